Context: an optimization exercise on an open-source flow, tuned for small area. The choices shown serve that exercise and are no tape-out recipe. Where RTL was checked, it was by simulation tests only, not by an equivalence proof against the original. Order is by start time. A run may have started before the one above it ended, and the first run may already hold edits. Not every run is shown, and edits may drop behaviour that the tests do not exercise. Function not checked in run 1: the RTL went through the layout flow alone. Power is estimated from default activity; no workload was simulated.

## design/flow/run.sh

```bash
#!/bin/bash
# synth_recipe.tcl (not shown) runs the flow's synth.tcl, then flattens the netlist and writes it again
# the make line also repeats each setting of config.mk as NAME=value (left out here)
make -C /OpenROAD-flow-scripts/flow DESIGN_CONFIG=/design/flow/config.mk WORK_HOME=/design/flow/orfs CLKGATE_MAP_FILE= SYNTH_SCRIPT=/design/flow/synth_recipe.tcl finish
```

## design/flow/config.mk

```make
export PLATFORM = sky130hd
export DESIGN_NAME = processor
export DESIGN_NICKNAME = processor
export VERILOG_FILES = /design/flow/design.v
export SDC_FILE = /design/flow/constraint.sdc
export NUM_CORES = 4
export LEC_CHECK = 0
export CAP_MARGIN = 20
export CORE_MARGIN = 2
export CORE_UTILIZATION = 45
export SLEW_MARGIN = 20
```

## design/flow/constraint.sdc

```tcl
create_clock -name core_clock -period 12.5 [get_ports {clk}]
set_input_delay 2.5000 -clock core_clock [delete_from_list [all_inputs] [get_ports {clk}]]
set_output_delay 2.5000 -clock core_clock [all_outputs]
set_load 0.01 [all_outputs]
```

## design/flow/design.v

```verilog
module processor( input         clk, reset,
                  output [31:0] PC,
                  input  [31:0] instruction,
                  output        WE,
                  output [31:0] address_to_mem,
                  output [31:0] data_to_mem,
                  input  [31:0] data_from_mem
                );
	wire [4:0]  Rs;
	wire [4:0]  Rt;
	wire [4:0]  Rd;
	wire [5:0]  Opcode;
	wire [5:0]  Funct;
	wire [4:0]  Shamt;
	wire [15:0] Immediate;
	wire [31:0] SignImm;
	wire [3:0] ALUControl;
	wire RegWrite, RegDst, ALUSrc, Branch, MemWrite, MemToReg, Jal, Jr;
	wire[4:0]  A1Input, A2Input, A3Input;
	wire[31:0] WD3Input;
	wire[31:0] RD1Wire, RD2Wire;
	wire[4:0]  WriteReg;
	wire[31:0] SrcA, SrcB, ALUOut;
	wire Zero;
	wire[31:0] inputPC, outputPC, PCPlus4, PCBranch, PCJal, PCJr;
	wire beqWire;
	wire[31:0] Result;
	assign Opcode =    instruction[31:26];
	assign Rs =        instruction[25:21];
	assign Rt =        instruction[20:16];
	assign Rd =        instruction[15:11];
	assign Shamt =     instruction[10:6];
	assign Funct =     instruction[5:0];
	assign Immediate = instruction[15:0];
	Extend16_32 myExtend(Immediate, SignImm);
	ControlUnit myControlUnit(Opcode, Funct, Shamt,
		                        ALUControl,
		                        RegWrite, RegDst, ALUSrc, Branch, MemWrite, MemToReg, Jal, Jr);
	assign A1Input = Rs;
	assign A2Input = Rt;
	Multx5b_2in MLTXJal_RegisterA3(5'b11111, WriteReg, Jal, A3Input);  
	Multx5b_2in MLTXRegDst_RtOrRd(Rd, Rt, RegDst, WriteReg);     
	Multx32b_2in MLTXJal_RegisterWD3(PCPlus4, Result, Jal, WD3Input);  
	Register32_Array myRegArray (RegWrite, clk, A1Input, A2Input, A3Input,
		                           WD3Input,
		                           RD1Wire, RD2Wire);
	assign SrcA = RD1Wire;
	Multx32b_2in MLTXAluSrc_ALU(SignImm, RD2Wire, ALUSrc, SrcB);
	ALU2 myAlu (SrcA, SrcB, ALUControl,
		          Zero, ALUOut);	
	Multx32b_2in MLTXMemToReg_CPUResult(data_from_mem, ALUOut, MemToReg, Result);
	assign PCPlus4 = outputPC + 4;
	assign PCBranch = (SignImm << 2) + (PCPlus4);
	assign PCJr = RD1Wire;
	assign PCJal = { PCPlus4[31:28], instruction[25:0], 2'b00 };
	assign beqWire = (Branch & Zero);	
	PCMutex myPCMultx(PCJr, PCJal, PCBranch, PCPlus4,
                    Jr, Jal, beqWire,
                    inputPC);
	Register32_reset myPC(inputPC, clk, reset, outputPC);
	assign PC = outputPC;
	assign WE =             MemWrite;
	assign data_to_mem =    RD2Wire;
	assign address_to_mem = ALUOut;
endmodule
module Multx5b_2in(input[4:0] a, b, input s, output[4:0] out);
	assign out = s==1 ? a : b;
endmodule
module Multx32b_2in(input[31:0] a, b, input s, output[31:0] out);
	assign out = s==1 ? a : b;
endmodule
module Comparator(input [31:0] ina, inb, output out);
	assign out = ina==inb;
endmodule
module Extend16_32(input [15:0] in, output [31:0] out);
	assign out = {{16{in[15]}},in[15:0]};
endmodule
module Register32(input[31:0] in,  input clk, output reg [31:0] out);
	always @(posedge clk) begin 
	    out <= in;
	end
endmodule
module Register32_reset( input[31:0] in,
	                     input clk, reset,
	                     output reg [31:0] out);
	always @(posedge clk or posedge reset) begin
		if (reset)	out <= 0;
		else        out <= in;
	end
endmodule
module Register32_Array( input WE3, clk, input[4:0] A1, A2, A3,
                         input[31:0] WD3,
                         output [31:0] RD1, RD2);
	reg [31:0] reg_array [31:0];
	assign RD1 = (A1==0) ? 0 : reg_array[A1[4:0]];
	assign RD2 = (A2==0) ? 0 : reg_array[A2[4:0]];
	always @(posedge clk) begin	
		if (WE3) begin
			reg_array[A3[4:0]] <= WD3[31:0];
		end
	end
endmodule
module PCMutex( input[31:0] jr, jal, beq, plus4,
								input sJr, sJal, sBeq,
								output reg[31:0] pc);
always @ (*) begin
	if      (sJr == 1)	pc = jr;
	else if (sJal ==1)	pc = jal;
	else if (sBeq == 1)	pc = beq;
	else                pc = plus4;
end
endmodule
module ALU2 (
input[31:0] SrcA, SrcB, 
input[3:0]  ALUControl, 
output reg  Zero,
output reg[31:0] ALUResult
);
wire [33:0] w1, w2, w3, w4, w5, w6, w7, w8, w9, w10, w11;
complementAdd32B                myCircuit1(SrcA, SrcB, w1[31:0], w1[32], w1[33]);    
complementSub32B                myCircuit2(SrcA, SrcB, w2[31:0], w2[32], w2[33]);    
logicAND32B                     myCircuit3(SrcA, SrcB, w3[31:0]);                    
logicOR32B                      myCircuit4(SrcA, SrcB, w4[31:0]);                    
logicXOR32B                     myCircuit5(SrcA, SrcB, w5[31:0]);                    
slt32B                          myCircuit6(SrcA, SrcB, w6[31:0]);                    
FourTimesUnsignedAdd8B          myCircuit7(SrcA, SrcB, w7[31:0]);                    
FourTimesSaturatedUnsignedAdd8B myCircuit8(SrcA, SrcB, w8[31:0]);                    
srlv32B                         myCircuit9(SrcA, SrcB, w9[31:0]);                    
sllv32B                        myCircuit10(SrcA, SrcB, w10[31:0]);                   
srav32B                        myCircuit11(SrcA, SrcB, w11[31:0]);                   
always @ (*) begin
	case (ALUControl)
	  4'b0010 : begin ALUResult = w1[31:0]; Zero = (ALUResult == 0) ? 1 : 0; end  
	  4'b0110 : begin ALUResult = w2[31:0]; Zero = (ALUResult == 0) ? 1 : 0; end  
	  4'b0000 : begin ALUResult = w3[31:0]; Zero = (ALUResult == 0) ? 1 : 0; end  
	  4'b0001 : begin ALUResult = w4[31:0]; Zero = (ALUResult == 0) ? 1 : 0; end  
	  4'b0011 : begin ALUResult = w5[31:0]; Zero = (ALUResult == 0) ? 1 : 0; end  
	  4'b0111 : begin ALUResult = w6[31:0]; Zero = (ALUResult == 0) ? 1 : 0; end  
	  4'b1000 : begin ALUResult = w7[31:0]; Zero = (ALUResult == 0) ? 1 : 0; end  
	  4'b1001 : begin ALUResult = w8[31:0]; Zero = (ALUResult == 0) ? 1 : 0; end  
	  4'b0101 : begin ALUResult = w9[31:0]; Zero = (ALUResult == 0) ? 1 : 0; end  
	  4'b1010 : begin ALUResult = w10[31:0]; Zero = (ALUResult == 0) ? 1 : 0; end  
	  4'b1111 : begin ALUResult = w11[31:0]; Zero = (ALUResult == 0) ? 1 : 0; end  
	  default : begin ALUResult = w1[31:0]; Zero = (ALUResult == 0) ? 1 : 0; end
	endcase
end
endmodule
module complementAdd32B(
	input [31:0] a,
	input [31:0] b,
    output [31:0] sum,
	output carry,
	output overflow);
	wire signA;
	wire signB;
	wire signSum;
	wire [32:0] widenSum;
	assign widenSum = a + b;
	assign sum = widenSum[31:0];
	assign signSum = sum[31];
	assign signA = a[31];
	assign signB = b[31];
	assign carry = widenSum[32];
	assign overflow = ((signA == signB) && (signA != signSum )) ? 1'd1 : 1'd0;
endmodule
module FourTimesUnsignedAdd8B(
	input [31:0] a,
	input [31:0] b,
    output [31:0] sum);
	wire [7:0] a1, a2, a3, a4;
	wire [7:0] b1, b2, b3, b4;
	assign a1 = a[7:0]; assign a2 = a[15:8]; assign a3 = a[23:16]; assign a4 = a[31:24];
	assign b1 = b[7:0]; assign b2 = b[15:8]; assign b3 = b[23:16]; assign b4 = b[31:24];
	assign sum = {a4+b4, a3+b3, a2+b2, a1+b1};
endmodule
module SaturatedUnsignedAdd8B(
	input [7:0] a,
	input [7:0] b,
	output [7:0] sum);
	wire [8:0] widenSum;
	wire [8:0] widenA;
	wire [8:0] widenB;
	assign widenA = {1'b0, a[7:0]};
	assign widenB = {1'b0, b[7:0]};
	assign widenSum = widenA + widenB;
	assign sum = (widenSum[8] == 1) ? 8'b11111111 : a + b;
endmodule
module FourTimesSaturatedUnsignedAdd8B(
	input [31:0] a,
	input [31:0] b,
	output [31:0] sum);
	SaturatedUnsignedAdd8B myCircuit1(a[7:0],   b[7:0],   sum[7:0]);
	SaturatedUnsignedAdd8B myCircuit2(a[15:8],  b[15:8],  sum[15:8]);
	SaturatedUnsignedAdd8B myCircuit3(a[23:16], b[23:16], sum[23:16]);
	SaturatedUnsignedAdd8B myCircuit4(a[31:24], b[31:24], sum[31:24]);
endmodule
module complementSub32B(
	input [31:0] a,
	input [31:0] b,
  output [31:0] sum,
	output carry,
	output overflow);
	wire[31:0] complementB;
	assign complementB = (~b) + 1;
	complementAdd32B add(a, complementB, sum, carry, overflow);
endmodule
module srlv32B(
	input [31:0] a,
	input [31:0] b,  
	output [31:0] result);
	assign result = b >> a;
endmodule
module sllv32B(
	input [31:0] a,
	input [31:0] b,
	output [31:0] result);
	assign result = b << a;
endmodule
module srav32B(
	input [31:0] a,
	input signed [31:0] b,  
	output [31:0] result);
	assign result = b >>> a;
endmodule
module logicAND32B(
	input [31:0] a,
	input [31:0] b,
	output [31:0] result);
	assign result = a & b;
endmodule
module logicOR32B(
	input [31:0] a,
	input [31:0] b,
	output [31:0] result);
	assign result = a | b;
endmodule
module logicXOR32B(
	input [31:0] a,
	input [31:0] b,
	output [31:0] result);
	assign result = a ^ b;
endmodule
module slt32B(
	input [31:0] a,
	input [31:0] b,
	output [31:0] result);
	assign result = (a < b) ? 1 : 0;
endmodule
module MainDecoder(
input[5:0] Opcode,
output reg RegWrite, RegDst, ALUSrc,
output reg[1:0] ALUOp,
output reg  Branch, MemWrite, MemToReg, Jal, Jr);
always @ (*) begin
	case (Opcode)
	  6'b000000 : {RegWrite, RegDst, ALUSrc, ALUOp, Branch, MemWrite, MemToReg, Jal, Jr} = {1'b1, 1'b1, 1'b0, 2'b10, 1'b0, 1'b0, 1'b0, 1'b0, 1'b0};
	  6'b100011 : {RegWrite, RegDst, ALUSrc, ALUOp, Branch, MemWrite, MemToReg, Jal, Jr} = {1'b1, 1'b0, 1'b1, 2'b00, 1'b0, 1'b0, 1'b1, 1'b0, 1'b0};
	  6'b101011 : {RegWrite, RegDst, ALUSrc, ALUOp, Branch, MemWrite, MemToReg, Jal, Jr} = {1'b0, 1'b0, 1'b1, 2'b00, 1'b0, 1'b1, 1'b0, 1'b0, 1'b0};
	  6'b000100 : {RegWrite, RegDst, ALUSrc, ALUOp, Branch, MemWrite, MemToReg, Jal, Jr} = {1'b0, 1'b0, 1'b0, 2'b01, 1'b1, 1'b0, 1'b0, 1'b0, 1'b0};
	  6'b001000 : {RegWrite, RegDst, ALUSrc, ALUOp, Branch, MemWrite, MemToReg, Jal, Jr} = {1'b1, 1'b0, 1'b1, 2'b00, 1'b0, 1'b0, 1'b0, 1'b0, 1'b0};
	  6'b000011 : {RegWrite, RegDst, ALUSrc, ALUOp, Branch, MemWrite, MemToReg, Jal, Jr} = {1'b1, 1'b0, 1'b0, 2'b00, 1'b0, 1'b0, 1'b0, 1'b1, 1'b0};
	  6'b000111 : {RegWrite, RegDst, ALUSrc, ALUOp, Branch, MemWrite, MemToReg, Jal, Jr} = {1'b0, 1'b0, 1'b0, 2'b00, 1'b0, 1'b0, 1'b0, 1'b0, 1'b1};
	  6'b011111 : {RegWrite, RegDst, ALUSrc, ALUOp, Branch, MemWrite, MemToReg, Jal, Jr} = {1'b1, 1'b1, 1'b0, 2'b11, 1'b0, 1'b0, 1'b0, 1'b0, 1'b0};
	  default   : {RegWrite, RegDst, ALUSrc, ALUOp, Branch, MemWrite, MemToReg, Jal, Jr} = {1'b0, 1'b0, 1'b0, 2'b00, 1'b0, 1'b0, 1'b0, 1'b0, 1'b0};
	endcase
end
endmodule
module ALUDecoder(
input[1:0] ALUOp,
input [4:0] Shamt,
input [5:0] Funct,
output reg [3:0] ALUControl
);
always @ (*) begin
	case (ALUOp)
	  2'b00 : ALUControl = 4'b0010;
	  2'b01 : ALUControl = 4'b0110;
	  2'b10 : begin
	  	if      ( Funct == 6'b100000 ) ALUControl = 4'b0010;
	  	else if ( Funct == 6'b100010 ) ALUControl = 4'b0110;
	  	else if ( Funct == 6'b100100 ) ALUControl = 4'b0000;
	  	else if ( Funct == 6'b100101 ) ALUControl = 4'b0001;
	  	else if ( Funct == 6'b101010 ) ALUControl = 4'b0111;
	  	else if ( Funct == 6'b000100 ) ALUControl = 4'b1010;   
	  	else if ( Funct == 6'b000110 ) ALUControl = 4'b0101;   
	  	else if ( Funct == 6'b000111 ) ALUControl = 4'b1111;   
	  	else                           ALUControl = 4'b0010;
	  end
	  2'b11 : begin
		if      (( Funct == 6'b010000 ) && ( Shamt == 5'b00000 )) ALUControl = 4'b1000;
	  else if (( Funct == 6'b010000 ) && ( Shamt == 5'b00100 )) ALUControl = 4'b1001;	  	
	  else                                                       ALUControl = 4'b0010;
	  end
	endcase
end
endmodule
module ControlUnit(
input [5:0] Opcode,
input [5:0] Funct,
input [4:0] Shamt,
output[3:0] ALUControl,
output RegWrite, RegDst, ALUSrc, Branch, MemWrite, MemToReg, Jal, Jr
);
wire [1:0] WIREALUOp;
MainDecoder myDecoder1(Opcode, RegWrite, RegDst, ALUSrc, WIREALUOp, Branch, MemWrite, MemToReg, Jal, Jr);
ALUDecoder  myDecoder2(WIREALUOp, Shamt, Funct, ALUControl);
endmodule
```

==> reports/metrics.cfg, run 1 <==
[run_status]
outcome=timing/DRC/antenna clean

[power_and_ir_drop]
power.switching_mw=4.35
internal-power_mw=7.48
leakagePower_nw=24.6
power_mw=11.8
comb_power_share=0.354
pwr-share-clk=0.263
ir_drop_uv=141
pwr_density_cell_mw_per_mm2=163
power_frac_seq=0.383
p_sw_frac=0.368

[timing]
rsz0062_at_grt=no
max_freq_ghz=0.0811
setup_tns_ns=0
finalMaxSlewViolations=0
timing.final.hold_violations=0
worstMarginPinSlew_ns=1.32
maxSlewHeadroom=0.111
period_minus_slack_ns=12.33
finalSetupViolations=0
period_share=0.986
fin_skew_ns=0.0658

[synthesis]
ys_top_cells_by_area=edfxtp_1 48%, mux4_2 16%, mux2i_1 4.5%, ha_1 2.5%, nand2_1 1.9%
synthAdderAreaFrac=0.0267
synth_xor_xnor_area_share=0.0157
yosys.area.top_type=edfxtp_1
ys_seq_area_frac=0.497
synth_async_sr_flop_share=0.0303
yosys.area_share.simple=0.0810
synth-edff-count=1024
synth-compound-area-share=0.124
synth_top_family_by_area=multiplexers
yosysWarnings=6
syn_area_sq_mm=0.0635
synth-seq-cells=1056
synth_mux_area_frac=0.220
synth_top_area_share=0.484
yosysUniqueCellTypes=98
synth_ff_type=edfxtp_1
syn_inst=4819
syn_area_per_cell_sq_um=13.2

[layout]
fillers=11900
fin_cells=7100
areaGrowthSynthToFinish_pct=14.7
final_layout_size_suffix_gt1_frac=0.236
nNetsFinal=5321
final_area_sq_mm=0.0729

[placement]
dp_hpwl_mm=212
gp_congestion=1.15
portBuffers=162
placed_cells=6888
placed_cell_area_sq_mm=0.0694

[clock_tree]
clk_latency_ns=0.76
hold_buffers=0
h-tree-depth=3
cts_inserted_buffers=108
clkSinkCount=1056
clk_pin_slew_worst_paths_ns=0.07
clock-root-buffer=clkbuf_16
cts_tree=done
clock_path_buffers=3

[setup_path]
start_kind=primary input
cp-end-kind=output pin
required_ns=10.00
cp.arrival_ns=9.83
critPathMaxFanout=18
reg2reg_slack_ns=4.49
startpoint=instruction[29]
worstSetupPathType=in2out
reg2reg_from=myRegArray.reg_array[30][20]

[routing]
drtIter0Drc=7782
drt-total-wl_mm=298
viasPerCell=7.13
firstDrtPassIters=7
postRouteAntennaNets=0
vias=50600
wl_per_cell_um=42.0
drcViolationCount=0

[floorplan]
start_util=0.455
core.rowCount=137
num_io_pins=163
dieWidth_um=380
core_sq_mm=0.140
die_area_sq_mm=0.144
die_h_um=380

[grt]
grt_max_degree=70
grt-ovfl-total=0
antenna_found_initial=24
grt_pass1_wl_mm=405
grt_pass1_vias=48500
grt_util_all_layers=0.407

[worst_hold_path]
min_from=myPC.out[1]
hp-class=reg2reg

[job]
maxCapViolCount=0

-- per-layer routing --
metal	wire (um)	up-vias	global-route usage
met2	133000	3664	0.619
met5	64	-	0
li1	-	20100	-
met4	24200	10	0.268
met1	108000	25900	0.527
met3	33700	845	0.0876
-- per-stage QoR --
stage	utilization	hold slack [ns]	worst slack [ns]
6_report	0.522	0.524	0.173
5_1_grt	0.521	0.539	0.0236
4_1_cts	0.521	0.527	0.147
3_5_place_dp	0.497	0.513	0.196
3_3_place_gp	0.496	0.495	0.109
2_1_floorplan	-	0.534	1.17
-- layout make-up --
type	count	area, sq um	area share
multi-input combinational	3282	30300	0.416
clock buffer	135	2800	0.0385
tap	1876	2350	0.0322
antenna	9	22.5	0.000309
timing repair buffer	557	4870	0.0668
sequential	1056	31600	0.433
clock inverter	67	546	0.00749
inverter	118	443	0.00608
-- worst max-delay path, stage by stage --
cell	delay, ns
clkdlybuf4s50_1	0.70
or4b_1	0.55
a211oi_4	0.27
buf_12	0.18
buf_4	0.23
nor2_1	0.09
a32oi_1	0.37
inv_2	0.12
ha_1	0.22
inv_1	0.09
fa_1	0.22
nor2b_1	0.19
o21ai_0	0.17
a2111oi_0	0.61
buf_4	0.22
or3_1	0.18
and3_1	0.44
o32ai_1	0.25
o211a_1	0.28
nor3_1	0.25
nor2_1	0.09
a21oi_1	0.20
a21oi_1	0.21
o21ai_0	0.42
buf_4	0.19
a21oi_1	0.08
clkdlybuf4s50_1	0.49
-- cell usage after synthesis, drive strengths merged (15+ instances only) --
cell and instances:
edfxtp 1024, mux4 451, nand2 318, nor2 311, mux2i 285, a21oi 219
o21ai 198, buf 197, clkbuf 166, ha 126, inv 114, a211oi 107
xnor2 95, nor3 88, mux2 83, a221oi 78, o22ai 72, a22oi 71
nand3 68, o221ai 45, and2 42, nand4 42, nor2b 39, and3 36
nor4 35, a22o 34, a31oi 32, dfrtp 32, o211ai 30, a21o 28
nand2b 22, o21bai 22, xor2 19, a221o 16, a211o 15, o31ai 15
or3 15
-- timing repair --
item | CTS | global route
endpoints found under the setup margin | 0 | 4
buffers inserted | 0 | 1
gates resized for setup | 0 | 5
-- state kept, by name, summed over array words and instances, names as in the netlist --
register / flops
myPC.out: 32
myRegArray.reg_array: 1024
-- power groups by stage --
stage	logic (mW)	registers [mW]	clock network [mW]
after global routing	4.32	4.53	3.27
final	4.19	4.53	3.12
after floorplan	2.03	4.63	0
after CTS	4.03	4.53	3.14
after global placement	4.01	4.60	0
after detailed placement	4.02	4.60	0
-- worst paths after layout --
check / to / depth (start not counted)
worst max-delay path: address_to_mem[0] / 27
min in group asynchronous: myPC.out[22] / 3
worst min register to register: myPC.out[1] / 2
worst min-delay path: myPC.out[1] / 2
max in group asynchronous: myPC.out[2] / 3
worst max register to register: myPC.out[23] / 25
-- layout by cell type, fill, tap and decap left out, types with 32 or more instances in the layout --
cell,Yosys,final
edfxtp_1,1024,1024
mux4_2,451,451
buf_4,38,374
nand2_1,318,318
mux2i_1,285,285
nor2_1,308,270
a21oi_1,218,218
o21ai_0,195,161
clkdlybuf4s50_1,0,153
ha_1,126,126
clkbuf_16,0,108
inv_1,110,107
a211oi_1,107,105
xnor2_1,95,93
nor3_1,87,85
mux2_2,81,81
a221oi_1,75,73
o22ai_1,72,72
a22oi_1,70,68
nand3_1,68,68
o221ai_1,45,45
nand4_1,42,42
and2_1,41,38
nor2_4,1,36
and3_1,36,35
nor2b_1,39,35
a22o_1,34,34
dfrtp_1,32,32
-- cells by family after synthesis --
logic type               after synthesis
multiplexers                         819
adder cells (fa/ha/maj)              132
buffers and inverters                481
AO/OA/AOI/OAI                       1135
flip-flops                          1056
AND/OR/NAND/NOR                     1082
XOR/XNOR                             114
==> run 2, diff against run 1 <==
==> design/flow/design.v (replaced) <==
module processor( input         clk, reset,
                  output [31:0] PC,
                  input  [31:0] instruction,
                  output        WE,
                  output [31:0] address_to_mem,
                  output [31:0] data_to_mem,
                  input  [31:0] data_from_mem
                );
	wire [5:0]  op = instruction[31:26];
	wire [4:0]  rs = instruction[25:21];
	wire [4:0]  rt = instruction[20:16];
	wire [4:0]  rd = instruction[15:11];
	wire [5:0]  fn = instruction[5:0];
	wire grp0    = ~op[5] & ~op[4] & ~op[3];           
	wire is_jump = grp0 & op[0];                       
	wire is_jr   = is_jump & op[2];
	wire is_jal  = is_jump & ~op[2];
	wire is_beq  = grp0 & ~op[0] & op[2];
	wire is_lw   = op[5] & ~op[3];
	wire reg_we  = ~((op[5] & op[3]) | (~op[5] & ~op[4] & op[2]));
	wire wa_31   = ~op[5] & ~op[4] & op[0];
	wire use_rd  = op[4] | (~op[5] & ~op[3]);
	wire alu_imm = op[5] | (op[3] & ~op[4]);
	wire subm    = grp0 & ~op[2] & fn[1];              
	wire bytem   = op[4];
	wire r_alu   = ~op[4] & ~op[3];
	wire sel_sum = ~op[5] & (~r_alu | (fn[5] & ~fn[2] & ~fn[3]));
	wire sel_slt = r_alu & fn[5] & ~fn[2] & fn[3];
	wire sel_g   = r_alu & fn[5] & fn[2];              
	wire sel_p   = r_alu & fn[5] & fn[2] & fn[0];      
	wire sel_sh  = r_alu & ~fn[5];
	wire sel_shr = sel_sh & fn[1];
	wire sel_shl = sel_sh & ~fn[1];
	wire [31:0] rv1, rv2, wd;
	wire [4:0]  wa = wa_31 ? 5'd31 : (use_rd ? rd : rt);
	wire [31:1] wen, wenb, sel1, sel2;
	wire [31:0] rf_q [1:31];
	wdecoder wdec(.a(wa), .en(reg_we), .y(wen), .yb(wenb));
	rdecoder rdec1(.a(rs), .y(sel1));
	rdecoder rdec2(.a(rt), .y(sel2));
	genvar k, b;
	generate
		for (k = 1; k < 32; k = k + 1) begin : regs
			reg  [31:0] q;
			wire [31:0] d;
			for (b = 0; b < 32; b = b + 1) begin : bits
				hold h(.en(wen[k]), .enb(wenb[k]), .d(wd[b]), .q(q[b]), .y(d[b]));
			end
			always @(posedge clk) q <= d;
			assign rf_q[k] = q;
		end
		for (b = 0; b < 32; b = b + 1) begin : rd_bits
			wire [31:1] col;
			for (k = 1; k < 32; k = k + 1) begin : c
				assign col[k] = rf_q[k][b];
			end
			rd_bit p1(.sel(sel1), .q(col), .y(rv1[b]));
			rd_bit p2(.sel(sel2), .q(col), .y(rv2[b]));
		end
	endgenerate
	wire [31:0] simm = {{16{instruction[15]}}, instruction[15:0]};
	wire [31:0] bop  = alu_imm ? simm : (rv2 ^ {32{subm}});
	wire [31:0] sum, p, g;
	wire [3:0]  cby;
	adder u_add(.a(rv1), .b(bop), .cin(subm), .bytem(bytem), .sum(sum), .p(p), .g(g), .cby(cby));
	wire [3:0] sat = cby & {4{bytem & instruction[8]}};
	wire eq = ~|p;                                     
	wire [31:0] shr;
	wire fill = fn[0] & rv2[31];
	wire big  = |rv1[31:5];
	shifter u_sh(.a(rv1[4:0]), .b(rv2), .left(~fn[1]), .fill(fill), .y(shr));
	reg  [31:0] pc;
	wire [31:0] pc4, pc_next;
	pc_logic u_pc(.pc(pc), .instruction(instruction), .rv1(rv1),
	              .is_jr(is_jr), .is_jal(is_jal), .take(is_beq & eq),
	              .pc4(pc4), .pc_next(pc_next));
	always @(posedge clk or posedge reset)
		if (reset) pc <= 32'd0;
		else       pc <= pc_next;
	wire bigfill = alu_on & sel_sh & big & fill;
	wire sw_mem = is_lw;
	wire sw_pc4 = wa_31;
	wire alu_on = ~is_lw & ~wa_31;
	generate
		for (b = 0; b < 32; b = b + 1) begin : wb
			res_bit r(.s_sum(alu_on & sel_sum), .sum(sum[b]),
			          .s_g(alu_on & sel_g), .g(g[b]), .s_p(alu_on & sel_p), .p(p[b]),
			          .s_shr(alu_on & sel_shr & ~big), .shr(shr[b]),
			          .s_shl(alu_on & sel_shl & ~big), .shl(shr[31-b]),
			          .s_mem(sw_mem), .mem(data_from_mem[b]),
			          .s_pc4(sw_pc4), .pc4(pc4[b]),
			          .x(sat[b/8] | bigfill | (b == 0 ? (alu_on & sel_slt & ~cby[3]) : 1'b0)),
			          .y(wd[b]));
		end
	endgenerate
	assign PC             = pc;
	assign WE             = op[5] & op[3];
	assign address_to_mem = sum;
	assign data_to_mem    = rv2;
endmodule
module wdecoder(input [4:0] a, input en, output [31:1] y, output [31:1] yb);
	wire [3:0] lo = {4{en}} & {a[1] & a[0], a[1] & ~a[0], ~a[1] & a[0], ~a[1] & ~a[0]};
	wire [7:0] hi;
	genvar k;
	generate
		for (k = 0; k < 8; k = k + 1) begin : h
			assign hi[k] = (a[4:2] == k);
		end
		for (k = 1; k < 32; k = k + 1) begin : d
			assign y[k]  = hi[k/4] & lo[k%4];
			assign yb[k] = ~(hi[k/4] & lo[k%4]);
		end
	endgenerate
endmodule
module rdecoder(input [4:0] a, output [31:1] y);
	wire [3:0] lo = {a[1] & a[0], a[1] & ~a[0], ~a[1] & a[0], ~a[1] & ~a[0]};
	wire [7:0] hi;
	genvar k;
	generate
		for (k = 0; k < 8; k = k + 1) begin : h
			assign hi[k] = (a[4:2] == k);
		end
		for (k = 1; k < 32; k = k + 1) begin : d
			assign y[k] = hi[k/4] & lo[k%4];
		end
	endgenerate
endmodule
module hold(input en, enb, d, q, output y);
	assign y = (en & d) | (enb & q);
endmodule
module aoi222(input a1, b1, a2, b2, a3, b3, output y);
	assign y = ~((a1 & b1) | (a2 & b2) | (a3 & b3));
endmodule
module rd_bit(input [31:1] sel, input [31:1] q, output y);
	wire [10:0] n;
	genvar k;
	generate
		for (k = 0; k < 10; k = k + 1) begin : g
			aoi222 a(.a1(sel[3*k+1]), .b1(q[3*k+1]), .a2(sel[3*k+2]), .b2(q[3*k+2]),
			         .a3(sel[3*k+3]), .b3(q[3*k+3]), .y(n[k]));
		end
	endgenerate
	assign n[10] = ~(sel[31] & q[31]);
	assign y = ~(&n);
endmodule
module res_bit(input s_sum, sum, s_g, g, s_p, p, s_shr, shr, s_shl, shl,
               s_mem, mem, s_pc4, pc4, x, output y);
	assign y = (s_sum & sum) | (s_g & g) | (s_p & p) | (s_shr & shr) |
	           (s_shl & shl) | (s_mem & mem) | (s_pc4 & pc4) | x;
endmodule
module adder(input [31:0] a, b, input cin, bytem,
             output [31:0] sum, output [31:0] p, output [31:0] g, output [3:0] cby);
	localparam N = 36;
	assign p = a ^ b;
	assign g = a & b;
	wire [N-1:0] g0, p0;
	genvar i, l;
	generate
		for (i = 0; i < N; i = i + 1) begin : pos
			if (i == 0) begin : c0
				assign g0[i] = cin; assign p0[i] = 1'b0;
			end else if (i % 9 == 0) begin : cut
				assign g0[i] = 1'b0; assign p0[i] = ~bytem;
			end else begin : nb
				assign g0[i] = g[i - 1 - (i / 9)]; assign p0[i] = p[i - 1 - (i / 9)];
			end
		end
	endgenerate
	wire [N-1:0] gl [0:11];
	wire [N-1:0] pl [0:11];
	assign gl[0] = g0; assign pl[0] = p0;
	generate
		for (l = 0; l < 6; l = l + 1) begin : up
			for (i = 0; i < N; i = i + 1) begin : n
				if ((i + 1) % (2 << l) == 0) begin : op
					assign gl[l+1][i] = gl[l][i] | (pl[l][i] & gl[l][i - (1 << l)]);
					assign pl[l+1][i] = pl[l][i] & pl[l][i - (1 << l)];
				end else begin : pass
					assign gl[l+1][i] = gl[l][i]; assign pl[l+1][i] = pl[l][i];
				end
			end
		end
		for (l = 4; l >= 0; l = l - 1) begin : dn
			for (i = 0; i < N; i = i + 1) begin : n
				if ((i + 1) % (2 << l) == (1 << l) && i >= (2 << l)) begin : op
					assign gl[11-l][i] = gl[10-l][i] | (pl[10-l][i] & gl[10-l][i - (1 << l)]);
					assign pl[11-l][i] = pl[10-l][i] & pl[10-l][i - (1 << l)];
				end else begin : pass
					assign gl[11-l][i] = gl[10-l][i]; assign pl[11-l][i] = pl[10-l][i];
				end
			end
		end
		for (i = 1; i < N; i = i + 1) begin : s
			if (i % 9 != 0) begin : nb
				assign sum[i - 1 - (i / 9)] = p0[i] ^ gl[11][i - 1];
			end
		end
	endgenerate
	assign cby = {gl[11][35], gl[11][26], gl[11][17], gl[11][8]};
endmodule
module shifter(input [4:0] a, input [31:0] b, input left, fill, output [31:0] y);
	wire [31:0] t0, t1, t2, t3, t4;
	genvar k;
	generate
		for (k = 0; k < 32; k = k + 1) begin : st
			mux2i m0(.a0(b[k]), .a1(b[31-k]), .s(left), .y(t0[k]));                    
			mux2i m1(.a0(t0[k]), .a1(k + 1 < 32 ? t0[k+1] : ~fill), .s(a[0]), .y(t1[k]));
			mux2i m2(.a0(t1[k]), .a1(k + 2 < 32 ? t1[k+2] : fill), .s(a[1]), .y(t2[k]));  
			mux2i m3(.a0(t2[k]), .a1(k + 4 < 32 ? t2[k+4] : ~fill), .s(a[2]), .y(t3[k]));
			mux2i m4(.a0(t3[k]), .a1(k + 8 < 32 ? t3[k+8] : fill), .s(a[3]), .y(t4[k]));  
			mux2i m5(.a0(t4[k]), .a1(k + 16 < 32 ? t4[k+16] : ~fill), .s(a[4]), .y(y[k]));
		end
	endgenerate
endmodule
module mux2i(input a0, a1, s, output y);
	assign y = ~(s ? a1 : a0);
endmodule
module pc_logic(input [31:0] pc, input [31:0] instruction, input [31:0] rv1,
                input is_jr, is_jal, take,
                output [31:0] pc4, output [31:0] pc_next);
	wire [32:2] ci;
	assign ci[2] = 1'b1;
	genvar i;
	generate
		for (i = 2; i < 32; i = i + 1) begin : inc
			assign pc4[i] = pc[i] ^ ci[i];
			assign ci[i+1] = pc[i] & ci[i];
		end
	endgenerate
	assign pc4[1:0] = pc[1:0];
	wire [15:0] imm = instruction[15:0];
	wire s = imm[15];
	wire [18:2] cb;
	wire [31:0] br;
	assign cb[2] = 1'b1;
	generate
		for (i = 2; i < 18; i = i + 1) begin : low
			assign br[i] = pc[i] ^ imm[i-2] ^ cb[i];
			assign cb[i+1] = (pc[i] & imm[i-2]) | (cb[i] & (pc[i] ^ imm[i-2]));
		end
	endgenerate
	wire [32:18] ch;         
	wire mv = cb[18] ^ s;    
	assign ch[18] = 1'b1;
	generate
		for (i = 18; i < 32; i = i + 1) begin : high
			br_high h(.pc(pc[i]), .s(s), .mv(mv), .ch(ch[i]), .br(br[i]), .cho(ch[i+1]));
		end
	endgenerate
	assign br[1:0] = pc[1:0];
	wire s_jr = is_jr;
	wire s_jal = ~is_jr & is_jal;
	wire s_br = ~is_jr & ~is_jal & take;
	wire s_p4 = ~is_jr & ~is_jal & ~take;
	wire [31:0] jt = {pc4[31:28], instruction[25:0], 2'b00};
	generate
		for (i = 0; i < 32; i = i + 1) begin : nx
			pc_bit m(.s_jr(s_jr), .jr(rv1[i]), .s_jal(s_jal), .jal(jt[i]),
			         .s_br(s_br), .br(br[i]), .s_p4(s_p4), .p4(pc4[i]), .y(pc_next[i]));
		end
	endgenerate
endmodule
module br_high(input pc, s, mv, ch, output br, cho);
	assign br = pc ^ (mv & ch);
	assign cho = ch & (pc ^ s);
endmodule
module pc_bit(input s_jr, jr, s_jal, jal, s_br, br, s_p4, p4, output y);
	assign y = (s_jr & jr) | (s_jal & jal) | (s_br & br) | (s_p4 & p4);
endmodule
==> design/flow/flow/run.sh (new file) <==
#!/bin/bash
# Layout flow: the standard ORFS flow (standard.sh), with the port buffers that
# global placement inserts made from the smallest buffer cell instead of the default.
# ORFS keeps each step's full log under orfs/logs/; make's own output goes to make.log.
set -euo pipefail
cd "$(dirname "$0")/.."
export BUFFER_PORTS_ARGS="-buffer_cell sky130_fd_sc_hd__buf_1"
bash standard.sh > make.log 2>&1
==> design/flow/standard.sh (new file) <==
#!/bin/bash
# synth_recipe.tcl (not shown) runs the flow's synth.tcl, then flattens the netlist and writes it again
# the make line also repeats each setting of config.mk as NAME=value (left out here)
make -C /OpenROAD-flow-scripts/flow DESIGN_CONFIG=/design/flow/config.mk WORK_HOME=/design/flow/orfs CLKGATE_MAP_FILE= SYNTH_SCRIPT=/design/flow/synth_recipe.tcl "${@:-finish}"
--- a/design/flow/config.mk
+++ b/design/flow/config.mk
@@ -9,3 +9,8 @@
 export CORE_MARGIN = 2
 export CORE_UTILIZATION = 45
+export CTS_BUF_LIST = sky130_fd_sc_hd__clkbuf_8
+export CTS_CLUSTER_DIAMETER = 50
+export CTS_CLUSTER_SIZE = 16
+export SETUP_SLACK_MARGIN = 0.1
 export SLEW_MARGIN = 20
+export SYNTH_HIERARCHICAL = 1
removed: design/flow/run.sh
==> reports/metrics.cfg, run 2 <==
[floorplan]
die_h_um=323  ; -15%
core.rowCount=117  ; -15%
num_io_pins=163  ; unchanged
core_sq_mm=0.101  ; -27%
die_area_sq_mm=0.105  ; -27%
dieWidth_um=323  ; -15%
start_util=0.452  ; -0.00217

[clock_tree]
clock-root-buffer=clkbuf_8
clkSinkCount=1024  ; -3.0%
cts_tree=done
cts_setup_buffers=0  ; unchanged
cts_resized=0  ; unchanged
clock_path_buffers=3  ; unchanged
clk_pin_slew_worst_paths_ns=0.08  ; about the same
h-tree-depth=3  ; unchanged
hold_buffers=0  ; unchanged
cts_inserted_buffers=112  ; +3.7%
clk_latency_ns=0.86  ; +0.10 ns

[routing]
viasPerCell=7.95  ; +12%
drt-total-wl_mm=229  ; -23%
vias=46800  ; -7.4%
drcViolationCount=0  ; unchanged
drtIter0Drc=11600  ; +49%
firstDrtPassIters=13  ; +6
postRouteAntennaNets=0  ; unchanged
wl_per_cell_um=38.9  ; -7.5%

[setup_path]
cp.depth=20  ; -26%
cp-end-kind=output pin
critPathMaxStageDelay_ns=0.72  ; +0.02 ns
required_ns=10.00  ; about the same
cp_num_buf_inv=3  ; -5
reg2reg_slack_ns=4.74  ; +0.25 ns
critPathMaxFanout=24  ; +6
crit_end=address_to_mem[31]
startpoint=instruction[16]
reg2reg_to=pc[28]
reg2reg_from=pc[2]
reg2reg_depth=24  ; -4.0%
cp.arrival_ns=9.42  ; -0.41 ns
start_kind=primary input
crit_path_cell_trace=buf_1, nand2b_1, nor2_4, buf_4, a222oi_1, nand4_1, a2111o_1, xor2_1, a21oi_1, ha_1, a21o_1, a21o_1, a211o_1, a221o_1, or2_1, a211o_1, a221o_1, fa_1, xor2_1, buf_1
worstSetupPathType=in2out
cp_slowest_cell=nand2b_1
cp_top_family=compound AO/OA/AOI/OAI gates

[power_and_ir_drop]
leakagePower_nw=21.0  ; -15%
ir_drop_uv=172  ; +22%
power_mw=12.2  ; +3.4%
pwr_density_cell_mw_per_mm2=230  ; +42%

[timing]
worstMarginPinSlew_ns=1.21  ; -0.105 ns
maxSlewHeadroom=0.189  ; +0.0772
fin_ws_ns=0.581  ; +0.407 ns
holdWs_ns=0.502  ; -0.0222 ns
finalMaxSlewViolations=0  ; unchanged
fin_skew_ns=0.0557  ; -0.0102 ns
setup_tns_ns=0  ; unchanged
timing.final.hold_violations=0  ; unchanged
period_share=0.954  ; -0.0326
rsz0062_at_grt=no
max_freq_ghz=0.0839  ; +3.4%
finalSetupViolations=0  ; unchanged
period_minus_slack_ns=11.92  ; -0.407 ns

[layout]
nNetsFinal=4582  ; -14%
final_layout_size_suffix_gt1_frac=0.125  ; -0.112
final_area_sq_mm=0.0531  ; -27%
finalCoreUtilization=0.524  ; +0.00220
areaGrowthSynthToFinish_pct=15.8
fin_cells=5892  ; -17%
final_common_cell=a22o_1
layout_common_cells=1024 x a22o_1, 992 x dfxtp_1, 640 x a222oi_1, 192 x mux2i_1, 179 x buf_4
largest_reg_flops=992  ; -3.1%

[grt]
gr-usage-met3=0.167  ; +0.0795
antenna_found_initial=10  ; -58%
top_usage_layer=met2
grt_pass1_wl_mm=319  ; -21%
gr-usage-met1=0.544  ; +0.0163
grt_util_all_layers=0.419  ; +0.0120
grt-ovfl-total=0  ; unchanged
grt_max_degree=37  ; -47%
grt_pass1_vias=43300  ; -11%
grt_use_met2=0.575  ; -0.0438

[placement]
placed_cell_area_sq_mm=0.0502  ; -28%
dp_hpwl_mm=144  ; -32%
dp_slack_ns=0.991  ; +0.795 ns
portBuffers=161  ; -0.62%
gp_congestion=0.995  ; -14%
placed_cells=5672  ; -18%

[job]
maxCapViolCount=0  ; unchanged

[run_status]
outcome=timing/DRC/antenna clean

[worst_hold_path]
hp-class=reg2reg
min_from=regs[8].q[7]

[synthesis]
yosysWarnings=8  ; +2
syn_inst=3987  ; -17%
syn_area_sq_mm=0.0459  ; -28%
syn_area_per_cell_sq_um=11.5  ; -13%

==> run 2: cell types whose count changed in the layout (fill, tap and decap cells not counted), moves of 241 or more <==
cell      previous run  this run
a222oi_1             4       640
a22o_1              34      1024
dfxtp_1              0       992
edfxtp_1          1024         0
mux4_2             451         0
nor2_1             270        29
==> run 2: area by class of cell <==
class / instances / area (sq um)
clock buffers: 121 / 1670
fillers: 9167 / 48300
well taps: 1368 / 1710
multi-input cells: 2903 / 25600
repair buffers: 350 / 2200
flip-flops and latches: 1024 / 20700
diodes: 3 / 7.51
clock inverters: 91 / 1120
inverters: 32 / 120
==> run 2: where the power goes <==
group | internal [mW] | total [mW] | switching (mW)
Combinational | 1.55 | 4.02 | 2.47
Clock | 1.32 | 2.76 | 1.45
Sequential | 4.47 | 5.46 | 0.984
==> run 2: per-layer routing <==
layer / part of all wire / routed length, um
met4: 0.070 / 16100
met3: 0.15 / 35000
met1: 0.38 / 86600
met2: 0.40 / 91100
met5: 0.00095 / 217
==> run 2: how the worst min path moves through the flow <==
stage	endpoint	slack, ns	cells past startpoint
2_1_floorplan	regs[10].q[0]	0.46	1
3_3_place_gp	regs[10].q[5]	0.47	1
3_5_place_dp	regs[2].q[8]	0.48	1
4_1_cts	regs[9].q[1]	0.50	1
5_1_grt	regs[26].q[9]	0.52	1
6_report	regs[8].q[7]	0.50	1
==> run 3, diff against run 2 <==
==> design/flow/run.sh (new file) <==
#!/bin/bash
# synth_recipe.tcl (not shown) runs the flow's synth.tcl, then flattens the netlist and writes it again
# the make line also repeats each setting of config.mk as NAME=value (left out here)
make -C /OpenROAD-flow-scripts/flow DESIGN_CONFIG=/design/flow/config.mk WORK_HOME=/design/flow/orfs CLKGATE_MAP_FILE= SYNTH_SCRIPT=/design/flow/synth_recipe.tcl finish
--- a/design/flow/config.mk
+++ b/design/flow/config.mk
@@ -12,5 +12,5 @@
 export CTS_CLUSTER_DIAMETER = 50
 export CTS_CLUSTER_SIZE = 16
-export SETUP_SLACK_MARGIN = 0.1
+export SETUP_SLACK_MARGIN = 0.3
 export SLEW_MARGIN = 20
 export SYNTH_HIERARCHICAL = 1
removed: design/flow/flow/run.sh
removed: design/flow/standard.sh
==> reports/metrics.cfg, run 3 <==
[run_status]
outcome=timing/DRC/antenna clean

[grt]
grt_pass1_wl_mm=320  ; +0.36%
grt_max_degree=48  ; +30%
grt_pass1_vias=43800  ; +1.1%
antenna_found_initial=11  ; +1
grt-ovfl-total=0  ; unchanged
grt_util_all_layers=0.421  ; +0.00244

[setup_path]
cp_slowest_cell=clkdlybuf4s50_1
crit_path_cell_trace=clkdlybuf4s50_1, or2_2, nor2_4, a222oi_1, nand4_1, a2111o_1, xor2_1, a21oi_1, ha_1, a211oi_1, a211oi_1, a211o_1, a221o_1, or2_1, a211o_1, a221o_1, fa_1, xor2_1, clkdlybuf4s50_1
startpoint=instruction[20]
cp-end-kind=output pin
reg2reg_from=pc[2]
reg2reg_depth=25  ; +4.2%
worstSetupPathType=in2out
reg2reg_to=pc[25]
critPathMaxFanout=19  ; -21%
reg2reg_slack_ns=4.89  ; +0.15 ns
start_kind=primary input
critPathMaxStageDelay_ns=0.84  ; +0.12 ns
crit_end=address_to_mem[31]
cp.arrival_ns=9.72  ; +0.30 ns
required_ns=10.00  ; about the same

[placement]
gp_congestion=1.03  ; +3.9%
portBuffers=161  ; unchanged
dp_hpwl_mm=147  ; +2.1%
placed_cell_area_sq_mm=0.0517  ; +3.0%

[timing]
holdWs_ns=0.504  ; +0.00156 ns
max_freq_ghz=0.0818  ; -2.5%
period_minus_slack_ns=12.22  ; +0.301 ns
maxSlewHeadroom=0.172  ; -0.0166
finalMaxSlewViolations=0  ; unchanged
finalSetupViolations=0  ; unchanged
setup_tns_ns=0  ; unchanged
rsz0062_at_grt=no
period_share=0.978  ; +0.0241
timing.final.hold_violations=0  ; unchanged
worstMarginPinSlew_ns=1.24  ; +0.0263 ns
fin_skew_ns=0.0681  ; +0.0124 ns

[clock_tree]
clk_latency_ns=0.86  ; about the same
clkSinkCount=1024  ; unchanged
cts_inserted_buffers=108  ; -3.6%
clock-root-buffer=clkbuf_8
h-tree-depth=3  ; unchanged
clock_path_buffers=3  ; unchanged
clk_pin_slew_worst_paths_ns=0.08  ; about the same
cts_tree=done

[synthesis]
syn_inst=3987  ; unchanged
syn_area_per_cell_sq_um=11.5  ; unchanged
syn_area_sq_mm=0.0459  ; unchanged
yosysWarnings=8  ; unchanged

[worst_hold_path]
hp-class=reg2reg

[floorplan]
core_sq_mm=0.101  ; unchanged
core.rowCount=117  ; unchanged
start_util=0.452  ; unchanged
die_h_um=323  ; unchanged
die_area_sq_mm=0.105  ; unchanged
dieWidth_um=323  ; unchanged
num_io_pins=163  ; unchanged

[layout]
layout_common_cells=1024 x a22o_1, 992 x dfxtp_1, 640 x a222oi_1, 242 x buf_4, 192 x mux2i_1
final_common_cell=a22o_1
final_area_sq_mm=0.0544  ; +2.4%
largest_reg_flops=992  ; unchanged
final_layout_size_suffix_gt1_frac=0.135  ; +0.0109
areaGrowthSynthToFinish_pct=18.6
nNetsFinal=4644  ; +1.4%

[routing]
firstDrtPassIters=12  ; -1
drcViolationCount=0  ; unchanged
wl_per_cell_um=38.7  ; -0.33%
vias=47000  ; +0.39%
viasPerCell=7.90  ; -0.57%
postRouteAntennaNets=0  ; unchanged
drt-total-wl_mm=230  ; +0.64%
drtIter0Drc=11700  ; +0.49%

[power_and_ir_drop]
p_sw_frac=0.397  ; -0.00320
power.switching_mw=4.89  ; -0.11%
power_frac_seq=0.443  ; -0.003
internal-power_mw=7.43  ; +1.2%
comb_power_share=0.348  ; +0.020
pwr-share-clk=0.209  ; -0.017
pwr_density_cell_mw_per_mm2=227  ; -1.7%
leakagePower_nw=21.6  ; +3.1%
power_mw=12.3  ; +0.69%
ir_drop_uv=118  ; -31%

[job]
maxCapViolCount=0  ; unchanged

## run 3: layer usage
layer | GRT usage | wire length, um
met3 | 0.158 | 34800
met1 | 0.540 | 86100
met5 | 0 | 62
met4 | 0.265 | 16800
met2 | 0.594 | 92800
## run 3: per-stage QoR
stage,worst slack [ns],std cells,util
2_1_floorplan,2.21,3989,-
3_3_place_gp,0.524,5733,0.509
3_5_place_dp,0.512,5736,0.510
4_1_cts,0.500,5939,0.535
5_1_grt,0.335,5948,0.536
6_report,0.280,5949,0.536
## run 3: power groups by stage
stage               Sequential, mW  Clock, mW  Combinational, mW
finish                        5.46       2.57               4.29
global route                  5.57       2.70               4.42
floorplan                     5.22          0               2.45
detailed placement            5.44          0               4.09
global placement              5.43          0               4.03
CTS                           5.40       2.57               4.10
## run 3: worst min path at each step
stage | cells after the start | slack (ns) | end | start
finish | 1 | 0.50 | regs[4].q[28] | regs[4].q[28]
global route | 1 | 0.52 | regs[8].q[20] | regs[8].q[20]
CTS | 1 | 0.50 | regs[22].q[5] | regs[22].q[5]
detailed placement | 1 | 0.48 | regs[26].q[21] | regs[26].q[21]
global placement | 1 | 0.47 | regs[7].q[4] | regs[7].q[4]
floorplan | 1 | 0.46 | regs[10].q[0] | regs[10].q[0]
## run 3: worst max-delay path: cells and delay by family
kind,cells,cell delay (ns)
AOI/OAI and AO/OA,9,2.84
and+or+nand+nor,4,1.60
buffers and inverters,2,1.45
adders and majority gates,2,0.67
xor gates and xnor gates,2,0.64
## run 3: what timing repair did
action,4_1_cts,5_1_grt
setup buffers,0,6
hold buffers,0,0
endpoints found under the setup margin,0,4
gates resized for setup,0,5
## run 3: layout make-up
type	instances	area, sq um
repair buffers	416	3700
clock inverters	83	912
clock buffers	120	1650
flip-flops and latches	1024	20700
inverters	32	120
multi-input cells	2903	25600
well taps	1368	1710
diodes	3	7.51
fillers	8977	47000
==> run 4, diff against run 3 <==
--- a/design/flow/design.v
+++ b/design/flow/design.v
@@ -100,16 +100,27 @@
 endmodule
 module wdecoder(input [4:0] a, input en, output [31:1] y, output [31:1] yb);
-	wire [3:0] lo = {4{en}} & {a[1] & a[0], a[1] & ~a[0], ~a[1] & a[0], ~a[1] & ~a[0]};
-	wire [7:0] hi;
-	genvar k;
-	generate
+	wire [3:0] lo, lon;
+	wire [7:0] hi, hin;
+	genvar k;
+	generate
+		for (k = 0; k < 4; k = k + 1) begin : l
+			assign lo[k]  = en & (a[1:0] == k);
+			assign lon[k] = ~(en & (a[1:0] == k));
+		end
 		for (k = 0; k < 8; k = k + 1) begin : h
-			assign hi[k] = (a[4:2] == k);
+			assign hi[k]  = (a[4:2] == k);
+			assign hin[k] = ~(a[4:2] == k);
 		end
 		for (k = 1; k < 32; k = k + 1) begin : d
-			assign y[k]  = hi[k/4] & lo[k%4];
-			assign yb[k] = ~(hi[k/4] & lo[k%4]);
-		end
-	endgenerate
+			nor2  n(.a(hin[k/4]), .b(lon[k%4]), .y(y[k]));
+			nand2 m(.a(hi[k/4]), .b(lo[k%4]), .y(yb[k]));
+		end
+	endgenerate
+endmodule
+module nor2(input a, b, output y);
+	assign y = ~(a | b);
+endmodule
+module nand2(input a, b, output y);
+	assign y = ~(a & b);
 endmodule
 module rdecoder(input [4:0] a, output [31:1] y);
@@ -146,6 +157,15 @@
 module res_bit(input s_sum, sum, s_g, g, s_p, p, s_shr, shr, s_shl, shl,
                s_mem, mem, s_pc4, pc4, x, output y);
-	assign y = (s_sum & sum) | (s_g & g) | (s_p & p) | (s_shr & shr) |
-	           (s_shl & shl) | (s_mem & mem) | (s_pc4 & pc4) | x;
+	wire n1, n2, n3;
+	aoi222 a1(.a1(s_sum), .b1(sum), .a2(s_g), .b2(g), .a3(s_p), .b3(p), .y(n1));
+	aoi222 a2(.a1(s_shr), .b1(shr), .a2(s_shl), .b2(shl), .a3(s_mem), .b3(mem), .y(n2));
+	aoi21 a3(.a1(s_pc4), .a2(pc4), .b1(x), .y(n3));
+	nand3 o(.a(n1), .b(n2), .c(n3), .y(y));
+endmodule
+module aoi21(input a1, a2, b1, output y);
+	assign y = ~((a1 & a2) | b1);
+endmodule
+module nand3(input a, b, c, output y);
+	assign y = ~(a & b & c);
 endmodule
 module adder(input [31:0] a, b, input cin, bytem,
==> design/flow/flow/run.sh (new file) <==
#!/bin/bash
# Layout flow: the standard ORFS flow (standard.sh), with the port buffers that
# global placement inserts made from the smallest buffer cell instead of the default.
# ORFS keeps each step's full log under orfs/logs/; make's own output goes to make.log.
set -euo pipefail
cd "$(dirname "$0")/.."
export BUFFER_PORTS_ARGS="-buffer_cell sky130_fd_sc_hd__buf_1"
bash standard.sh > make.log 2>&1
==> design/flow/standard.sh (new file) <==
#!/bin/bash
# synth_recipe.tcl (not shown) runs the flow's synth.tcl, then flattens the netlist and writes it again
# the make line also repeats each setting of config.mk as NAME=value (left out here)
make -C /OpenROAD-flow-scripts/flow DESIGN_CONFIG=/design/flow/config.mk WORK_HOME=/design/flow/orfs CLKGATE_MAP_FILE= SYNTH_SCRIPT=/design/flow/synth_recipe.tcl "${@:-finish}"
--- a/design/flow/config.mk
+++ b/design/flow/config.mk
@@ -9,8 +9,8 @@
 export CORE_MARGIN = 2
 export CORE_UTILIZATION = 45
-export CTS_BUF_LIST = sky130_fd_sc_hd__clkbuf_8
-export CTS_CLUSTER_DIAMETER = 50
-export CTS_CLUSTER_SIZE = 16
-export SETUP_SLACK_MARGIN = 0.3
+export CTS_BUF_LIST = sky130_fd_sc_hd__clkbuf_4
+export CTS_CLUSTER_DIAMETER = 35
+export CTS_CLUSTER_SIZE = 8
+export SETUP_SLACK_MARGIN = 0.1
 export SLEW_MARGIN = 20
 export SYNTH_HIERARCHICAL = 1
removed: design/flow/run.sh
==> reports/metrics.cfg, run 4 <==
[setup_path]
cp.arrival_ns=9.45  ; -0.27 ns
reg2reg_depth=25  ; unchanged
reg2reg_to=pc[20]
startpoint=instruction[19]
cp-end-kind=output pin
required_ns=10.00  ; about the same
reg2reg_from=pc[2]
critPathMaxFanout=17  ; -2
worstSetupPathType=in2out
start_kind=primary input
reg2reg_slack_ns=5.10  ; +0.21 ns

[routing]
viasPerCell=7.89  ; -0.16%
postRouteAntennaNets=0  ; unchanged
firstDrtPassIters=11  ; -1
drt-total-wl_mm=226  ; -1.8%
drtIter0Drc=12200  ; +4.3%
wl_per_cell_um=38.0  ; -1.8%
vias=47000  ; -0.16%
drcViolationCount=0  ; unchanged

[timing]
rsz0062_at_grt=no
period_share=0.956  ; -0.0217
fin_ws_ns=0.551  ; +0.272 ns
finalSetupViolations=0  ; unchanged
fin_skew_ns=0.0862  ; +0.0181 ns
period_minus_slack_ns=11.95  ; -0.272 ns
finalMaxSlewViolations=0  ; unchanged
maxSlewHeadroom=0.158  ; -0.0139
worstMarginPinSlew_ns=1.26  ; +0.0193 ns
setup_tns_ns=0  ; unchanged
timing.final.hold_violations=0  ; unchanged
max_freq_ghz=0.0837  ; +2.3%

[layout]
nNetsFinal=4629  ; -0.32%
fin_cells=5949  ; unchanged
areaGrowthSynthToFinish_pct=16.0
largest_reg_flops=992  ; unchanged
multi_input_area_sq_mm=0.0254  ; -1.0%
layout_common_cells=992 x a22o_1, 992 x dfxtp_1, 704 x a222oi_1, 221 x clkbuf_4, 192 x mux2i_1
fillers=8930  ; -0.52%
finalCoreUtilization=0.527  ; -0.00891
final_layout_size_suffix_gt1_frac=0.142  ; +0.00624
seqCellArea_sq_mm=0.0207  ; unchanged

[placement]
portBuffers=161  ; unchanged
placed_cells=5635  ; -1.8%
gp_congestion=1.01  ; -1.9%
dp_slack_ns=1.04  ; +0.524 ns
dp_hpwl_mm=142  ; -3.3%

[clock_tree]
hold_buffers=0  ; unchanged
clock-root-buffer=clkbuf_4
clkSinkCount=1024  ; unchanged
clk_pin_slew_worst_paths_ns=0.08  ; about the same
h-tree-depth=4  ; +1
clk_latency_ns=1.16  ; +0.30 ns
cts_setup_buffers=0  ; unchanged
cts_tree=done
clock_path_buffers=3  ; unchanged
cts_inserted_buffers=182  ; +69%
cts_resized=0  ; unchanged

[worst_hold_path]
hold_end=regs[29].q[20]
hp-class=reg2reg
min_from=regs[29].q[20]
hold_depth=1  ; unchanged

[floorplan]
core.rowCount=116  ; -0.85%
core_sq_mm=0.100  ; -1.1%
dieWidth_um=322  ; -0.32%
die_h_um=322  ; -0.32%
num_io_pins=163  ; unchanged
start_util=0.455  ; +0.00225
die_area_sq_mm=0.104  ; -0.64%

[grt]
antenna_found_initial=10  ; -1
grt_pass1_wl_mm=316  ; -1.5%
grt_util_all_layers=0.416  ; -0.00515
grt_pass1_vias=43100  ; -1.5%
grt-ovfl-total=0  ; unchanged
grt_max_degree=35  ; -27%

[synthesis]
syn_inst=3948  ; -0.98%
syn_area_per_cell_sq_um=11.5  ; +0.33%
syn_area_sq_mm=0.0456  ; -0.65%
yosysWarnings=8  ; unchanged

[power_and_ir_drop]
internal-power_mw=7.38  ; -0.71%
power.switching_mw=4.77  ; -2.6%
p_sw_frac=0.392  ; -0.00451
power_mw=12.1  ; -1.4%
leakagePower_nw=21.0  ; -2.7%
pwr_density_cell_mw_per_mm2=230  ; +1.4%
power_frac_seq=0.448  ; +0.005
comb_power_share=0.329  ; -0.019
ir_drop_uv=163  ; +38%
pwr-share-clk=0.223  ; +0.014

[run_status]
outcome=timing/DRC/antenna clean

[job]
maxCapViolCount=0  ; unchanged

-- run 4: changes by cell type in the layout (fill, tap and decap cells not counted), sizes merged, moves of 18 or more --
cell,delta
buf,+104
a22o,-32
a22oi,-32
clkdlybuf4s50,-159
a221oi,-32
inv,-23
clkbuf,+101
clkinv,+18
a222oi,+64
-- run 4: layer usage --
metal	up-vias	GRT usage	routed length [um]
met5	-	0	162
met4	8	0.273	16400
met3	844	0.158	35100
met2	4172	0.564	89500
met1	22900	0.547	85200
li1	19100	-	-
-- run 4: layout make-up --
type	count	share of cell area
multi-input combinational	2870	0.480
sequential	1024	0.391
timing repair buffer	359	0.0438
tap	1357	0.0321
clock buffer	221	0.0314
clock inverter	81	0.0197
inverter	33	0.00234
antenna	4	0.000189
-- run 4: through the flow --
step | cell area (sq um) | hold WS, ns
6_report | 52900 | 0.505
5_1_grt | 52900 | 0.514
4_1_cts | 52700 | 0.501
3_5_place_dp | 50000 | 0.477
3_3_place_gp | 49900 | 0.473
2_1_floorplan | 45600 | 0.460
-- run 4: worst max path at each step --
stage | end | slack, ns | cells after the start
2_1_floorplan | address_to_mem[31] | 2.22 | 16
3_3_place_gp | address_to_mem[20] | 1.09 | 20
3_5_place_dp | address_to_mem[31] | 1.04 | 20
4_1_cts | address_to_mem[31] | 1.02 | 20
5_1_grt | address_to_mem[20] | 0.59 | 20
6_report | address_to_mem[20] | 0.55 | 20
-- run 4: power groups by stage --
stage	Sequential [mW]	Combinational [mW]	Clock, mW
after global routing	5.57	4.11	2.87
after global placement	5.41	3.72	0
after detailed placement	5.42	3.78	0
after CTS	5.38	3.79	2.73
after floorplan	5.22	2.44	0
final	5.45	3.99	2.71
-- run 4: worst max-delay path, stage by stage --
cell and delay (ns):
buf_1 0.64, nand3b_1 0.60, nor2_4 0.85, buf_4 0.33, a222oi_1 0.11, nand4_1 0.32
a2111o_1 0.41, xor2_1 0.35, a21oi_1 0.18, ha_1 0.36, nor2b_1 0.18, a31o_2 0.26
a21oi_1 0.35, a21boi_0 0.25, or3_1 0.37, a31oi_1 0.26, o21ai_0 0.18, fa_1 0.40
xor2_1 0.22, buf_1 0.30
==> run 5, diff against run 4 <==
--- a/design/flow/config.mk
+++ b/design/flow/config.mk
@@ -8,5 +8,5 @@
 export CAP_MARGIN = 20
 export CORE_MARGIN = 2
-export CORE_UTILIZATION = 45
+export CORE_UTILIZATION = 55
 export CTS_BUF_LIST = sky130_fd_sc_hd__clkbuf_4
 export CTS_CLUSTER_DIAMETER = 35
==> reports/metrics.cfg, run 5 <==
[run_status]
outcome=timing/DRC/antenna clean

[synthesis]
syn_area_per_cell_sq_um=11.5  ; unchanged
syn_area_sq_mm=0.0456  ; unchanged
syn_inst=3948  ; unchanged
yosysWarnings=8  ; unchanged

[placement]
gp_congestion=1.09  ; +7.5%
portBuffers=161  ; unchanged
placed_cell_area_sq_mm=0.0496  ; -0.75%
dp_hpwl_mm=145  ; +2.5%

[clock_tree]
clk_latency_ns=1.22  ; +0.06 ns
clock-root-buffer=clkbuf_4
clk_pin_slew_worst_paths_ns=0.08  ; about the same
cts_setup_buffers=0  ; unchanged
clock_path_buffers=3  ; unchanged
clkSinkCount=1024  ; unchanged
cts_inserted_buffers=169  ; -7.1%
cts_tree=done
h-tree-depth=4  ; unchanged
hold_buffers=0  ; unchanged
cts_resized=0  ; unchanged

[job]
maxCapViolCount=0  ; unchanged

[floorplan]
core.rowCount=105  ; -9.5%
core_sq_mm=0.0821  ; -18%
num_io_pins=163  ; unchanged
start_util=0.555  ; +0.101
die_h_um=292  ; -9.4%
die_area_sq_mm=0.0852  ; -18%
dieWidth_um=292  ; -9.4%

[routing]
drtIter0Drc=13900  ; +14%
postRouteAntennaNets=0  ; unchanged
wl_per_cell_um=42.1  ; +11%
firstDrtPassIters=17  ; +6
drt-total-wl_mm=237  ; +4.7%
drcViolationCount=0  ; unchanged
vias=48300  ; +2.8%
viasPerCell=8.57  ; +8.6%

[power_and_ir_drop]
pwr_density_cell_mw_per_mm2=231  ; +0.68%
ir_drop_uv=122  ; -25%
leakagePower_nw=20.7  ; -1.3%

[setup_path]
reg2reg_depth=33  ; +32%
cp.arrival_ns=9.69  ; +0.24 ns
reg2reg_from=pc[2]
cp_num_buf_inv=3  ; unchanged
cp-end-kind=output pin
cp.depth=19  ; -5.0%
required_ns=10.00  ; about the same
worst_path_most_repeated_cell=a21oi_1
worstSetupPathType=in2out
reg2reg_to=regs[24].q[31]
critPathMaxFanout=16  ; -1
reg2reg_slack_ns=4.93  ; -0.17 ns
critPathMaxStageDelay_ns=0.79  ; -0.06 ns
cp_top_family=compound AO/OA/AOI/OAI gates
crit_path_cell_trace=buf_1, nand3b_1, nor2_4, buf_4, a222oi_1, nand4_1, a2111o_1, xor2_1, a21oi_1, ha_1, and4_1, a21oi_1, a21oi_1, or2_1, a211o_1, a221o_1, fa_1, xor2_1, buf_1
startpoint=instruction[18]
cp_slowest_cell=nand4_1
start_kind=primary input
crit_end=address_to_mem[31]

[timing]
setup_tns_ns=0  ; unchanged
rsz0062_at_grt=no
finalSetupViolations=0  ; unchanged
timing.final.hold_violations=0  ; unchanged
period_minus_slack_ns=12.19  ; +0.238 ns
maxSlewHeadroom=0.109  ; -0.0493
max_freq_ghz=0.0821  ; -2.0%
fin_skew_ns=0.116  ; +0.0298 ns
worstMarginPinSlew_ns=1.33  ; +0.0738 ns
finalMaxSlewViolations=0  ; unchanged
period_share=0.975  ; +0.0191

[grt]
grt_pass1_vias=43900  ; +1.9%
antenna_found_initial=23  ; +13
grt_pass1_wl_mm=327  ; +3.6%
grt_max_degree=36  ; +2.9%
grt_util_all_layers=0.530  ; +0.113
grt-ovfl-total=0  ; unchanged

[layout]
areaGrowthSynthToFinish_pct=14.1
layout_common_cells=992 x a22o_1, 992 x dfxtp_1, 704 x a222oi_1, 201 x clkbuf_4, 192 x mux2i_1
final_area_sq_mm=0.0520  ; -1.7%
largest_reg_flops=992  ; unchanged
nNetsFinal=4613  ; -0.35%
final_layout_size_suffix_gt1_frac=0.136  ; -0.00610

[worst_hold_path]
hp-class=reg2reg

==> run 5: per-stage QoR <==
step           utilization  setup WS (ns)  cells  total power [mW]  hold WS [ns]
2_1_floorplan            -           2.22   3950              7.66         0.460
3_3_place_gp         0.602           1.04   5341              9.23         0.472
3_5_place_dp         0.604           1.03   5347              9.32         0.477
4_1_cts              0.631           1.00   5615              11.6         0.501
5_1_grt              0.633          0.415   5628              12.3         0.512
6_report             0.634          0.313   5633              12.0         0.504
==> run 5: cell type report <==
class | count | area, sq um
fillers | 6786 | 30100
clock buffers | 201 | 1510
diodes | 12 | 30.0
clock inverters | 67 | 698
well taps | 1070 | 1340
multi-input cells | 2870 | 25400
repair buffers | 356 | 2260
inverters | 33 | 124
flip-flops and latches | 1024 | 20700
==> run 5: routing by layer <==
| metal | vias to the layer above | share of wire | global-route usage |
|---|---|---|---|
| met2 | 4913 | 0.38 | 0.699 |
| met1 | 23100 | 0.35 | 0.659 |
| met5 | - | 0.0013 | 0.0182 |
| li1 | 19000 | - | - |
| met3 | 1215 | 0.18 | 0.256 |
| met4 | 34 | 0.090 | 0.393 |
==> run 5: worst min-delay path by stage <==
stage | start | to | slack [ns] | depth (start not counted)
3_3_place_gp | regs[10].q[1] | regs[10].q[1] | 0.47 | 1
6_report | regs[26].q[24] | regs[26].q[24] | 0.50 | 1
2_1_floorplan | regs[10].q[0] | regs[10].q[0] | 0.46 | 1
4_1_cts | regs[17].q[22] | regs[17].q[22] | 0.50 | 1
5_1_grt | regs[14].q[9] | regs[14].q[9] | 0.51 | 1
3_5_place_dp | regs[11].q[12] | regs[11].q[12] | 0.48 | 1
==> run 5: power by group <==
part / leakage (nW) / internal [mW] / switching (mW)
logic: 10.9 / 1.55 / 2.64
registers: 8.60 / 4.47 / 0.986
clock network: 1.24 / 1.06 / 1.31
==> run 6, diff against run 5 <==
==> design/flow/flow/run.sh (replaced) <==
#!/bin/bash
# Layout flow: the standard ORFS flow (standard.sh) with two changes:
#  - the port buffers that global placement inserts use the smallest buffer cell;
#  - clock tree synthesis clusters flip-flops in small groups driven by clkbuf_4 and
#    adds no dummy load cells at the tree's leaves.
# ORFS keeps each step's full log under orfs/logs/; make's own output goes to make.log.
set -euo pipefail
cd "$(dirname "$0")/.."
export BUFFER_PORTS_ARGS="-buffer_cell sky130_fd_sc_hd__buf_1"
export CTS_ARGS="-sink_clustering_enable -repair_clock_nets -sink_clustering_size 8 -sink_clustering_max_diameter 35 -buf_list sky130_fd_sc_hd__clkbuf_4 -dont_use_dummy_load"
bash standard.sh > make.log 2>&1
--- a/design/flow/config.mk
+++ b/design/flow/config.mk
@@ -8,8 +8,6 @@
 export CAP_MARGIN = 20
 export CORE_MARGIN = 2
-export CORE_UTILIZATION = 55
-export CTS_BUF_LIST = sky130_fd_sc_hd__clkbuf_4
-export CTS_CLUSTER_DIAMETER = 35
-export CTS_CLUSTER_SIZE = 8
+export CORE_UTILIZATION = 45
+export PLACE_DENSITY = 0.8
 export SETUP_SLACK_MARGIN = 0.1
 export SLEW_MARGIN = 20
==> reports/metrics.cfg, run 6 <==
[routing]
viasPerCell=8.24  ; -3.9%
drcViolationCount=0  ; unchanged
firstDrtPassIters=17  ; unchanged
drt-total-wl_mm=216  ; -9.0%
postRouteAntennaNets=0  ; unchanged
vias=47800  ; -1.0%
wl_per_cell_um=37.2  ; -12%
drtIter0Drc=14700  ; +5.8%

[layout]
final_area_sq_mm=0.0512  ; -1.5%
fillers=8890  ; +31%
nNetsFinal=4600  ; -0.28%
largest_reg_flops=992  ; unchanged
layout_common_cells=992 x a22o_1, 992 x dfxtp_1, 704 x a222oi_1, 192 x mux2i_1, 172 x buf_4
areaGrowthSynthToFinish_pct=12.4
final_layout_size_suffix_gt1_frac=0.116  ; -0.0191

[synthesis]
syn_inst=3948  ; unchanged
syn_area_sq_mm=0.0456  ; unchanged
syn_area_per_cell_sq_um=11.5  ; unchanged
yosysWarnings=8  ; unchanged

[power_and_ir_drop]
ir_drop_uv=112  ; -8.0%
power_mw=11.2  ; -6.7%
leakagePower_nw=20.2  ; -2.8%
pwr_density_cell_mw_per_mm2=219  ; -5.3%

[floorplan]
core_sq_mm=0.100  ; +22%
num_io_pins=163  ; unchanged
start_util=0.455  ; -0.101
die_h_um=322  ; +10%
core.rowCount=116  ; +10%
dieWidth_um=322  ; +10%
die_area_sq_mm=0.104  ; +22%

[placement]
placed_cell_area_sq_mm=0.0497  ; +0.21%
dp_hpwl_mm=132  ; -9.0%
portBuffers=161  ; unchanged
gp_congestion=1.03  ; -5.6%

[setup_path]
start_kind=primary input
required_ns=10.00  ; about the same
critPathMaxFanout=17  ; +1
cp.arrival_ns=9.68  ; about the same
worstSetupPathType=in2out
cp-end-kind=output pin

[timing]
finalSetupViolations=0  ; unchanged
max_freq_ghz=0.0821  ; about the same
maxSlewHeadroom=0.0802  ; -0.0286
fin_skew_ns=0.161  ; +0.0449 ns
rsz0062_at_grt=no
timing.final.hold_violations=0  ; unchanged
worstMarginPinSlew_ns=1.38  ; +0.0428 ns
period_minus_slack_ns=12.18  ; -0.00239 ns
period_share=0.975  ; about the same
holdWs_ns=0.501  ; -0.00246 ns
finalMaxSlewViolations=0  ; unchanged
setup_tns_ns=0  ; unchanged

[clock_tree]
cts_setup_buffers=0  ; unchanged
cts_tree=done
cts_resized=0  ; unchanged
clock-root-buffer=clkbuf_4
clk_latency_ns=1.21  ; about the same
cts_inserted_buffers=163  ; -3.6%
h-tree-depth=4  ; unchanged
clock_path_buffers=3  ; unchanged
clkSinkCount=1024  ; unchanged
clk_pin_slew_worst_paths_ns=0.05  ; -0.03 ns
hold_buffers=0  ; unchanged

[grt]
grt_pass1_wl_mm=303  ; -7.4%
grt_max_degree=48  ; +33%
grt_util_all_layers=0.393  ; -0.137
grt-ovfl-total=0  ; unchanged
grt_pass1_vias=44000  ; +0.096%
antenna_found_initial=9  ; -61%

[job]
maxCapViolCount=0  ; unchanged

[run_status]
outcome=timing/DRC/antenna clean

[worst_hold_path]
hp-class=reg2reg

[run 6: per-layer routing]
| layer | routed length, um | part of all wire | global-route usage |
|---|---|---|---|
| met5 | 358 | 0.0017 | 0.0222 |
| met4 | 18400 | 0.086 | 0.273 |
| met3 | 40400 | 0.19 | 0.200 |
| met2 | 82700 | 0.38 | 0.524 |
| met1 | 73800 | 0.34 | 0.484 |
[run 6: critical path, stage by stage]
cell and delay [ns]:
buf_1 0.61, nand3b_1 0.57, nor2_2 1.06, buf_4 0.44, a222oi_1 0.16, nand4_1 0.44
a2111o_1 0.36, xor2_1 0.26, a21oi_1 0.16, ha_1 0.36, nor2b_1 0.17, a31o_2 0.26
a21oi_1 0.20, a21boi_0 0.18, or3_1 0.35, a31oi_1 0.29, o21ai_0 0.24, fa_1 0.43
xor2_1 0.31, buf_1 0.29
[run 6: final cells by class]
type,count,area (sq um),area share
Multi-Input combinational cell,2870,25300,0.494
Sequential cell,1024,20700,0.403
Timing Repair Buffer,349,2220,0.0434
Tap cell,1357,1700,0.0331
Clock buffer,163,1220,0.0239
Inverter,33,124,0.00242
Antenna cell,7,17.5,0.000342
[run 6: worst paths after layout]
check,from,endpoint,slack [ns],cells past startpoint
max in group asynchronous,reset,pc[25],10.72,3
min in group asynchronous,reset,pc[9],1.40,3
worst min-delay path,regs[21].q[9],regs[21].q[9],0.50,1
worst max register to register,pc[2],pc[25],4.75,24
worst max-delay path,instruction[18],address_to_mem[20],0.32,20
worst min register to register,regs[21].q[9],regs[21].q[9],0.50,1
[run 6: through the flow]
stage / std cells / setup WS [ns] / utilization
floorplan: 3950 / 2.22 / -
global placement: 5618 / 1.09 / 0.495
detailed placement: 5621 / 1.01 / 0.496
CTS: 5784 / 1.03 / 0.508
global route: 5800 / 0.516 / 0.511
finish: 5803 / 0.316 / 0.511
[run 6: power breakdown]
part / leakage, nW / switching [mW] / internal (mW)
Clock: 0.750 / 1.16 / 0.595
Combinational: 10.8 / 2.45 / 1.55
Sequential: 8.60 / 0.993 / 4.47
Total: 20.2 / 4.60 / 6.62
==> run 7, diff against run 6 <==
--- a/design/flow/config.mk
+++ b/design/flow/config.mk
@@ -8,6 +8,6 @@
 export CAP_MARGIN = 20
 export CORE_MARGIN = 2
-export CORE_UTILIZATION = 45
-export PLACE_DENSITY = 0.8
+export CORE_UTILIZATION = 55
+export PLACE_DENSITY = 0.7
 export SETUP_SLACK_MARGIN = 0.1
 export SLEW_MARGIN = 20
==> reports/metrics.cfg, run 7 <==
[placement]
placed_cells=5331  ; -5.2%
dp_hpwl_mm=137  ; +3.8%
gp_congestion=1.07  ; +4.2%
portBuffers=161  ; unchanged

[layout]
final_layout_size_suffix_gt1_frac=0.115  ; -0.000970
finalCoreUtilization=0.619  ; +0.108
areaGrowthSynthToFinish_pct=11.5
nNetsFinal=4594  ; -0.13%
fin_cells=5514  ; -5.0%
layout_common_cells=992 x a22o_1, 992 x dfxtp_1, 704 x a222oi_1, 192 x mux2i_1, 168 x buf_4
largest_reg_flops=992  ; unchanged
fillers=6940  ; -22%

[power_and_ir_drop]
power_frac_seq=0.486  ; about the same
comb_power_share=0.357  ; about the same
leakagePower_nw=20.1  ; -0.16%
ir_drop_uv=116  ; +3.7%
internal-power_mw=6.63  ; +0.17%
p_sw_frac=0.410  ; about the same
pwr_density_cell_mw_per_mm2=221  ; +0.89%
power.switching_mw=4.60  ; about the same
pwr-share-clk=0.157  ; about the same
power_mw=11.2  ; +0.12%

[floorplan]
core.rowCount=105  ; -9.5%
num_io_pins=163  ; unchanged
die_area_sq_mm=0.0852  ; -18%
start_util=0.555  ; +0.101
dieWidth_um=292  ; -9.4%
die_h_um=292  ; -9.4%
core_sq_mm=0.0821  ; -18%

[synthesis]
syn_area_per_cell_sq_um=11.5  ; unchanged
syn_inst=3948  ; unchanged
yosysWarnings=8  ; unchanged
syn_area_sq_mm=0.0456  ; unchanged

[clock_tree]
cts_tree=done
cts_setup_buffers=0  ; unchanged
h-tree-depth=4  ; unchanged
clkSinkCount=1024  ; unchanged
hold_buffers=0  ; unchanged
cts_resized=0  ; unchanged
cts_inserted_buffers=167  ; +2.5%
clock_path_buffers=3  ; unchanged
clk_pin_slew_worst_paths_ns=0.06  ; about the same
clk_latency_ns=1.18  ; -0.03 ns
clock-root-buffer=clkbuf_4

[routing]
viasPerCell=8.61  ; +4.6%
postRouteAntennaNets=0  ; unchanged
drt-total-wl_mm=222  ; +2.8%
drtIter0Drc=12800  ; -13%
wl_per_cell_um=40.2  ; +8.2%
firstDrtPassIters=14  ; -3
drcViolationCount=0  ; unchanged
vias=47500  ; -0.61%

[setup_path]
cp_slowest_cell=nor2_4
start_kind=primary input
startpoint=instruction[19]
reg2reg_depth=24  ; unchanged
reg2reg_from=pc[2]
worstSetupPathType=in2out
worst_path_most_repeated_cell=a21oi_1
required_ns=10.00  ; about the same
crit_end=address_to_mem[31]
reg2reg_slack_ns=4.99  ; +0.24 ns
critPathMaxStageDelay_ns=1.12  ; +0.06 ns
cp-end-kind=output pin
critPathMaxFanout=27  ; +10
crit_path_cell_trace=buf_1, nand3b_1, nor2_4, a222oi_1, nand4_1, a2111o_1, xor2_1, a21oi_1, ha_1, nor2b_1, a31o_2, a21oi_1, a21oi_1, or2_1, a211o_1, a221o_1, fa_1, xor2_1, buf_1
reg2reg_to=pc[22]
cp.arrival_ns=9.53  ; -0.15 ns

[grt]
grt_max_degree=35  ; -27%
grt-ovfl-total=0  ; unchanged
grt_pass1_wl_mm=309  ; +2.2%
grt_util_all_layers=0.493  ; +0.100
antenna_found_initial=17  ; +8
grt_pass1_vias=43600  ; -0.80%

[timing]
timing.final.hold_violations=0  ; unchanged
maxSlewHeadroom=0.134  ; +0.0534
worstMarginPinSlew_ns=1.30  ; -0.0799 ns
max_freq_ghz=0.0831  ; +1.3%
fin_skew_ns=0.138  ; -0.0232 ns
period_share=0.962  ; -0.0124
setup_tns_ns=0  ; unchanged
finalMaxSlewViolations=0  ; unchanged
period_minus_slack_ns=12.03  ; -0.155 ns
rsz0062_at_grt=no
finalSetupViolations=0  ; unchanged

[worst_hold_path]
hold_depth=1  ; unchanged
hp-class=reg2reg

[run_status]
outcome=timing/DRC/antenna clean

[job]
maxCapViolCount=0  ; unchanged

## run 7: per-layer routing
layer / part of all wire / global-route usage / vias to the layer above / wire length, um
met2: 0.38 / 0.651 / 4666 / 84700
met4: 0.087 / 0.356 / 24 / 19300
met5: 0.0015 / 0.0193 / - / 328
li1: - / - / 18900 / -
met1: 0.35 / 0.621 / 22800 / 77900
met3: 0.18 / 0.233 / 1111 / 39600
## run 7: metrics by stage
stage          hold slack (ns)  area [sq um]  setup slack (ns)
6_report                 0.499         50900             0.470
5_1_grt                  0.511         50800             0.675
4_1_cts                  0.494         50700              1.08
3_5_place_dp             0.477         49400              1.10
3_3_place_gp             0.473         49300              1.11
2_1_floorplan            0.460         45600              2.22
## run 7: area by class of cell
cell class	instances	area (sq um)	share of cell area
Clock buffer	167	1250	0.0247
Timing Repair Buffer	339	2120	0.0417
Multi-Input combinational cell	2870	25300	0.498
Tap cell	1070	1340	0.0263
Sequential cell	1024	20700	0.406
Inverter	33	124	0.00244
Antenna cell	11	27.5	0.000541
## run 7: worst min-delay path by stage
stage                     end  slack, ns           start
2_1_floorplan   regs[10].q[0]       0.46   regs[10].q[0]
3_3_place_gp    regs[7].q[25]       0.47   regs[7].q[25]
3_5_place_dp   regs[11].q[31]       0.48  regs[11].q[31]
4_1_cts        regs[11].q[20]       0.49  regs[11].q[20]
5_1_grt          regs[5].q[1]       0.51    regs[5].q[1]
6_report        regs[2].q[31]       0.50   regs[2].q[31]
## run 7: worst max-delay path, delay by kind of cell
family / cells / cell delay, ns
adders and majority gates: 2 / 0.79
buffers and inverters: 2 / 0.88
AOI/OAI and AO/OA: 8 / 2.28
xor gates and xnor gates: 2 / 0.64
and+or+nand+nor: 5 / 2.41
## run 7: power by group through the flow
stage | clock network [mW] | logic [mW] | registers (mW)
global route | 1.90 | 4.10 | 5.57
CTS | 1.76 | 3.76 | 5.39
global placement | 0 | 3.68 | 5.41
detailed placement | 0 | 3.76 | 5.43
finish | 1.77 | 4.01 | 5.46
floorplan | 0 | 2.44 | 5.22
==> run 8, diff against run 7 <==
--- a/design/flow/config.mk
+++ b/design/flow/config.mk
@@ -9,5 +9,5 @@
 export CORE_MARGIN = 2
 export CORE_UTILIZATION = 55
-export PLACE_DENSITY = 0.7
+export PLACE_DENSITY = 0.8
 export SETUP_SLACK_MARGIN = 0.1
 export SLEW_MARGIN = 20
==> reports/metrics.cfg, run 8 <==
[run_status]
outcome=timing/DRC/antenna clean

[worst_hold_path]
hp-class=reg2reg

[floorplan]
num_io_pins=163  ; unchanged
die_h_um=292  ; unchanged
start_util=0.555  ; unchanged
die_area_sq_mm=0.0852  ; unchanged
core_sq_mm=0.0821  ; unchanged
dieWidth_um=292  ; unchanged
core.rowCount=105  ; unchanged

[grt]
grt_pass1_vias=43900  ; +0.70%
grt_pass1_wl_mm=299  ; -3.5%
grt_max_degree=48  ; +37%
antenna_found_initial=17  ; unchanged
grt-ovfl-total=0  ; unchanged
grt_util_all_layers=0.470  ; -0.0237

[synthesis]
yosysWarnings=8  ; unchanged
syn_inst=3948  ; unchanged
syn_area_sq_mm=0.0456  ; unchanged
syn_area_per_cell_sq_um=11.5  ; unchanged

[routing]
drtIter0Drc=14400  ; +12%
postRouteAntennaNets=0  ; unchanged
wl_per_cell_um=38.8  ; -3.5%
drt-total-wl_mm=213  ; -3.9%
firstDrtPassIters=15  ; +1
drcViolationCount=0  ; unchanged
vias=47900  ; +0.78%
viasPerCell=8.71  ; +1.1%

[timing]
period_share=0.960  ; -0.00221
setup_tns_ns=0  ; unchanged
max_freq_ghz=0.0833  ; +0.23%
finalSetupViolations=0  ; unchanged
maxSlewHeadroom=0.114  ; -0.0195
timing.final.hold_violations=0  ; unchanged
finalMaxSlewViolations=0  ; unchanged
worstMarginPinSlew_ns=1.33  ; +0.0323 ns
fin_skew_ns=0.188  ; +0.0506 ns
period_minus_slack_ns=12.00  ; -0.0277 ns
rsz0062_at_grt=no

[layout]
nNetsFinal=4578  ; -0.35%
largest_reg_flops=992  ; unchanged
areaGrowthSynthToFinish_pct=11.4
layout_common_cells=992 x a22o_1, 992 x dfxtp_1, 704 x a222oi_1, 192 x mux2i_1, 165 x clkbuf_4
final_area_sq_mm=0.0508  ; -0.16%
final_layout_size_suffix_gt1_frac=0.112  ; -0.00366

[setup_path]
cp.arrival_ns=9.50  ; -0.03 ns
crit_path_cell_trace=buf_1, nand3b_1, nor2_4, a222oi_1, nand4_1, a2111o_1, xor2_1, a21oi_1, ha_1, a21o_2, a21oi_1, o21ai_1, a221o_1, or2_1, a211o_1, a221o_1, fa_1, xor2_1, buf_1
start_kind=primary input
cp_slowest_cell=nor2_4
required_ns=10.00  ; about the same
worstSetupPathType=in2out
critPathMaxStageDelay_ns=1.17  ; +0.05 ns
cp-end-kind=output pin
critPathMaxFanout=32  ; +19%

[clock_tree]
hold_buffers=0  ; unchanged
h-tree-depth=4  ; unchanged
cts_setup_buffers=0  ; unchanged
clk_latency_ns=1.21  ; +0.03 ns
clock_path_buffers=3  ; unchanged
cts_inserted_buffers=164  ; -1.8%
clock-root-buffer=clkbuf_4
clk_pin_slew_worst_paths_ns=0.05  ; about the same
cts_tree=done
clkSinkCount=1024  ; unchanged
cts_resized=0  ; unchanged

[placement]
portBuffers=161  ; unchanged
placed_cell_area_sq_mm=0.0492  ; -0.50%
dp_hpwl_mm=127  ; -7.5%
gp_congestion=1.13  ; +5.1%

[power_and_ir_drop]
pwr_density_cell_mw_per_mm2=221  ; +0.20%
leakagePower_nw=20.1  ; -0.38%
ir_drop_uv=120  ; +3.0%

[job]
maxCapViolCount=0  ; unchanged

-- run 8: per-layer routing --
metal  vias up  part of all wire  GRT usage
met5         -            0.0019     0.0233
met4        34             0.087      0.342
met3      1243              0.19      0.236
met2      5131              0.38      0.621
met1     22700              0.34      0.579
li1      18800                 -          -
-- run 8: cell type report --
cell class	count	area, sq um
sequential	1024	20700
antenna	7	17.5
fill	6608	31300
timing repair buffer	326	2080
clock buffer	164	1230
multi-input combinational	2870	25300
tap	1070	1340
inverter	33	124
-- run 8: worst max-delay path: cells and delay by family --
family / cells / cell delay [ns]
adders and majority gates: 2 / 0.80
xor gates and xnor gates: 2 / 0.52
and+or+nand+nor: 4 / 2.42
AOI/OAI and AO/OA: 9 / 2.38
buffers and inverters: 2 / 0.85
-- run 8: worst paths after layout --
kind | slack (ns) | to | start | cells after the start
min in group asynchronous | 1.47 | pc[24] | reset | 3
hold / removal | 0.50 | regs[17].q[22] | regs[17].q[22] | 1
hold reg to reg | 0.50 | regs[17].q[22] | regs[17].q[22] | 1
setup / recovery | 0.50 | address_to_mem[31] | instruction[18] | 19
setup reg to reg | 5.08 | pc[24] | pc[2] | 24
max in group asynchronous | 10.67 | pc[2] | reset | 3
-- run 8: per-stage QoR --
stage          utilization  setup WS (ns)  hold slack (ns)  total power, mW  std cells
2_1_floorplan            -           2.22            0.460             7.66       3950
3_5_place_dp         0.599           1.12            0.477             9.14       5309
3_3_place_gp         0.599           1.06            0.473             8.99       5309
4_1_cts              0.614           1.11            0.497             10.8       5473
6_report             0.618          0.498            0.496             11.2       5494
5_1_grt              0.618          0.696            0.510             11.5       5492
-- run 8: power by group --
| part | switching (mW) | total [mW] | internal [mW] |
|---|---|---|---|
| combinational | 2.47 | 4.01 | 1.55 |
| clock | 1.15 | 1.75 | 0.599 |
| sequential | 0.995 | 5.47 | 4.47 |
==> run 9, diff against run 8 <==
--- a/design/flow/design.v
+++ b/design/flow/design.v
@@ -78,8 +78,8 @@
 		if (reset) pc <= 32'd0;
 		else       pc <= pc_next;
+	wire alu_on = ~is_lw & ~wa_31;
 	wire bigfill = alu_on & sel_sh & big & fill;
 	wire sw_mem = is_lw;
 	wire sw_pc4 = wa_31;
-	wire alu_on = ~is_lw & ~wa_31;
 	generate
 		for (b = 0; b < 32; b = b + 1) begin : wb
@@ -133,7 +133,10 @@
 		end
 		for (k = 1; k < 32; k = k + 1) begin : d
-			assign y[k] = hi[k/4] & lo[k%4];
-		end
-	endgenerate
+			and2 g(.a(hi[k/4]), .b(lo[k%4]), .y(y[k]));
+		end
+	endgenerate
+endmodule
+module and2(input a, b, output y);
+	assign y = a & b;
 endmodule
 module hold(input en, enb, d, q, output y);
--- a/design/flow/config.mk
+++ b/design/flow/config.mk
@@ -9,5 +9,5 @@
 export CORE_MARGIN = 2
 export CORE_UTILIZATION = 55
-export PLACE_DENSITY = 0.8
+export PLACE_DENSITY = 0.7
 export SETUP_SLACK_MARGIN = 0.1
 export SLEW_MARGIN = 20
==> reports/metrics.cfg, run 9 <==
[clock_tree]
cts_resized=0  ; unchanged
clkSinkCount=1024  ; unchanged
h-tree-depth=4  ; unchanged
cts_inserted_buffers=171  ; +4.3%
hold_buffers=0  ; unchanged
clock_path_buffers=3  ; unchanged
clk_latency_ns=1.18  ; -0.03 ns
clk_pin_slew_worst_paths_ns=0.06  ; about the same
cts_tree=done
clock-root-buffer=clkbuf_4
cts_setup_buffers=0  ; unchanged

[layout]
finalCoreUtilization=0.616  ; -0.00250
layout_common_cells=992 x a22o_1, 992 x dfxtp_1, 704 x a222oi_1, 192 x mux2i_1, 175 x buf_4
final_area_sq_mm=0.0506  ; -0.40%
fillers=6929  ; +4.9%
areaGrowthSynthToFinish_pct=10.7
final_layout_size_suffix_gt1_frac=0.108  ; -0.00369
largest_reg_flops=992  ; unchanged
nNetsFinal=4590  ; +0.26%

[grt]
grt_pass1_wl_mm=306  ; +2.4%
grt_util_all_layers=0.484  ; +0.0143
grt_max_degree=35  ; -27%
grt_pass1_vias=43200  ; -1.7%
antenna_found_initial=15  ; -2
grt-ovfl-total=0  ; unchanged

[timing]
maxSlewHeadroom=0.126  ; +0.0121
rsz0062_at_grt=no
finalMaxSlewViolations=0  ; unchanged
max_freq_ghz=0.0813  ; -2.5%
setup_tns_ns=0  ; unchanged
period_share=0.984  ; +0.0242
worstMarginPinSlew_ns=1.31  ; -0.0181 ns
holdWs_ns=0.499  ; +0.00362 ns
period_minus_slack_ns=12.30  ; +0.302 ns
finalSetupViolations=0  ; unchanged
timing.final.hold_violations=0  ; unchanged
fin_skew_ns=0.150  ; -0.0387 ns

[job]
maxCapViolCount=0  ; unchanged

[power_and_ir_drop]
p_sw_frac=0.408  ; -0.00318
power_frac_seq=0.487  ; about the same
leakagePower_nw=20.3  ; +1.1%
internal-power_mw=6.62  ; about the same
power.switching_mw=4.55  ; -1.3%
ir_drop_uv=125  ; +4.0%
pwr-share-clk=0.160  ; +0.004
pwr_density_cell_mw_per_mm2=221  ; -0.16%
comb_power_share=0.353  ; -0.004
power_mw=11.2  ; -0.57%

[worst_hold_path]
hold_end=regs[11].q[2]
hp-class=reg2reg
hold_depth=1  ; unchanged
min_from=regs[11].q[2]

[run_status]
outcome=timing/DRC/antenna clean

[setup_path]
cp-end-kind=output pin
cp_slowest_cell=nand4_1
reg2reg_to=pc[23]
reg2reg_depth=24  ; unchanged
critPathMaxStageDelay_ns=0.72  ; -0.45 ns
cp.arrival_ns=9.80  ; +0.30 ns
crit_path_cell_trace=buf_1, and3b_2, and2_1, buf_4, a222oi_1, nand4_1, a2111o_1, xor2_1, a21oi_1, ha_1, a21oi_1, o21ai_2, a2111oi_4, a2111oi_2, a21o_2, a41o_4, a211o_1, fa_1, xor2_1, buf_1
reg2reg_from=pc[2]
critPathMaxFanout=16  ; -50%
cp_top_family=compound AO/OA/AOI/OAI gates
reg2reg_slack_ns=4.95  ; -0.13 ns
cp_num_buf_inv=3  ; +1
worstSetupPathType=in2out
start_kind=primary input
required_ns=10.00  ; about the same

[synthesis]
syn_area_sq_mm=0.0457  ; +0.23%
yosysWarnings=8  ; unchanged
syn_inst=3931  ; -0.43%
syn_area_per_cell_sq_um=11.6  ; +0.66%

[floorplan]
start_util=0.557  ; +0.00125
die_h_um=292  ; +0.11%
core_sq_mm=0.0821  ; unchanged
num_io_pins=163  ; unchanged
core.rowCount=105  ; unchanged
dieWidth_um=292  ; +0.11%
die_area_sq_mm=0.0854  ; +0.22%

[placement]
dp_hpwl_mm=138  ; +9.0%
gp_congestion=1.06  ; -5.5%
portBuffers=161  ; unchanged
placed_cell_area_sq_mm=0.0492  ; about the same

[routing]
viasPerCell=8.50  ; -2.5%
drtIter0Drc=12700  ; -11%
wl_per_cell_um=39.4  ; +1.5%
vias=46800  ; -2.2%
drt-total-wl_mm=217  ; +1.8%
firstDrtPassIters=15  ; unchanged
postRouteAntennaNets=0  ; unchanged
drcViolationCount=0  ; unchanged

==> run 9: changes by cell type in the layout (fill, tap and decap cells not counted), sizes merged, moves of 3 or more <==
cell and change:
nand3b -6, o21ai -3, and2 +61, or3b -6
nor3b +6, and3b +6, nor3 +3, clkbuf +6
nor2 -61, buf +17
==> run 9: area by class of cell <==
type,count,area (sq um),area share
antenna,9,22.5,0.000445
clock buffer,171,1280,0.0254
inverter,32,120,0.00238
multi-input combinational,2860,25100,0.496
sequential,1024,20700,0.409
tap,1070,1340,0.0265
timing repair buffer,342,2050,0.0405
==> run 9: power groups by stage <==
stage | Combinational (mW) | Clock (mW) | Sequential [mW]
finish | 3.95 | 1.78 | 5.44
global placement | 3.65 | 0 | 5.40
floorplan | 2.42 | 0 | 5.21
global route | 4.06 | 1.90 | 5.55
detailed placement | 3.72 | 0 | 5.42
CTS | 3.73 | 1.77 | 5.37
==> run 9: per-stage QoR <==
stage          setup slack (ns)  cells
2_1_floorplan              2.65   3933
5_1_grt                   0.169   5507
6_report                  0.196   5508
3_3_place_gp              0.962   5323
3_5_place_dp              0.963   5324
4_1_cts                   0.940   5495
==> run 9: metal layers <==
metal  part of all wire  wire (um)  global-route usage
met3               0.17      36800               0.200
met2               0.39      85400               0.659
met4              0.076      16500               0.322
met5            0.00043         93             0.00113
met1               0.36      78100               0.623
==> run 9: worst max path at each step <==
stage / from / end / slack [ns] / cells past startpoint
2_1_floorplan: instruction[25] / address_to_mem[31] / 2.65 / 16
3_3_place_gp: instruction[20] / address_to_mem[29] / 0.96 / 20
3_5_place_dp: instruction[20] / address_to_mem[31] / 0.96 / 22
4_1_cts: instruction[17] / address_to_mem[31] / 0.94 / 21
5_1_grt: instruction[19] / address_to_mem[29] / 0.17 / 20
6_report: instruction[19] / address_to_mem[29] / 0.20 / 20
==> run 10, diff against run 9 <==
--- a/design/flow/config.mk
+++ b/design/flow/config.mk
@@ -9,5 +9,5 @@
 export CORE_MARGIN = 2
 export CORE_UTILIZATION = 55
-export PLACE_DENSITY = 0.7
+export PLACE_DENSITY = 0.8
 export SETUP_SLACK_MARGIN = 0.1
 export SLEW_MARGIN = 20
==> reports/metrics.cfg, run 10 <==
[routing]
met2_length_mm=80.5  ; -5.7%
vias=47500  ; +1.4%
postRouteAntennaNets=0  ; unchanged
drt-total-wl_mm=210  ; -3.2%
drtIter0Drc=13900  ; +9.0%
viasPerCell=8.62  ; +1.4%
wl_per_cell_um=38.1  ; -3.2%
wl_met1_mm=71.6  ; -8.3%
firstDrtPassIters=17  ; +2
top_layer=met5
drcViolationCount=0  ; unchanged
wl_met3_mm=38.6  ; +4.7%

[grt]
grt_pass1_wl_mm=299  ; -2.2%
grt_pass1_vias=43900  ; +1.6%
grt_util_all_layers=0.467  ; -0.0166
antenna_found_initial=13  ; -2
grt-ovfl-total=0  ; unchanged
grt_max_degree=35  ; unchanged

[timing]
finalSetupViolations=0  ; unchanged
worstMarginPinSlew_ns=1.32  ; +0.00558 ns
max_freq_ghz=0.0819  ; +0.80%
finalMaxSlewViolations=0  ; unchanged
period_minus_slack_ns=12.21  ; -0.0978 ns
fin_skew_ns=0.154  ; +0.00403 ns
period_share=0.977  ; -0.00783
setup_tns_ns=0  ; unchanged
maxSlewHeadroom=0.122  ; -0.00372
rsz0062_at_grt=no
timing.final.hold_violations=0  ; unchanged

[setup_path]
critPathMaxFanout=20  ; +4
worstSetupPathType=in2out
reg2reg_slack_ns=4.94  ; about the same
cp-end-kind=output pin
critPathMaxStageDelay_ns=0.67  ; -0.05 ns
crit_path_cell_trace=buf_1, nor3_1, and2_1, a222oi_1, nand4_1, a2111o_1, xor2_1, a21oi_1, ha_1, a21o_1, or2b_1, o211ai_1, a2111oi_2, a21o_2, a41o_4, a211oi_2, nor2_1, fa_1, xor2_1, buf_1
cp.arrival_ns=9.71  ; -0.09 ns
start_kind=primary input
required_ns=10.00  ; about the same
cp_slowest_cell=nand4_1

[placement]
dp_hpwl_mm=133  ; -3.8%
gp_congestion=1.07  ; +0.74%
placed_cell_area_sq_mm=0.0492  ; about the same
portBuffers=161  ; unchanged

[run_status]
outcome=timing/DRC/antenna clean

[power_and_ir_drop]
pwr_density_cell_mw_per_mm2=221  ; about the same
ir_drop_uv=108  ; -13%
leakagePower_nw=20.3  ; about the same

[floorplan]
core_sq_mm=0.0821  ; unchanged
start_util=0.557  ; unchanged
dieWidth_um=292  ; unchanged
core.rowCount=105  ; unchanged
die_area_sq_mm=0.0854  ; unchanged
num_io_pins=163  ; unchanged
die_h_um=292  ; unchanged

[clock_tree]
cts_tree=done
clkSinkCount=1024  ; unchanged
clk_pin_slew_worst_paths_ns=0.05  ; about the same
cts_resized=0  ; unchanged
hold_buffers=0  ; unchanged
h-tree-depth=4  ; unchanged
clock_path_buffers=3  ; unchanged
cts_setup_buffers=0  ; unchanged
clock-root-buffer=clkbuf_4
cts_inserted_buffers=165  ; -3.5%
clk_latency_ns=1.18  ; about the same

[layout]
nNetsFinal=4589  ; -0.022%
seqCellArea_sq_mm=0.0207  ; unchanged
fillers=6738  ; -2.8%
multi_input_area_sq_mm=0.0251  ; about the same
largest_reg_flops=992  ; unchanged
final_area_sq_mm=0.0506  ; about the same
areaGrowthSynthToFinish_pct=10.6  ; about the same
layout_common_cells=992 x a22o_1, 992 x dfxtp_1, 704 x a222oi_1, 192 x mux2i_1, 180 x buf_4
final_layout_size_suffix_gt1_frac=0.105  ; -0.00336

[synthesis]
syn_area_per_cell_sq_um=11.6  ; unchanged
yosysWarnings=8  ; unchanged
syn_area_sq_mm=0.0457  ; unchanged
syn_inst=3931  ; unchanged

[job]
maxCapViolCount=0  ; unchanged

[worst_hold_path]
hp-class=reg2reg

## run 10: cell type report
type | count | share of cell area
diodes | 10 | 0.000495
clock buffers | 165 | 0.0245
inverters | 32 | 0.00238
multi-input cells | 2860 | 0.496
flip-flops and latches | 1024 | 0.409
well taps | 1070 | 0.0265
repair buffers | 347 | 0.0414
## run 10: layer usage
metal,track usage,up-vias
met1,0.581,22500
li1,-,18800
met3,0.225,1190
met2,0.618,4892
met4,0.346,20
met5,0.0261,-
## run 10: path summary, 6_finish.rpt
path,start,depth (start not counted),end
min,regs[23].q[16],1,regs[23].q[16]
max in group asynchronous,reset,3,pc[22]
max,instruction[20],20,address_to_mem[31]
max reg2reg,pc[2],24,pc[21]
min reg2reg,regs[23].q[16],1,regs[23].q[16]
min in group asynchronous,reset,3,pc[25]
## run 10: power by group
| group | switching, mW | internal (mW) |
|---|---|---|
| clock network | 1.15 | 0.603 |
| logic | 2.43 | 1.53 |
| registers | 0.989 | 4.47 |
## run 10: worst max-delay path, delay by kind of cell
family | cells | cell delay (ns)
fa+ha+maj | 2 | 0.67
xor+xnor | 2 | 0.78
buf+inv | 2 | 0.92
simple gates | 5 | 1.87
compound gates | 9 | 2.94
## run 10: through the flow
step,std cells,power (mW),setup WS [ns],util,hold WS (ns)
2_1_floorplan,3933,7.63,2.65,-,0.460
3_3_place_gp,5329,8.98,0.983,0.599,0.472
3_5_place_dp,5329,9.11,0.986,0.599,0.477
4_1_cts,5494,10.8,0.963,0.614,0.495
5_1_grt,5504,11.5,0.364,0.616,0.508
6_report,5508,11.2,0.294,0.616,0.500

==> re-timing with driven ports <==
Ports are ideal in the flow. The routed layouts listed here were re-timed in OpenROAD. Step 1 (the two cells are an assumption about what drives the block):
set clk [get_ports {clk}]
set_driving_cell -lib_cell sky130_fd_sc_hd__clkbuf_16 $clk
set_driving_cell -lib_cell sky130_fd_sc_hd__buf_2 [delete_from_list [all_inputs] $clk]
Step 2 adds t to the input delays and takes it off the output delays; t is the mean of the earliest and latest rising clock arrival at the registers after step 1. Input paths then give back, and output paths get back, about the clock's delay inside the block. a / b / c = ideal ports / drivers / drivers and shift; a / b = the first two.
| run | t, ns | setup WS [ns] | hold WS [ns] | worst setup path at the end | cell pins on the clock port's net |
|---|---|---|---|---|---|
| run 1 | 0.812 | 0.173 / 0.050 / 0.050 | 0.524 / 0.524 / 0.524 | input to output | 1 |
| run 2 | 0.902 | 0.581 / 0.551 / 0.551 | 0.502 / 0.502 / 0.502 | input to output | 1 |
| run 3 | 0.897 | 0.280 / 0.255 / 0.255 | 0.504 / 0.504 / 0.504 | input to output | 1 |
| run 4 | 1.191 | 0.551 / 0.523 / 0.523 | 0.505 / 0.505 / 0.505 | input to output | 1 |
| run 5 | 1.240 | 0.313 / 0.287 / 0.287 | 0.504 / 0.504 / 0.504 | input to output | 1 |
| run 6 | 1.196 | 0.316 / 0.290 / 0.290 | 0.501 / 0.501 / 0.501 | input to output | 1 |
| run 7 | 1.179 | 0.470 / 0.440 / 0.440 | 0.499 / 0.499 / 0.499 | input to output | 1 |
| run 8 | 1.193 | 0.498 / 0.465 / 0.465 | 0.496 / 0.496 / 0.496 | input to output | 1 |
| run 9 | 1.167 | 0.196 / 0.137 / 0.137 | 0.499 / 0.499 / 0.499 | input to output | 1 |
| run 10 | 1.165 | 0.294 / 0.265 / 0.265 | 0.500 / 0.500 / 0.500 | input to output | 1 |
After both steps every run listed still meets setup and hold. For run 1, which loses most, drivers alone change the setup slack by -0.123 ns; drivers and shift together by -0.123 ns.
